From an optimization exercise on the open Yosys and OpenROAD flow, aimed at small area, a short achievable clock period and few clock cycles; shortcuts taken in it are not production practice.
At most, simulation tests tie the RTL to the original design; equivalence was not proved.
Order is by start time. A run may have started before the one above it ended, and the first run may already hold edits.
Some runs may be left out. An edit can pass the tests and still lose a function that they never use.
No functional check of the RTL was part of run 2.
No activity file was given, so power comes from the tool's default toggle rates.

--- flow/design.v ---
module add_sub_comp #(
   parameter DATA_W = 4
)(
   input  wire [DATA_W-1:0]   oprand_A,
   input  wire [DATA_W-1:0]   oprand_B,
   input  wire                sub_sel,       
   input  wire                unsigned_sel,
   output wire [DATA_W-1:0]   result,
   output wire                less,          
   output wire                equal       
);
   wire  [DATA_W:0]  extended_A, 
                     extended_B, 
                     new_extended_B;
   assign extended_A     = unsigned_sel ? {1'b0, oprand_A} : {oprand_A[DATA_W-1], oprand_A};
   assign extended_B     = unsigned_sel ? {1'b0, oprand_B} : {oprand_B[DATA_W-1], oprand_B};
   assign new_extended_B = sub_sel      ? (~extended_B + 1'b1) : (extended_B);
   assign {less, result} = extended_A + new_extended_B;
   assign equal          = ~(less|(|result));
endmodule
module alu (
   input  wire [31:0] oprand_a,
   input  wire [31:0] oprand_b,
   input  wire [3:0]  alu_sel,
   output reg  [31:0] alu_data
);
   wire [31:0] result;
   wire        sub_sel, 
               unsigned_sel,
               less;
   assign sub_sel       = (alu_sel == 4'd2) | (alu_sel == 4'd3) | (alu_sel == 4'd4);
   assign unsigned_sel  = (alu_sel == 4'd4);
   add_sub_comp #(
      .DATA_W (32)
   ) u_add_sub_comp (
      .oprand_A      (oprand_a      ),
      .oprand_B      (oprand_b      ),
      .sub_sel       (sub_sel       ),
      .unsigned_sel  (unsigned_sel  ),
      .result        (result        ),
      .less          (less          ),
      .equal         (              )
   );
   always @(*) begin
      case(alu_sel)
         4'd1  : alu_data = result;
         4'd2  : alu_data = result;
         4'd3  : alu_data = {31'b0, less};
         4'd4 : alu_data = {31'b0, less};
         4'd5  : alu_data = oprand_a ^ oprand_b;
         4'd6   : alu_data = oprand_a | oprand_b;
         4'd7  : alu_data = oprand_a & oprand_b;
         4'd8  : alu_data = oprand_a << oprand_b[4:0];
         4'd9  : alu_data = oprand_a >> oprand_b[4:0];
         4'd10  : alu_data = oprand_a[31] ? ((oprand_a >> oprand_b[4:0]) | ~(32'hFFFF_FFFF >> oprand_b[4:0])) : (oprand_a >> oprand_b[4:0]);
         4'd11  : alu_data = oprand_b;
         default : alu_data = 32'b0;
      endcase
   end  
endmodule
module branch_cmp (
   input  wire [31:0]   a,
                        b,
   input  wire          br_unsigned,
   output wire          br_less,
                        br_equal
);
   add_sub_comp #(
      .DATA_W (32)
   ) u_add_sub_comp (
      .oprand_A      (a          ),
      .oprand_B      (b          ),
      .sub_sel       (1'b1       ),
      .unsigned_sel  (br_unsigned),
      .result        (           ),
      .less          (br_less    ),
      .equal         (br_equal   )
   );
endmodule
module control_unit (
   input  wire [31:0]   instr,
   input  wire          br_less,
                        br_equal,
   output reg           br_unsigned,
                        instr_vld,
                        mem_wr_en,
                        rd_wr_en,
                        pc_sel,
                        a_sel,
                        b_sel,
   output reg  [1:0]    wb_sel,
   output reg  [2:0]    data_mode,
   output reg  [3:0]    alu_sel
);
   wire [6:0] opcode;
   wire [2:0] funct3;
   wire [6:0] funct7;
   assign opcode = instr[6:0];
   assign funct3 = instr[14:12];
   assign funct7 = instr[31:25];
   always @(*) begin
      case (opcode)
         7'b0010011: begin
            instr_vld = 1;
            pc_sel = 0;
            rd_wr_en = 1;
            br_unsigned = 0;
            a_sel = 0;
            b_sel = 1;
            mem_wr_en = 0;
            data_mode = 3'd3;
            wb_sel = 2'd1;
            case (funct3)
               0: alu_sel = 4'd1;
               1: alu_sel = 4'd8;
               2: alu_sel = 4'd3;
               3: alu_sel = 4'd4;
               4: alu_sel = 4'd5;
               5: alu_sel = ((funct7 == 7'h20) ? 4'd10 : 4'd9);
               6: alu_sel = 4'd6;
               7: alu_sel = 4'd7;
               default: alu_sel = 0; 
            endcase
         end
         7'b0000011: begin
            instr_vld = 1;
            pc_sel = 0;
            rd_wr_en = 1;
            br_unsigned = 0;
            a_sel = 0;
            b_sel = 1;
            alu_sel = 4'd1;
            mem_wr_en = 0;
            wb_sel = 2'd2;
            case (funct3)
               0: data_mode = 3'd1;
               1: data_mode = 3'd2;
               2: data_mode = 3'd3;
               4: data_mode = 3'd4;
               5: data_mode = 3'd5;
               default: data_mode = 0;
            endcase
         end
         7'b1100111: begin
            instr_vld = 1;
            pc_sel = 1;
            rd_wr_en = 1;
            br_unsigned = 0;
            a_sel = 0;
            b_sel = 1;
            alu_sel = 4'd1;
            mem_wr_en = 0;
            wb_sel = 2'd3;
            data_mode = 0;
         end
         7'b0110011: begin
            instr_vld = 1;
            pc_sel = 0;
            rd_wr_en = 1;
            br_unsigned = 0;
            a_sel = 0;
            b_sel = 0;
            mem_wr_en = 0;
            wb_sel = 2'd1;
            data_mode = 0;
            case (funct3)
               0: alu_sel = ((funct7 == 7'h20) ? 4'd2 : 4'd1);
               1: alu_sel = 4'd8;
               2: alu_sel = 4'd3;
               3: alu_sel = 4'd4;
               4: alu_sel = 4'd5;
               5: alu_sel = ((funct7 == 7'h20) ? 4'd10 : 4'd9); 
               6: alu_sel = 4'd6;
               7: alu_sel = 4'd7;
               default: alu_sel = 0;
            endcase
         end
         7'b0100011: begin
            instr_vld = 1;
            pc_sel = 0;
            rd_wr_en = 0;
            br_unsigned = 0;
            a_sel = 0;
            b_sel = 1;
            alu_sel = 4'd1;
            mem_wr_en = 1;
            wb_sel = 0;
            case (funct3)
               0: data_mode = 3'd1;
               1: data_mode = 3'd2;
               2: data_mode = 3'd3;
               default: data_mode = 0;
            endcase
         end
         7'b1100011: begin
            instr_vld = 1;
            rd_wr_en = 0;
            a_sel = 1;
            b_sel = 1;
            alu_sel = 4'd1;
            mem_wr_en = 0;
            wb_sel = 0;
            data_mode = 0;
            case (funct3)
               0: begin
                  br_unsigned = 0;
                  pc_sel = br_equal;
               end
               1: begin
                  br_unsigned = 0;
                  pc_sel = ~br_equal;
               end
               4: begin
                  br_unsigned = 0;
                  pc_sel = br_less;
               end
               5: begin
                  br_unsigned = 0;
                  pc_sel = ~br_less;
               end
               6: begin
                  br_unsigned = 1;
                  pc_sel = br_less;
               end
               7: begin
                  br_unsigned = 1;
                  pc_sel = ~br_less;
               end
               default: begin
                  pc_sel = 0;
                  br_unsigned = 0;
               end
            endcase
         end
         7'b1101111: begin
            instr_vld = 1;
            pc_sel = 1;
            rd_wr_en = 1;
            br_unsigned = 0;
            a_sel = 1;
            b_sel = 1;
            alu_sel = 4'd1;
            mem_wr_en = 0;
            wb_sel = 2'd3;
            data_mode = 0;
         end
         7'b0110111: begin
            instr_vld = 1; 
            pc_sel = 0;
            rd_wr_en = 1;
            br_unsigned = 0;
            a_sel = 0;
            b_sel = 1;
            alu_sel = 4'd11;
            mem_wr_en = 0;
            wb_sel = 2'd1;
            data_mode = 0;
         end
         7'b0010111: begin
            instr_vld = 1;
            pc_sel = 0;
            rd_wr_en = 1;
            br_unsigned = 0;
            a_sel = 1;
            b_sel = 1;
            alu_sel = 4'd1;
            mem_wr_en = 0;
            wb_sel = 2'd1;
            data_mode = 0;
         end
         default: begin
            instr_vld = 0;
            pc_sel = 0;
            rd_wr_en = 0;
            br_unsigned = 0;
            a_sel = 0;
            b_sel = 0;
            alu_sel = 0;
            mem_wr_en = 0;
            wb_sel = 0;
            data_mode = 0;
         end
      endcase
   end
endmodule
module imm_gen (
   input  wire [31:0]   instr,
   output reg  [31:0]   imm
);
   always @(*) begin
      case(instr[6:0])
         7'b0010011, 7'b0000011, 7'b1100111: 
            imm = {{20{instr[31]}}, instr[31:20]};
         7'b0100011: 
            imm = {{20{instr[31]}}, instr[31:25], instr[11:7]};
         7'b1100011: 
            imm = {{19{instr[31]}}, instr[31], instr[7], instr[30:25], instr[11:8], 1'b0};
         7'b0110111, 7'b0010111:
            imm = {{instr[31:12]}, 12'b0};
         7'b1101111:
            imm = {{11{instr[31]}}, instr[31], instr[19:12], instr[20], instr[30:21], 1'b0};
         default: 
            imm = 32'b0;
      endcase
   end
endmodule
module reg_file (
   input  wire          clk, 
                        rst_n,
                        rd_wr_en,
   input  wire [4:0]    rs1_addr, 
                        rs2_addr, 
                        rd_addr,
   input  wire [31:0]   rd_data,
   output wire [31:0]   rs1_data, 
                        rs2_data
);
   reg [31:0] REG [0:31];
   always @(negedge clk or negedge rst_n) begin
      if (!rst_n) begin
         REG[0]   <= 32'b0;
         REG[1]   <= 32'b0;
         REG[2]   <= 32'b0;
         REG[3]   <= 32'b0;
         REG[4]   <= 32'b0;
         REG[5]   <= 32'b0;
         REG[6]   <= 32'b0;
         REG[7]   <= 32'b0;
         REG[8]   <= 32'b0;
         REG[9]   <= 32'b0;
         REG[10]  <= 32'b0;
         REG[11]  <= 32'b0;
         REG[12]  <= 32'b0;
         REG[13]  <= 32'b0;
         REG[14]  <= 32'b0;
         REG[15]  <= 32'b0;
         REG[16]  <= 32'b0;
         REG[17]  <= 32'b0;
         REG[18]  <= 32'b0;
         REG[19]  <= 32'b0;
         REG[20]  <= 32'b0;
         REG[21]  <= 32'b0;
         REG[22]  <= 32'b0;
         REG[23]  <= 32'b0;
         REG[24]  <= 32'b0;
         REG[25]  <= 32'b0;
         REG[26]  <= 32'b0;
         REG[27]  <= 32'b0;
         REG[28]  <= 32'b0;
         REG[29]  <= 32'b0;
         REG[30]  <= 32'b0;
         REG[31]  <= 32'b0; 
      end
      else begin 
         if (rd_wr_en && rd_addr != 0) begin
            REG[rd_addr] <= rd_data;
         end
      end
   end
   assign rs1_data = REG[rs1_addr];            
   assign rs2_data = REG[rs2_addr];
endmodule
module lsu (
   input  wire          w_en,
   input  wire [31:0]   w_data,
   output reg  [31:0]   r_data,
   input  wire [31:0]   addr,
   input  wire [2:0]    data_mode,      
   output wire          dmem_we,
   output reg  [3:0]    dmem_wstrb,
   output wire [31:0]   dmem_addr,
   output wire [31:0]   dmem_wdata,
   input  wire [31:0]   dmem_rdata
); 
   assign dmem_we    = w_en;
   assign dmem_addr  = addr;
   assign dmem_wdata = w_data;
   always @(*) begin
      case (data_mode)
         3'd1: dmem_wstrb = 4'b0001;
         3'd2: dmem_wstrb = 4'b0011;
         3'd3: dmem_wstrb = 4'b1111;
         default: dmem_wstrb = 4'b0000;
      endcase
   end
   always @(*) begin
      case (data_mode)
         3'd1: r_data = {{24{dmem_rdata[7]}}, dmem_rdata[7:0]};
         3'd2: r_data = {{16{dmem_rdata[15]}}, dmem_rdata[15:0]};
         3'd3: r_data = dmem_rdata;
         3'd4: r_data = {24'b0, dmem_rdata[7:0]};
         3'd5: r_data = {16'b0, dmem_rdata[15:0]};
         default: r_data = 32'b0;
      endcase
   end
endmodule
module F_reg (
   input  wire          clk,
                        rst_n,
                        stallF,
   input  wire [31:0]   nxt_pc,
   output reg  [31:0]   pcF
);
   always @(posedge clk or negedge rst_n) begin
      if (~rst_n) begin
         pcF <= 0;
      end
      else begin
         if (~stallF) begin
            pcF <= nxt_pc;
         end
         else begin
            pcF <= pcF;
         end
      end
   end
endmodule
module D_reg (
   input  wire          clk,
                        rst_n,
   input  wire          stallD, flushD,
   input  wire [31:0]   pcF, instrF, pc4F,
   output reg  [31:0]   pcD, instrD, pc4D
);
   always @(posedge clk or negedge rst_n) begin
      if (~rst_n) begin
         pcD <= 0;
         instrD <= 0;
         pc4D <= 0;
      end
      else begin
         if (flushD) begin
            pcD <= 0;
            instrD <= 0;
            pc4D <= 0;
         end
         else begin
            if (~stallD) begin
               pcD <= pcF;
               instrD <= instrF;
               pc4D <= pc4F;
            end
            else begin
               pcD <= pcD;
               instrD <= instrD;
               pc4D <= pc4D;               
            end
         end
      end
   end
endmodule
module E_reg (
   input  wire          clk,
                        rst_n,
   input  wire          flushE,
   input  wire          rd_wr_enD,
   input  wire [1:0]    wb_selD,
   input  wire          mem_wr_enD,
   input  wire [2:0]    data_modeD,
   input  wire [3:0]    alu_selD,
   input  wire          b_selD, a_selD,
                        br_unsignedD,
   input  wire [31:0]   instrD,
                        pcD,
                        rs1_dataD, rs2_dataD,
                        immD,
                        pc4D,
   input  wire [4:0]    rs1_addrD, rs2_addrD, rd_addrD,
   output reg           rd_wr_enE,
   output reg  [1:0]    wb_selE,
   output reg           mem_wr_enE,
   output reg  [2:0]    data_modeE,
   output reg  [3:0]    alu_selE,
   output reg           b_selE, a_selE,
                        br_unsignedE,
   output reg  [31:0]   instrE,
                        pcE,
                        rs1_dataE, rs2_dataE,
                        immE,
                        pc4E,
   output reg  [4:0]    rs1_addrE, rs2_addrE, rd_addrE
);
   always @(posedge clk or negedge rst_n) begin
      if (~rst_n) begin
         rd_wr_enE <= 0;
         wb_selE <= 0;
         mem_wr_enE <= 0;
         data_modeE <= 0;
         alu_selE <= 0;
         b_selE <= 0;
         a_selE <= 0;
         br_unsignedE <= 0;
         instrE <= 0;
         pcE <= 0;
         rs1_dataE <= 0; 
         rs2_dataE <= 0;
         immE <= 0;
         pc4E <= 0;
         rs1_addrE <= 0; 
         rs2_addrE <= 0;
         rd_addrE <= 0;
      end
      else begin
         if (flushE) begin
            rd_wr_enE <= 0;
            wb_selE <= 0;
            mem_wr_enE <= 0;
            data_modeE <= 0;
            alu_selE <= 0;
            b_selE <= 0;
            a_selE <= 0;
            br_unsignedE <= 0;
            instrE <= 0;
            pcE <= 0;
            rs1_dataE <= 0; 
            rs2_dataE <= 0;
            immE <= 0;
            pc4E <= 0;
            rs1_addrE <= 0; 
            rs2_addrE <= 0;
            rd_addrE <= 0;            
         end
         else begin
            rd_wr_enE <= rd_wr_enD;
            wb_selE <= wb_selD;
            mem_wr_enE <= mem_wr_enD;
            data_modeE <= data_modeD;
            alu_selE <= alu_selD;
            b_selE <= b_selD;
            a_selE <= a_selD;
            br_unsignedE <= br_unsignedD;
            instrE <= instrD;
            pcE <= pcD;
            rs1_dataE <= rs1_dataD; 
            rs2_dataE <= rs2_dataD;
            immE <= immD;
            pc4E <= pc4D;
            rs1_addrE <= rs1_addrD; 
            rs2_addrE <= rs2_addrD;
            rd_addrE <= rd_addrD;
         end
      end
   end
endmodule
module M_reg (
   input  wire          clk,
                        rst_n,
   input  wire          rd_wr_enE,
   input  wire [1:0]    wb_selE,
   input  wire          mem_wr_enE,
   input  wire [2:0]    data_modeE,
   input  wire [31:0]   alu_dataE,
                        FW_bE,
                        pc4E,
   input  wire [4:0]    rd_addrE,  
   output reg           rd_wr_enM,
   output reg  [1:0]    wb_selM,
   output reg           mem_wr_enM,
   output reg  [2:0]    data_modeM,
   output reg  [31:0]   alu_dataM,
                        FW_bM,
                        pc4M,
   output reg  [4:0]    rd_addrM
);
   always @(posedge clk or negedge rst_n) begin
      if (~rst_n) begin
         rd_wr_enM <= 0;
         wb_selM <= 0;
         mem_wr_enM <= 0;
         data_modeM <= 0;
         alu_dataM <= 0;
         FW_bM <= 0;
         pc4M <= 0;
         rd_addrM <= 0;
      end
      else begin
         rd_wr_enM <= rd_wr_enE;
         wb_selM <= wb_selE;
         mem_wr_enM <= mem_wr_enE;
         data_modeM <= data_modeE;
         alu_dataM <= alu_dataE;
         FW_bM <= FW_bE;
         pc4M <= pc4E;
         rd_addrM <= rd_addrE;       
      end
   end
endmodule
module W_reg (
   input  wire          clk,
                        rst_n,
   input  wire          rd_wr_enM,
   input  wire [1:0]    wb_selM,
   input  wire [31:0]   alu_dataM,
                        lsu_dataM,
                        pc4M,
   input  wire [4:0]    rd_addrM,
   output reg           rd_wr_enW,
   output reg  [1:0]    wb_selW,
   output reg  [31:0]   alu_dataW,
                        lsu_dataW,
                        pc4W,
   output reg  [4:0]    rd_addrW                      
);
   always @(posedge clk or negedge rst_n) begin
      if (~rst_n) begin
         rd_wr_enW <= 0;
         wb_selW <= 0;
         alu_dataW <= 0;
         lsu_dataW <= 0;
         pc4W <= 0;
         rd_addrW <= 0;
      end
      else begin
         rd_wr_enW <= rd_wr_enM;
         wb_selW <= wb_selM;
         alu_dataW <= alu_dataM;
         lsu_dataW <= lsu_dataM;
         pc4W <= pc4M;
         rd_addrW <= rd_addrM;
      end
   end
endmodule
module hazard_unit (
   input  wire [4:0] rs1_addrD, rs1_addrE,
                     rs2_addrD, rs2_addrE,
                     rd_addrE, rd_addrM, rd_addrW,
   input  wire       rd_wr_enM, rd_wr_enW,
                     br_selE, 
   input  wire [1:0] wb_selE,
   output reg        stallF, stallD,
                     flushD, flushE,
   output reg  [1:0] fwa_sel, fwb_sel
);
   wire lw_detect;
   always @(*) begin
      if (rs1_addrE != 5'b0) begin
         if ((rs1_addrE == rd_addrM) && rd_wr_enM) begin
            fwa_sel = 1;
         end
         else begin
            if ((rs1_addrE == rd_addrW) && rd_wr_enW) begin
               fwa_sel = 2;
            end
            else begin
               fwa_sel = 0;
            end
         end
      end
      else begin
         fwa_sel = 0;
      end   
   end
   always @(*) begin
      if (rs2_addrE != 5'b0) begin
         if ((rs2_addrE == rd_addrM) && rd_wr_enM) begin
            fwb_sel = 1;
         end
         else begin
            if ((rs2_addrE == rd_addrW) && rd_wr_enW) begin
               fwb_sel = 2;
            end
            else begin
               fwb_sel = 0;
            end
         end
      end
      else begin
         fwb_sel = 0;
      end   
   end
   assign lw_detect = (wb_selE == 2'd2) && ((rd_addrE == rs1_addrD)||(rd_addrE == rs2_addrD));
   always @(*) begin
      stallF = lw_detect;
      stallD = lw_detect; 
   end
   always @(*) begin
      flushD = 1'b0;
      flushE = lw_detect;
   end
endmodule   
module branch_sel (
   input  wire          br_lessE,
                        br_equalE,
   input  wire [31:0]   instrE,
   output reg           br_selE
);
   wire [6:0] opcode;
   wire [2:0] funct3;
   wire [6:0] funct7;
   assign opcode = instrE[6:0];
   assign funct3 = instrE[14:12];
   assign funct7 = instrE[31:25];
   always @(*) begin
      case (opcode)
         7'b1100111: begin
            br_selE = 1;
         end
         7'b1101111: begin
            br_selE = 1;
         end
         7'b1100011: begin
            case (funct3) 
               0: br_selE = br_equalE;
               1: br_selE = ~br_equalE;
               4: br_selE = br_lessE;
               5: br_selE = ~br_lessE;
               6: br_selE = br_lessE;
               7: br_selE = ~br_lessE;
               default: br_selE = 0;
            endcase
         end
         default: br_selE = 0;
      endcase
   end
endmodule
module two_bit_predictor (
   input  wire clk,
               rst_n,
               is_branch,
               prev_taken,
   output reg  predict_taken
);
   localparam STRONG_TAKEN = 2'b00;
   localparam WEAK_TAKEN   = 2'b01;
   localparam STRONG_NOT_TAKEN = 2'b10;
   localparam WEAK_NOT_TAKEN = 2'b11;
   reg [1:0] state, next_state;
   always @(*) begin
      case (state)
         STRONG_TAKEN:     next_state = prev_taken ? STRONG_TAKEN : WEAK_TAKEN;
         WEAK_TAKEN:       next_state = prev_taken ? STRONG_TAKEN : WEAK_NOT_TAKEN;
         WEAK_NOT_TAKEN:   next_state = prev_taken ? WEAK_TAKEN : STRONG_NOT_TAKEN;
         STRONG_NOT_TAKEN: next_state = prev_taken ? WEAK_NOT_TAKEN : STRONG_NOT_TAKEN;
         default: next_state = STRONG_NOT_TAKEN;
      endcase
   end
   always @(posedge clk or negedge rst_n) begin
      if (~rst_n) begin
         state <= STRONG_NOT_TAKEN;
      end
      else begin
         if (is_branch) begin
            state <= next_state;
         end
      end
   end
   always @(*) begin
      if (is_branch) begin
         case (state)
         STRONG_TAKEN:     predict_taken = 1;
         WEAK_TAKEN:       predict_taken = 1;
         WEAK_NOT_TAKEN:   predict_taken = 0;
         STRONG_NOT_TAKEN: predict_taken = 0;
         default:          predict_taken = 0;
         endcase      
      end
      else begin
         predict_taken = 0;
      end
   end
endmodule
module btb (
   input  wire          clk,
                        rst_n,
   input  wire [2:0]    r_addr, w_addr,         
   input  wire          w_en,
   input  wire [31:0]   pc_target_i,
   input  wire [26:0]   tag_i,                  
   output wire [31:0]   pc_target_o,
   output wire [26:0]   tag_o,
   output wire          vld_o
);
   reg        vld   [0:7];
   reg [56:0] cache [0:7];
   integer i;
   always @(posedge clk or negedge rst_n) begin
      if (~rst_n) begin
         for (i = 0; i < 8; i = i + 1) begin
            vld[i] <= 0;                
         end
      end
      else begin
         if (w_en) begin
            vld[w_addr] <= 1'b1;
         end      
      end
   end   
   always @(posedge clk) begin
      if (w_en) begin
         cache[w_addr] <= {tag_i, pc_target_i[31:2]};
      end
   end
   assign vld_o = vld[r_addr];
   assign {tag_o, pc_target_o[31:2]} = cache[r_addr];
   assign pc_target_o[1:0] = 2'b00;
endmodule
module branch_predictor (
   input  wire          clk,
                        rst_n,
   input  wire [31:0]   pcF, pc4F, pcD, pcE, pc4E,
                        alu_dataE,
   input  wire [31:0]   instrF, instrE,
   input  wire          br_selE,
   output wire [31:0]   nxt_pc,
   output               br_flush
);
   wire [6:0]  opcodeE, opcodeF;
   wire [2:0]  funct3E, funct3F;
   wire [6:0]  funct7E, funct7F;
   wire        is_branchF, is_branchE,
               predict_taken,
               vld_o;
   wire [31:0] pc_target_o,
               expected_pc,
               nxt_pc_tmp;
   wire [26:0] tag_o;
   assign opcodeE = instrE[6:0];
   assign funct3E = instrE[14:12];
   assign funct7E = instrE[31:25];
   assign opcodeF = instrF[6:0];
   assign funct3F = instrF[14:12];
   assign funct7F = instrF[31:25];
   assign is_branchE = (opcodeE == 7'b1100111) || (opcodeE == 7'b1101111) || (opcodeE == 7'b1100011);
   assign is_branchF = (opcodeF == 7'b1100111) || (opcodeF == 7'b1101111) || (opcodeF == 7'b1100011);
   assign expected_pc = br_selE ? alu_dataE : pc4E;
   assign br_flush = is_branchE && (pcD != expected_pc);
   assign nxt_pc_tmp = ((pcF[31:5] == tag_o) && vld_o && predict_taken && is_branchF) ? pc_target_o : pc4F;
   assign nxt_pc   = br_flush ? expected_pc : nxt_pc_tmp;
      two_bit_predictor u_two_bit_predictor (
         .clk           (clk),
         .rst_n         (rst_n),
         .is_branch     (is_branchE),
         .prev_taken    (br_selE),
         .predict_taken (predict_taken)
      );
   btb u_btb (
      .clk        (clk),
      .rst_n      (rst_n),
      .r_addr     (pcF[4:2]),
      .w_addr     (pcE[4:2]),
      .w_en       (is_branchE),
      .pc_target_i(alu_dataE),
      .tag_i      (pcE[31:5]),
      .pc_target_o(pc_target_o),
      .tag_o      (tag_o),
      .vld_o      (vld_o)
   );
endmodule
module pipelined_ver2 (
   input  wire          clk,
                        rst_n,
   output wire [31:0]   imem_addr,
   input  wire [31:0]   imem_rdata,
   output wire          dmem_we,
   output wire [3:0]    dmem_wstrb,
   output wire [31:0]   dmem_addr,
   output wire [31:0]   dmem_wdata,
   input  wire [31:0]   dmem_rdata
);
   wire        instr_vld_tmp,
               br_selE, 
               stallF, stallD,
               flushD, flushE,
               br_unsignedD, br_unsignedE,
               mem_wr_enD, mem_wr_enE, mem_wr_enM,
               rd_wr_enD, rd_wr_enE, rd_wr_enM, rd_wr_enW,
               a_selD, a_selE,
               b_selD, b_selE,
               br_lessE, br_equalE;
   wire [1:0]  wb_selD, wb_selE, wb_selM, wb_selW,
               fwa_sel, fwb_sel;
   wire [2:0]  data_modeD, data_modeE, data_modeM;
   wire [3:0]  alu_selD, alu_selE;
   wire [4:0]  rs1_addrD, rs1_addrE,
               rs2_addrD, rs2_addrE,
               rd_addrD, rd_addrE, rd_addrM, rd_addrW;
   wire [31:0] nxt_pc,
               pcF, pcD, pcE,
               pc4F, pc4D, pc4E, pc4M, pc4W,
               alu_dataE, alu_dataM, alu_dataW,
               instrF, instrD, instrE,
               rs1_dataD, rs1_dataE,
               rs2_dataD, rs2_dataE,
               immD, immE,
               FW_bM,
               oprand_aE,
               oprand_bE,
               lsu_dataM, lsu_dataW;
	reg [31:0] 	FW_aE, FW_bE,
	            wb_data;
   assign rs1_addrD = instrD[19:15];
   assign rs2_addrD = instrD[24:20];
   assign rd_addrD = instrD[11:7];
   wire br_flush;
   branch_predictor u_branch_predictor (
      .clk(clk),
      .rst_n(rst_n),
      .pcF(pcF),
      .pc4F(pc4F),
      .pcD(pcD),
      .pcE(pcE),
      .pc4E(pc4E),
      .alu_dataE(alu_dataE),
      .instrF(instrF),
      .instrE(instrE),
      .br_selE(br_selE),
      .nxt_pc(nxt_pc),
      .br_flush(br_flush)
   );
   assign pc4F = pcF + 4;
   F_reg u_F_reg (
      .clk     (clk     ),
      .rst_n   (rst_n   ),
      .stallF  (stallF  ),
      .nxt_pc  (nxt_pc  ),
      .pcF     (pcF     )
   );
   assign imem_addr = pcF;
   assign instrF    = imem_rdata;
   D_reg u_D_reg (
      .clk     (clk     ),
      .rst_n   (rst_n   ),
      .stallD  (stallD  ),
      .flushD  (flushD || br_flush),
      .pcF     (pcF     ),
      .instrF  (instrF  ),
      .pc4F    (pc4F    ),
      .pcD     (pcD     ),
      .instrD  (instrD  ),
      .pc4D    (pc4D    )
   );
   control_unit u_control_unit (
      .instr      (instrD        ),
      .br_less    (1'b0          ),
      .br_equal   (1'b0          ),
      .br_unsigned(br_unsignedD  ),
      .instr_vld  (instr_vld_tmp ),
      .mem_wr_en  (mem_wr_enD    ),
      .rd_wr_en   (rd_wr_enD     ),
      .pc_sel     (              ),
      .a_sel      (a_selD        ),
      .b_sel      (b_selD        ),
      .wb_sel     (wb_selD       ),
      .data_mode  (data_modeD    ),
      .alu_sel    (alu_selD      )
   );
   reg_file u_reg_file (
      .clk     (clk        ),
      .rst_n   (rst_n      ),
      .rd_wr_en(rd_wr_enW  ),
      .rs1_addr(rs1_addrD  ),
      .rs2_addr(rs2_addrD  ),
      .rd_addr (rd_addrW   ),
      .rs1_data(rs1_dataD  ),
      .rs2_data(rs2_dataD  ),
      .rd_data (wb_data    )
   );
   imm_gen u_imm_gen (
      .instr(instrD  ),
      .imm  (immD    )
   );
   E_reg u_E_reg (
      .clk           (clk           ),
      .rst_n         (rst_n         ),
      .flushE        (flushE || br_flush),
      .rd_wr_enD     (rd_wr_enD     ),
      .wb_selD       (wb_selD       ),
      .mem_wr_enD    (mem_wr_enD    ),
      .data_modeD    (data_modeD    ),
      .alu_selD      (alu_selD      ),
      .b_selD        (b_selD        ),
      .a_selD        (a_selD        ),
      .br_unsignedD  (br_unsignedD  ),
      .instrD        (instrD        ),
      .pcD           (pcD           ),
      .rs1_dataD     (rs1_dataD     ),
      .rs2_dataD     (rs2_dataD     ),
      .immD          (immD          ),
      .pc4D          (pc4D          ),
      .rs1_addrD     (rs1_addrD     ),
      .rs2_addrD     (rs2_addrD     ),
      .rd_addrD      (rd_addrD      ),
      .rd_wr_enE     (rd_wr_enE     ),
      .wb_selE       (wb_selE       ),
      .mem_wr_enE    (mem_wr_enE    ),
      .data_modeE    (data_modeE    ),
      .alu_selE      (alu_selE      ),
      .b_selE        (b_selE        ),
      .a_selE        (a_selE        ),
      .br_unsignedE  (br_unsignedE  ),
      .instrE        (instrE        ),
      .pcE           (pcE           ),
      .rs1_dataE     (rs1_dataE     ),
      .rs2_dataE     (rs2_dataE     ),
      .immE          (immE          ),
      .pc4E          (pc4E          ),
      .rs1_addrE     (rs1_addrE     ),
      .rs2_addrE     (rs2_addrE     ),
      .rd_addrE      (rd_addrE      )
   );
   wire [31:0] fw_dataM = (wb_selM == 2'd3) ? pc4M : alu_dataM;
   always @(*) begin
      case (fwa_sel)
         0: FW_aE = rs1_dataE;
         1: FW_aE = fw_dataM;
         2: FW_aE = wb_data;
         default: FW_aE = 0;
      endcase
   end
   always @(*) begin
      case (fwb_sel)
         0: FW_bE = rs2_dataE;
         1: FW_bE = fw_dataM;
         2: FW_bE = wb_data;
         default: FW_bE = 0;
      endcase
   end
   assign oprand_aE = a_selE ? pcE : FW_aE;
   assign oprand_bE = b_selE ? immE : FW_bE;
   alu u_alu (
      .oprand_a(oprand_aE  ),
      .oprand_b(oprand_bE  ),
      .alu_sel (alu_selE   ),
      .alu_data(alu_dataE  )
   );
   branch_cmp u_branch_cmp (
      .a          (FW_aE         ),
      .b          (FW_bE         ),
      .br_unsigned(br_unsignedE  ),
      .br_less    (br_lessE      ),
      .br_equal   (br_equalE     )
   );
   branch_sel u_branch_sel (
      .br_lessE   (br_lessE   ),
      .br_equalE  (br_equalE  ),
      .instrE     (instrE     ),
      .br_selE    (br_selE    )
   );
   M_reg u_M_reg (
      .clk        (clk        ),
      .rst_n      (rst_n      ),
      .rd_wr_enE  (rd_wr_enE  ),
      .wb_selE    (wb_selE    ),
      .mem_wr_enE (mem_wr_enE ),
      .data_modeE (data_modeE ),
      .alu_dataE  (alu_dataE  ),
      .FW_bE      (FW_bE      ),
      .pc4E       (pc4E       ),
      .rd_addrE   (rd_addrE   ),
      .rd_wr_enM  (rd_wr_enM  ),
      .wb_selM    (wb_selM    ),
      .mem_wr_enM (mem_wr_enM ),
      .data_modeM (data_modeM ),
      .alu_dataM  (alu_dataM  ),
      .FW_bM      (FW_bM      ),
      .pc4M       (pc4M       ),
      .rd_addrM   (rd_addrM   )
   );
   lsu u_lsu (
      .w_en       (mem_wr_enM       ),
      .w_data     (FW_bM            ),
      .r_data     (lsu_dataM        ),
      .addr       (alu_dataM        ),
      .data_mode  (data_modeM       ),
      .dmem_we    (dmem_we          ),
      .dmem_wstrb (dmem_wstrb       ),
      .dmem_addr  (dmem_addr        ),
      .dmem_wdata (dmem_wdata       ),
      .dmem_rdata (dmem_rdata       )
   );
   W_reg u_W_reg (
      .clk        (clk        ),
      .rst_n      (rst_n      ),
      .rd_wr_enM  (rd_wr_enM  ),
      .wb_selM    (wb_selM    ),
      .alu_dataM  (alu_dataM  ),
      .lsu_dataM  (lsu_dataM  ),
      .pc4M       (pc4M       ),
      .rd_addrM   (rd_addrM   ),
      .rd_wr_enW  (rd_wr_enW  ),
      .wb_selW    (wb_selW    ),
      .alu_dataW  (alu_dataW  ),
      .lsu_dataW   (lsu_dataW  ),
      .pc4W       (pc4W       ),
      .rd_addrW   (rd_addrW   )
   );
   always @(*) begin
      case (wb_selW)
         2'd1: wb_data = alu_dataW;
         2'd2: wb_data = lsu_dataW;
         2'd3: wb_data = pc4W;
         default: wb_data = 0;
      endcase
   end
   hazard_unit u_hazard_unit (
      .rs1_addrD  (rs1_addrD  ),
      .rs2_addrD  (rs2_addrD  ),
      .rs1_addrE  (rs1_addrE  ),
      .rs2_addrE  (rs2_addrE  ),
      .rd_addrE   (rd_addrE   ),
      .rd_addrM   (rd_addrM   ),
      .rd_addrW   (rd_addrW   ),
      .rd_wr_enM  (rd_wr_enM  ),
      .rd_wr_enW  (rd_wr_enW  ),
      .br_selE    (br_selE    ),
      .wb_selE    (wb_selE    ),
      .stallF     (stallF     ),
      .stallD     (stallD     ),
      .flushD     (flushD     ),
      .flushE     (flushE     ),
      .fwa_sel    (fwa_sel    ),
      .fwb_sel    (fwb_sel    )
   );
endmodule
--- flow/run.sh ---
#!/bin/bash
# synth_recipe.tcl (not shown) runs the flow's synth.tcl, then flattens the netlist and writes it again
# the make line also repeats each setting of config.mk as NAME=value (left out here)
make -C /OpenROAD-flow-scripts/flow DESIGN_CONFIG=/design/flow/config.mk WORK_HOME=/design/flow/orfs CLKGATE_MAP_FILE= SYNTH_SCRIPT=/design/flow/synth_recipe.tcl finish
--- flow/config.mk ---
export PLATFORM = sky130hd
export DESIGN_NAME = pipelined_ver2
export DESIGN_NICKNAME = pipelined_ver2
export VERILOG_FILES = /design/flow/design.v
export SDC_FILE = /design/flow/constraint.sdc
export NUM_CORES = 4
export LEC_CHECK = 0
export CAP_MARGIN = 20
export CORE_MARGIN = 2
export CORE_UTILIZATION = 40
export SLEW_MARGIN = 20
--- flow/constraint.sdc ---
create_clock -name core_clock -period 20.0 [get_ports {clk}]
set_input_delay 4.0000 -clock core_clock [delete_from_list [all_inputs] [get_ports {clk}]]
set_output_delay 4.0000 -clock core_clock [all_outputs]
set_load 0.01 [all_outputs]
==> run summary, run 1 <==
- Status: timing/DRC/antenna clean
- Worst Setup End Kind: asynchronous set/reset pin
- GRT Total Usage: 38.1%
- Residual DRC: 0
- Synthesized area: 0.0995 sq mm
- Total congestion overflow: 0
- Initial DRC count: 16,725
- Drt total wl: 495,000 um
- Leakage: 46.9 nW
- Final worst slack: 5.32 ns
- Internal reg-to-reg setup slack: 6.33 ns
- Seq/Total Area, Yosys: 53.2%
- Post-synthesis async set-or-reset flop share: 77.5%
- # fillers: 23,038
- Crit path cell chain: buf_16 > buf_4
- Worst path max stage delay: 0.84 ns
- Initial antenna violation count: 50
- Startpoint Class: input pin
- Maximum vdd drop: 0.120 mV
- Slew @ Worst Pin: 1.33 ns
- Clock root cell: clkbuf_16
- Total CTS buffers: 211
- Syn avg cell area: 10.4 sq um
- Slew headroom: 11.3%
- Vias per Instance: 6.96
- Slowest-stage cell, CP: buf_4
- Final Hold Vio Count: 0
- Post-Syn Instances: 9,595
- Max cap viols: 0
- Chip Height: 503 um
- Worst setup path category: input pin to asynchronous set/reset pin
- EDFF count, synth: 456
- CTS clk-pin slew, worst paths: 0.06 ns
- Largest net degree at the start of global routing: 177
- Resized Gates After CTS: 0
- Core Area: 0.248 sq mm
- Nets: 9,673
- Hold Path End: u_W_reg.pc4W[14]
- Die X: 503 um
- HP Class: flip-flop to flip-flop
- Top FF cell, synth: dfrtn_1
- CP Depth: 2
- Worst Hold Path Cells: 0
- First-pass GRT wire length: 677,000 um
- Met1 usage: 48.2%
- Share of layout cells above drive strength 1: 11.7%
- Row cnt: 183
- Yosys Warn Count: 17
- Max FO, Critical Path: 127
- # hold bufs at CTS: 0
- Met3 Use GR: 13.7%
- Vias in the first global route: 84,313
- Worst EP required: 10.86 ns
- Worst r2r path cells: 5
- CTS tree: done
- Reg-to-reg endpoint: u_reg_file.REG[30][24]
- Setup bufs post-CTS: 0
- Via count: 90,557
- Cell variety after synth: 112
- Worst slack, placed: 4.53 ns
- Worst r2r src: u_W_reg.rd_addrW[1]
- Post-Route Skew: 0.163 ns
- Synth Register Bits: 2,025
- Slew Viols, Final: 0
- Die ar.: 0.253 sq mm
- Min-Delay Startpoint: u_M_reg.pc4M[14]
- Drt pass-1 iters: 8
- CTS Buffer Depth: 3
- WL per Instance: 38.0 um
- WHS: 0.341 ns
- Busiest grt layer: met2
- Syn-to-layout area delta: 13.8%
- Setup Total Neg Slack: 0 ns
- PD cells: 99.5 mW/mm^2
- Non-Filler Instances: 13,018
- Io pins: 167
- GR met2 Demand/Resource: 54.5%
- Clk Latency, worst-skew pair: 0.92 ns
- Setup violators final: 0
- CP top delay family: buffers and inverters
- GPL Wtd Cong: 1.02
- Routed Antenna Nets: 0
- Clock H-tree levels: 4
- CTS Sinks: 2,025
- Buf/Inv on CP: 2
- Input/output buffers: 166
- Detailed Place HPWL: 318,000 um
- RSZ-0062 raised after global routing: no
- Initial Util: 40.1%
- Crit path DAT: 5.54 ns
- Placed insts: 12,582
logic make-up after synthesis:
group | after synthesis | synth area share, %
simple gates | 2673 | 12.1
fa+ha+maj | 140 | 1.78
buf+inv | 1020 | 4.05
compound gates | 3140 | 21.5
flops | 2025 | 53.2
xor+xnor | 167 | 1.48
mux | 430 | 5.86
cell usage after synthesis, drive strengths merged (90+ instances only):
cell type	number	share of area (%)
and3	103	0.65
edfxtp	456	14
nand3	168	0.85
xnor2	113	1.0
a22o	326	2.9
nand2	870	3.3
nand4	162	1.0
o21ai	594	3.0
clkbuf	698	2.6
a211oi	93	0.70
o32ai	90	0.80
dfrtn	1024	26
ha	138	1.7
buf	157	0.79
a22oi	393	3.0
mux2i	253	2.6
nor2	981	3.7
a21oi	827	4.2
a221oi	358	3.2
inv	164	0.62
mux4	115	2.6
dfrtp	544	14
placed cells by master (no fill, tap or decap), types with 161 or more instances in the layout:
cell	count
clkdlybuf4s50_1	165
buf_4	336
o21ai_0	580
edfxtp_1	456
nand3_1	167
dfrtn_1	1024
nand4_1	161
a22o_1	326
a221oi_1	358
a21oi_1	823
nand2_1	860
a22oi_1	360
dfrtp_1	540
clkbuf_16	216
mux2i_1	251
nor2_1	898
routing by layer:
layer / vias to the layer above / wire [um]
met5: - / 389
met4: 28 / 42800
met3: 2421 / 66500
met2: 7755 / 205000
met1: 44762 / 180000
li1: 35591 / -
layout make-up:
type | instances | area [sq um] | area share, %
Sequential cell | 2025 | 53000 | 46.8
Timing Repair Buffer | 514 | 4440 | 3.92
Clock inverter | 88 | 1250 | 1.11
Multi-Input combinational cell | 6550 | 43500 | 38.4
Tap cell | 3330 | 4170 | 3.68
Antenna cell | 43 | 108 | 0.0951
Clock buffer | 303 | 6120 | 5.41
Inverter | 165 | 622 | 0.549
where the power goes:
group	internal, mW	switching [mW]
sequential	4.57	0.472
combinational	0.793	1.27
clock	2.37	1.79
total	7.73	3.53
stage by stage:
| step | utilization [%] | total power, mW | area [sq um] |
|---|---|---|---|
| 2_1_floorplan | - | 6.12 | 99500 |
| 3_3_place_gp | 42.6 | 7.09 | 106000 |
| 3_5_place_dp | 42.6 | 7.11 | 106000 |
| 4_1_cts | 45.6 | 11.2 | 113000 |
| 5_1_grt | 45.6 | 11.6 | 113000 |
| 6_report | 45.6 | 11.3 | 113000 |
state kept, by name, summed over array words and instances, names as in the netlist, 5 cells and up, named ones only:
signal                          count
u_M_reg.FW_bM                      32
u_W_reg.lsu_dataW                  32
u_F_reg.pcF                        32
u_E_reg.rs2_addrE                   5
u_E_reg.pcE                        32
u_E_reg.rs2_dataE                  32
u_branch_predictor.u_btb.cache    456
u_M_reg.rd_addrM                    5
u_E_reg.rs1_addrE                   5
u_E_reg.rs1_dataE                  32
u_W_reg.rd_addrW                    5
u_E_reg.instrE                     15
u_W_reg.pc4W                       32
u_E_reg.immE                       32
u_D_reg.instrD                     32
u_M_reg.pc4M                       32
u_D_reg.pc4D                       32
u_reg_file.REG                   1024
u_D_reg.pcD                        30
u_W_reg.alu_dataW                  32
u_branch_predictor.u_btb.vld        8
u_M_reg.alu_dataM                  32
u_E_reg.pc4E                       30
how the worst max path moves through the flow:
stage,to,start,slack (ns)
2_1_floorplan,u_reg_file.REG[0][0],rst_n,6.30
3_3_place_gp,u_reg_file.REG[26][18],rst_n,4.58
3_5_place_dp,u_reg_file.REG[29][18],rst_n,4.53
4_1_cts,u_reg_file.REG[29][18],rst_n,5.34
5_1_grt,u_reg_file.REG[29][18],rst_n,5.15
6_report,u_reg_file.REG[7][17],rst_n,5.32
Testbench counts, summed over its fixed seeds: cycles 193,428.
==> inputs of run 2 (changes only) <==
==> flow/design.v (replaced) <==
module pipelined_ver2 (
   input  wire          clk,
                        rst_n,
   output wire [31:0]   imem_addr,
   input  wire [31:0]   imem_rdata,
   output wire          dmem_we,
   output wire [3:0]    dmem_wstrb,
   output wire [31:0]   dmem_addr,
   output wire [31:0]   dmem_wdata,
   input  wire [31:0]   dmem_rdata
);
   integer i;
   reg  [31:2] pc;                       
   reg         x_vld;
   reg         x_stall;                  
   reg  [31:2] x_pc;
   reg  [31:0] x_imm;
   reg  [31:1] x_oh1, x_oh2;             
   reg         x_fm1, x_fw1, x_fm2, x_fw2;  
   reg         x_usep;                   
   reg         x_bimm, x_b4;             
   reg         x_sub;
   reg         x_sgn;                    
   reg         x_op_add, x_op_lt, x_op_xor, x_op_or, x_op_and, x_op_sh;
   reg         x_sh_l, x_sh_a;           
   reg         x_jal, x_jalr, x_br;
   reg         x_br_lt, x_br_inv;        
   reg         x_ld, x_st;
   reg  [2:0]  x_f3;
   reg         x_rw;                     
   reg  [4:0]  x_rd;
   reg         m_rw, m_we;
   reg  [4:0]  m_rd;
   reg  [31:0] m_res, m_wdata;
   reg  [3:0]  m_wstrb;
   reg         m_ldw, m_ldh, m_ldhs, m_ldbs, m_alu;
   reg         w_rw;
   reg  [4:0]  w_rd;
   reg  [31:0] w_data;
   reg  [32*32-1:32] rf;                
   reg  [31:1] rf_vld;
   wire [31:0] ins = imem_rdata;
   wire [4:0]  opc = ins[6:2];
   wire [4:0]  rs1 = ins[19:15];
   wire [4:0]  rs2 = ins[24:20];
   wire [4:0]  rd  = ins[11:7];
   wire [2:0]  f3  = ins[14:12];
   wire d_lui   = (opc == 5'b01101);
   wire d_auipc = (opc == 5'b00101);
   wire d_jal   = (opc == 5'b11011);
   wire d_jalr  = (opc == 5'b11001);
   wire d_br    = (opc == 5'b11000);
   wire d_ld    = (opc == 5'b00000);
   wire d_st    = (opc == 5'b01000);
   wire d_opi   = (opc == 5'b00100);
   wire d_op    = (opc == 5'b01100);
   wire d_use1  = d_jalr | d_br | d_ld | d_st | d_opi | d_op;
   wire d_use2  = d_br | d_st | d_op;
   wire d_rw    = (d_lui | d_auipc | d_jal | d_jalr | d_ld | d_opi | d_op) && (rd != 5'd0);
   reg [31:0] d_imm;
   always @(*) begin
      if (d_st)
         d_imm = {{20{ins[31]}}, ins[31:25], ins[11:7]};
      else if (d_br)
         d_imm = {{19{ins[31]}}, ins[31], ins[7], ins[30:25], ins[11:8], 1'b0};
      else if (d_lui | d_auipc)
         d_imm = {ins[31:12], 12'b0};
      else if (d_jal)
         d_imm = {{11{ins[31]}}, ins[31], ins[19:12], ins[20], ins[30:21], 1'b0};
      else
         d_imm = {{20{ins[31]}}, ins[31:20]};
   end
   wire d_alu = d_op | d_opi;
   wire d_sub = d_op & ins[30] & (f3 == 3'd0);
   wire x_adv_rw = x_vld & x_rw;
   wire d_fm1 = d_use1 & x_adv_rw & (x_rd == rs1);
   wire d_fm2 = d_use2 & x_adv_rw & (x_rd == rs2);
   wire d_fw1 = d_use1 & m_rw & (m_rd == rs1) & ~d_fm1;
   wire d_fw2 = d_use2 & m_rw & (m_rd == rs2) & ~d_fm2;
   wire d_stall = x_ld & (d_fm1 | d_fm2);
   reg [31:1] d_oh1, d_oh2;
   always @(*) begin
      for (i = 1; i < 32; i = i + 1) begin
         d_oh1[i] = d_use1 & (rs1 == i);
         d_oh2[i] = d_use2 & (rs2 == i);
      end
   end
   wire stall = x_stall & x_vld;
   reg [31:1] sel1, sel2;
   reg [31:0] rs1v, rs2v;
   always @(*) begin
      sel1 = x_oh1 & rf_vld & {31{~(x_fm1 | x_fw1)}};
      sel2 = x_oh2 & rf_vld & {31{~(x_fm2 | x_fw2)}};
      rs1v = ({32{x_fm1}} & m_res) | ({32{x_fw1}} & w_data);
      rs2v = ({32{x_fm2}} & m_res) | ({32{x_fw2}} & w_data);
      for (i = 1; i < 32; i = i + 1) begin
         rs1v = rs1v | ({32{sel1[i]}} & rf[32*i +: 32]);
         rs2v = rs2v | ({32{sel2[i]}} & rf[32*i +: 32]);
      end
   end
   wire [31:0] opa = x_usep ? {x_pc, 2'b00} : rs1v;
   wire [31:0] opb = x_b4 ? 32'd4 : (x_bimm ? x_imm : rs2v);
   wire [31:0] sum = opa + (opb ^ {32{x_sub}}) + {31'b0, x_sub};
   wire        eq  = (opa == opb);
   wire        lt  = ({opa[31] ^ x_sgn, opa[30:0]} < {opb[31] ^ x_sgn, opb[30:0]});
   reg  [31:0] sh_in, sh_rev;
   always @(*) begin
      for (i = 0; i < 32; i = i + 1) sh_in[i] = x_sh_l ? opa[31 - i] : opa[i];
   end
   wire [32:0] sh_ext = {x_sh_a & opa[31], sh_in};
   wire [32:0] sh_out = $signed(sh_ext) >>> opb[4:0];
   always @(*) begin
      for (i = 0; i < 32; i = i + 1) sh_rev[i] = x_sh_l ? sh_out[31 - i] : sh_out[i];
   end
   wire [31:0] res = ({32{x_op_add}} & sum)
                   | {31'b0, x_op_lt & lt}
                   | ({32{x_op_xor}} & (opa ^ opb))
                   | ({32{x_op_or }} & (opa | opb))
                   | ({32{x_op_and}} & (opa & opb))
                   | ({32{x_op_sh }} & sh_rev);
   wire        cond     = (x_br_lt ? lt : eq) ^ x_br_inv;
   wire        taken    = x_jal | x_jalr | (x_br & cond);
   wire [31:0] tgt      = (x_jalr ? rs1v : {x_pc, 2'b00}) + x_imm;
   wire        tgt_next = ~x_jalr & (x_imm == 32'd4);
   wire        redirect = x_vld & ~x_stall & taken & ~tgt_next;
   wire        x_go     = x_vld & ~stall;    
   always @(posedge clk or negedge rst_n) begin
      if (!rst_n) begin
         pc    <= 30'd0;
         x_vld <= 1'b0;
         m_rw  <= 1'b0;
         m_we  <= 1'b0;
         w_rw  <= 1'b0;
      end else begin
         if (!stall)
            pc <= redirect ? tgt[31:2] : pc + 30'd1;
         x_vld <= stall | ~redirect;
         m_rw  <= x_go & x_rw;
         m_we  <= x_go & x_st;
         w_rw  <= m_rw;
      end
   end
   always @(posedge clk) begin
      if (stall) begin
         x_stall <= 1'b0;
         x_fm1   <= 1'b0;
         x_fw1   <= x_fm1;
         x_fm2   <= 1'b0;
         x_fw2   <= x_fm2;
      end else begin
         x_stall  <= d_stall;
         x_pc     <= pc;
         x_imm    <= d_imm;
         x_oh1    <= d_oh1;
         x_oh2    <= d_oh2;
         x_fm1    <= d_fm1;
         x_fw1    <= d_fw1;
         x_fm2    <= d_fm2;
         x_fw2    <= d_fw2;
         x_usep   <= d_auipc | d_jal | d_jalr;
         x_bimm   <= ~(d_op | d_br);
         x_b4     <= d_jal | d_jalr;
         x_sub    <= d_sub;
         x_sgn    <= d_br ? ~f3[1] : ~f3[0];
         x_op_add <= ~d_alu | (f3 == 3'd0);
         x_op_lt  <= d_alu & (f3[2:1] == 2'b01);
         x_op_xor <= d_alu & (f3 == 3'd4);
         x_op_or  <= d_alu & (f3 == 3'd6);
         x_op_and <= d_alu & (f3 == 3'd7);
         x_op_sh  <= d_alu & (f3[1:0] == 2'b01);
         x_sh_l   <= ~f3[2];
         x_sh_a   <= ins[30] & f3[2];
         x_jal    <= d_jal;
         x_jalr   <= d_jalr;
         x_br     <= d_br;
         x_br_lt  <= f3[2];
         x_br_inv <= f3[0];
         x_ld     <= d_ld;
         x_st     <= d_st;
         x_f3     <= f3;
         x_rw     <= d_rw;
         x_rd     <= rd;
      end
      m_rd    <= x_rd;
      m_res   <= res;
      m_wdata <= rs2v;
      m_wstrb <= {x_f3[1], x_f3[1], x_f3[1] | x_f3[0], 1'b1};
      m_ldw   <= x_ld & (x_f3[1:0] == 2'b10);
      m_ldh   <= x_ld & (x_f3[1:0] == 2'b01);
      m_ldhs  <= x_ld & (x_f3[1:0] == 2'b01) & ~x_f3[2];
      m_ldbs  <= x_ld & (x_f3[1:0] == 2'b00) & ~x_f3[2];
      m_alu   <= ~x_ld;
      w_rd   <= m_rd;
      w_data[7:0]   <= ({8{m_alu}} & m_res[7:0]) | ({8{~m_alu}} & dmem_rdata[7:0]);
      w_data[15:8]  <= ({8{m_alu}} & m_res[15:8]) | ({8{m_ldw | m_ldh}} & dmem_rdata[15:8])
                     | ({8{m_ldbs & dmem_rdata[7]}});
      w_data[31:16] <= ({16{m_alu}} & m_res[31:16]) | ({16{m_ldw}} & dmem_rdata[31:16])
                     | ({16{m_ldbs & dmem_rdata[7]}}) | ({16{m_ldhs & dmem_rdata[15]}});
      for (i = 1; i < 32; i = i + 1)
         if (w_rw && w_rd == i) rf[32*i +: 32] <= w_data;
   end
   always @(posedge clk or negedge rst_n) begin
      if (!rst_n)
         rf_vld <= 31'd0;
      else
         for (i = 1; i < 32; i = i + 1)
            if (w_rw && w_rd == i) rf_vld[i] <= 1'b1;
   end
   assign imem_addr  = {pc, 2'b00};
   assign dmem_we    = m_we;
   assign dmem_wstrb = m_wstrb;
   assign dmem_addr  = m_res;
   assign dmem_wdata = m_wdata;
endmodule
==> run 2 against run 1 <==
Register-to-register slack better by 4.2 ns. Routed wire length down 35%. Sequential power down 31%. Clock power decreased by 35%. Sequential share of layout area is 5.2 points higher. Die area fell by 35%. Highest routed layer unchanged. Cell count is 43% lower. Largest power group unchanged.
==> run summary, run 2 <==
- Synthesized-area fraction occupied by adder cells: 3.07%
- Die X: 405 um
- Area share of the largest cell type after synthesis: 53.4%
- Slew headroom: 17.1%
- Switching power: 2.02 mW
- Post-Syn Instances: 5,014
- Worst setup path startpoint: x_fm1
- # hold bufs at CTS: 0
- CP top delay family: compound AO/OA/AOI/OAI gates
- Min Clock Period, post-route: 9.50 ns
- Max FO, Critical Path: 24
- Slew Viols, Final: 0
- Setup bufs post-CTS: 0
- Post-Route Skew: 0.0526 ns
- Row cnt: 147
- Worst EP required: 20.62 ns
- Post-synthesis mux area share: 2.78%
- Final Hold Vio Count: 0
- CTS Sinks: 1,326
- Setup Total Neg Slack: 0 ns
- Final Instance Area: 0.0738 sq mm
- Largest net degree at the start of global routing: 105
- Worst r2r path cells: 19
- Core Area: 0.160 sq mm
- Startpoint Class: flip-flop
- Leakage: 25.2 nW
- Total congestion overflow: 0
- Post-DP Area: 0.0690 sq mm
- Vias per Instance: 7.37
- Buf/Inv on CP: 4
- Share of layout cells above drive strength 1: 13.4%
- Initial antenna violation count: 28
- PD cells: 97.4 mW/mm^2
- Maximum vdd drop: 0.0589 mV
- Status: timing/DRC/antenna clean
- Worst r2r src: x_fm1
- Vias in the first global route: 50,755
- Crit path DAT: 10.12 ns
- Synth Area in Simple Gates: 10.6%
- Max FFs per register: 992
- Most common cell after layout, fill and taps aside: edfxtp_1
- Total power: 7.19 mW
- Non-Filler Instances: 7,481
- Synth Register Bits: 1,326
- Input/output buffers: 161
- Commonest cells in the netlist: edfxtp_1, a22oi_1, nor2_1
- Seq/Total Area, Yosys: 59.6%
- Max cap viols: 0
- Total CTS buffers: 140
- Switching part of the total power: 28.1%
- WL per Instance: 42.7 um
- Top post-synthesis cells by area: edfxtp_1, a22oi_1, dfxtp_1
- WHS: 0.404 ns
- Max Clock Freq: 0.105 GHz
- Slowest-stage cell, CP: nor3_1
- Top cell type by total area after synthesis: edfxtp_1
- Clock root cell: clkbuf_16
- Final worst slack: 10.50 ns
- Nets: 5,416
- GRT Total Usage: 37.9%
- Initial DRC count: 13,556
- GPL Wtd Cong: 1.01
- Syn-to-layout area delta: 14.7%
- Via count: 55,107
- XOR/XNOR Fraction of Synth Area: 1.48%
- Synthesized area: 0.0643 sq mm
- Clk Latency, worst-skew pair: 0.84 ns
- Fin crit share: 47.5%
- Crit path cell chain: buf_4 > buf_4 > nor4bb_4 > buf_4 > buf_4 > a222oi_1 > nand4_1 > nor3_1 > a31oi_2 > ha_1 > and4_1 > and3_1 > a2111oi_1 > o32a_1 > o311ai_0 > a31oi_1 > o311ai_0 > xnor2_1 > o221ai_1
- RSZ-0062 raised after global routing: no
- Comb pwr share: 13.6%
- CTS Buffer Depth: 3
- Sequential share of power: 48.7%
- Drt pass-1 iters: 12
- Worst Setup End Kind: flip-flop
- HP Class: flip-flop to flip-flop
- Final core occ: 46.0%
- CP Depth: 19
- Post-synthesis async set-or-reset flop share: 4.90%
- Routed Antenna Nets: 0
- Commonest cells after routing, fill and taps aside: edfxtp_1, a22oi_1, nor2_1, nand2_1, nand4_1
- Setup violators final: 0
- Placed insts: 7,209
- Main combinational cell family by area after synthesis: compound AO/OA/AOI/OAI gates
- Chip Height: 405 um
- CTS tree: done
- Clock H-tree levels: 4
- Internal power: 5.17 mW
- Initial Util: 40.2%
- Worst slack, placed: 11.28 ns
- Resized Gates After CTS: 0
- Worst setup path category: flip-flop to flip-flop
- Yosys Warn Count: 1
- Die ar.: 0.164 sq mm
- Detailed Place HPWL: 192,000 um
- Syn avg cell area: 12.8 sq um
- Min-Delay Startpoint: m_rd[0]
- Crit path top cell by count: buf_4
- Top FF cell, synth: edfxtp_1
- CTS clk-pin slew, worst paths: 0.06 ns
- Residual DRC: 0
- Largest reg by FF count: rf
- EDFF count, synth: 1,143
- Slew @ Worst Pin: 1.24 ns
- First-pass GRT wire length: 425,000 um
- Io pins: 167
- Worst Hold Path Cells: 0
- Cell variety after synth: 112
- Clock Power Share: 37.7%
- Post-synthesis compound-gate area fraction: 18.7%
- Drt total wl: 319,000 um
- Count leader, synth: edfxtp_1
- Worst path max stage delay: 1.01 ns
run 2: cell types whose count changed in the layout (fill, tap and decap cells not counted), sizes merged, moves of 479 or more:
cell and change:
a21oi -679, o21ai -493, nor2 -656, edfxtp +687, dfrtp -479, a22oi +487
dfrtn -1024, nand2 -621
run 2: power groups by stage:
stage / registers [mW] / logic, mW / clock network [mW]
floorplan: 3.46 / 0.527 / 0
global placement: 3.54 / 0.937 / 0
detailed placement: 3.54 / 0.943 / 0
CTS: 3.49 / 0.947 / 2.70
global route: 3.51 / 1.04 / 2.80
finish: 3.50 / 0.979 / 2.71
run 2: cell families after synthesis:
kind of cell | after synthesis
adder cells (fa/ha/maj) | 157
AO/OA/AOI/OAI | 1590
multiplexers | 141
flip-flops | 1326
AND/OR/NAND/NOR | 1193
other | 2
XOR/XNOR | 109
buffers and inverters | 496
run 2: path summary, 6_finish.rpt:
path | end | slack (ns)
worst max-delay path | m_res[30] | 10.50
worst min-delay path | w_rd[0] | 0.40
worst max register to register | m_res[30] | 10.50
worst min register to register | w_rd[0] | 0.40
max in group asynchronous | rf_vld[27] | 15.80
min in group asynchronous | pc[25] | 3.06
run 2: area by class of cell:
cell class | count | area, sq um
clock inverter | 64 | 823
antenna | 9 | 22.5
inverter | 147 | 564
fill | 14269 | 86400
multi-input combinational | 3193 | 24100
clock buffer | 197 | 3880
tap | 2160 | 2700
timing repair buffer | 385 | 3300
sequential | 1326 | 38300
run 2: worst register-to-register path, stage by stage (launching register included):
cell and delay, ns:
dfxtp_4 0.75, buf_4 0.70, buf_4 0.75, nor4bb_4 0.16, buf_4 0.36, buf_4 0.46
a222oi_1 0.39, nand4_1 0.19, nor3_1 1.01, a31oi_2 0.52, ha_1 0.52, and4_1 0.24
and3_1 0.19, a2111oi_1 0.90, o32a_1 0.31, o311ai_0 0.28, a31oi_1 0.34, o311ai_0 0.22
xnor2_1 0.19, o221ai_1 0.85
run 2: metal layers:
layer / vias up / part of all wire, % / GRT usage (%)
met1: 26709 / 34 / 46.4
met3: 1675 / 17 / 17.5
met4: 39 / 9.9 / 28.6
li1: 20707 / - / -
met2: 5977 / 39 / 51.6
met5: - / 0.13 / 0.357
==> inputs of run 3 (changes only) <==
==> flow/design.v (replaced) <==
module pipelined_ver2 (
   input  wire          clk,
                        rst_n,
   output wire [31:0]   imem_addr,
   input  wire [31:0]   imem_rdata,
   output wire          dmem_we,
   output wire [3:0]    dmem_wstrb,
   output wire [31:0]   dmem_addr,
   output wire [31:0]   dmem_wdata,
   input  wire [31:0]   dmem_rdata
);
   integer i;
   localparam IB = 2;
   localparam NE = 1 << IB;
   localparam TB = 11 - IB;
   reg  [31:2] pc;                       
   reg         x_vld;
   reg         x_pred;                   
   reg  [31:2] x_pc;
   reg  [31:0] x_imm;
   reg  [31:1] x_sel1, x_sel2;           
   reg         x_fm1, x_fw1, x_fm2, x_fw2;  
   reg         x_usep;                   
   reg         x_bimm;                   
   reg         x_ta;                     
   reg         x_sub;
   reg         x_sgn;                    
   reg         x_op_add, x_op_lt, x_op_xor, x_op_or, x_op_and, x_op_sh;
   reg         x_sh_l, x_sh_a;           
   reg         x_jal, x_jalr, x_br;
   reg         x_br_lt, x_br_inv;        
   reg         x_tnext;                  
   reg         x_ld, x_st;
   reg  [2:0]  x_f3;
   reg         x_rw;                     
   reg  [4:0]  x_rd;
   reg         m_rw, m_we;
   reg  [4:0]  m_rd;
   reg  [31:0] m_res, m_wdata;
   reg  [3:0]  m_wstrb;
   reg         m_ldw, m_ldh, m_ldhs, m_ldbs, m_alu;
   reg         w_rw;
   reg  [4:0]  w_rd;
   reg  [31:0] w_data;
   reg  [32*32-1:32] rf;
   reg  [NE-1:0]    bt_vld;
   reg  [NE*TB-1:0] bt_tag;
   reg  [NE*11-1:0] bt_tgt;
   wire [31:0] ins = imem_rdata;
   wire [4:0]  opc = ins[6:2];
   wire [4:0]  rs1 = ins[19:15];
   wire [4:0]  rs2 = ins[24:20];
   wire [4:0]  rd  = ins[11:7];
   wire [2:0]  f3  = ins[14:12];
   wire d_lui   = (opc == 5'b01101);
   wire d_auipc = (opc == 5'b00101);
   wire d_jal   = (opc == 5'b11011);
   wire d_jalr  = (opc == 5'b11001);
   wire d_br    = (opc == 5'b11000);
   wire d_ld    = (opc == 5'b00000);
   wire d_st    = (opc == 5'b01000);
   wire d_opi   = (opc == 5'b00100);
   wire d_op    = (opc == 5'b01100);
   wire d_use1  = d_jalr | d_br | d_ld | d_st | d_opi | d_op;
   wire d_use2  = d_br | d_st | d_op;
   wire d_rw    = (d_lui | d_auipc | d_jal | d_jalr | d_ld | d_opi | d_op) && (rd != 5'd0);
   reg [31:0] d_imm;
   always @(*) begin
      if (d_st)
         d_imm = {{20{ins[31]}}, ins[31:25], ins[11:7]};
      else if (d_br)
         d_imm = {{19{ins[31]}}, ins[31], ins[7], ins[30:25], ins[11:8], 1'b0};
      else if (d_lui | d_auipc)
         d_imm = {ins[31:12], 12'b0};
      else if (d_jal)
         d_imm = {{11{ins[31]}}, ins[31], ins[19:12], ins[20], ins[30:21], 1'b0};
      else
         d_imm = {{20{ins[31]}}, ins[31:20]};
   end
   wire d_tnext = d_jal ? (ins[31:12] == 20'h00400)
                        : ({ins[31:25], ins[11:7]} == 12'h004);
   wire d_alu = d_op | d_opi;
   wire d_sub = d_op & ins[30] & (f3 == 3'd0);
   wire x_adv_rw = x_vld & x_rw;
   wire d_fm1 = d_use1 & x_adv_rw & (x_rd == rs1);
   wire d_fm2 = d_use2 & x_adv_rw & (x_rd == rs2);
   wire d_fw1 = d_use1 & m_rw & (m_rd == rs1) & ~d_fm1;
   wire d_fw2 = d_use2 & m_rw & (m_rd == rs2) & ~d_fm2;
   wire x_ldv   = x_vld & x_ld & x_rw;
   wire d_stall = x_ldv & ((x_rd == rs1) | (x_rd == rs2));
   reg [31:1] d_sel1, d_sel2;
   always @(*) begin
      for (i = 1; i < 32; i = i + 1) begin
         d_sel1[i] = d_use1 & ~(d_fm1 | d_fw1) & (rs1 == i);
         d_sel2[i] = d_use2 & ~(d_fm2 | d_fw2) & (rs2 == i);
      end
   end
   wire [IB-1:0] f_idx  = pc[IB+1:2];
   wire          bt_hit = bt_vld[f_idx] & (bt_tag[f_idx*TB +: TB] == pc[12:IB+2]);
   wire [31:2]   bt_pc  = {pc[31:13], bt_tgt[f_idx*11 +: 11]};
   reg [31:0] opa, opb;
   always @(*) begin
      opa = ({32{x_fm1}} & m_res) | ({32{x_fw1}} & w_data) | ({32{x_usep}} & {x_pc, 2'b00});
      opb = ({32{x_fm2}} & m_res) | ({32{x_fw2}} & w_data) | ({32{x_bimm}} & x_imm);
      for (i = 1; i < 32; i = i + 1) begin
         opa = opa | ({32{x_sel1[i]}} & rf[32*i +: 32]);
         opb = opb | ({32{x_sel2[i]}} & rf[32*i +: 32]);
      end
   end
   wire [31:0] sum = opa + (opb ^ {32{x_sub}}) + {31'b0, x_sub};
   wire        eq  = (opa == opb);
   wire        lt  = ({opa[31] ^ x_sgn, opa[30:0]} < {opb[31] ^ x_sgn, opb[30:0]});
   reg  [31:0] sh_in, sh_rev;
   always @(*) begin
      for (i = 0; i < 32; i = i + 1) sh_in[i] = x_sh_l ? opa[31 - i] : opa[i];
   end
   wire        sh_f   = x_sh_a & opa[31];
   wire [31:0] sh_1   = opb[0] ? {sh_f, sh_in[31:1]} : sh_in;
   wire [31:0] sh_2   = opb[1] ? {{2{sh_f}}, sh_1[31:2]} : sh_1;
   wire [31:0] sh_4   = opb[2] ? {{4{sh_f}}, sh_2[31:4]} : sh_2;
   wire [31:0] sh_8   = opb[3] ? {{8{sh_f}}, sh_4[31:8]} : sh_4;
   wire [31:0] sh_out = opb[4] ? {{16{sh_f}}, sh_8[31:16]} : sh_8;
   always @(*) begin
      for (i = 0; i < 32; i = i + 1) sh_rev[i] = x_sh_l ? sh_out[31 - i] : sh_out[i];
   end
   wire [31:0] tgt   = (x_ta ? opa : {x_pc, 2'b00}) + x_imm;
   wire [31:2] x_pc1 = x_pc + 30'd1;
   wire [31:0] res = ({32{x_op_add}} & sum)
                   | {31'b0, x_op_lt & lt}
                   | ({32{x_op_xor}} & (opa ^ opb))
                   | ({32{x_op_or }} & (opa | opb))
                   | ({32{x_op_and}} & (opa & opb))
                   | ({32{x_op_sh }} & sh_rev)
                   | ({32{x_jal | x_jalr}} & {x_pc1, 2'b00})
                   | ({32{x_st}} & tgt);
   wire        cond     = (x_br_lt ? lt : eq) ^ x_br_inv;
   wire        taken    = x_jal | x_jalr | (x_br & cond);
   wire        fix_t    = x_vld & (x_jalr | ~(x_pred | x_tnext));
   wire        fix_n    = x_vld & x_pred;
   wire [31:2] seq_pc   = d_stall ? pc : (bt_hit ? bt_pc : pc + 30'd1);
   wire [31:2] npc_t    = fix_t ? tgt[31:2] : seq_pc;
   wire [31:2] npc_n    = fix_n ? x_pc1 : seq_pc;
   wire [31:2] npc      = taken ? npc_t : npc_n;
   wire        redirect = taken ? fix_t : fix_n;
   wire [IB-1:0] x_idx  = x_pc[IB+1:2];
   wire        bt_ins   = x_vld & (x_jal | x_br) & taken;
   wire        bt_del   = x_vld & x_br & ~taken & x_pred;
   wire [31:0] rf_wd = w_data & {32{rst_n}};
   reg  [31:1] rf_we;
   always @(*) begin
      for (i = 1; i < 32; i = i + 1) rf_we[i] = ~rst_n | (w_rw & (w_rd == i));
   end
   always @(posedge clk or negedge rst_n) begin
      if (!rst_n) begin
         pc     <= 30'd0;
         x_vld  <= 1'b0;
         m_rw   <= 1'b0;
         m_we   <= 1'b0;
         w_rw   <= 1'b0;
         bt_vld <= {NE{1'b0}};
      end else begin
         pc    <= npc;
         x_vld <= ~redirect & ~d_stall;
         m_rw  <= x_vld & x_rw;
         m_we  <= x_vld & x_st;
         w_rw  <= m_rw;
         if (bt_ins) bt_vld[x_idx] <= 1'b1;
         else if (bt_del) bt_vld[x_idx] <= 1'b0;
      end
   end
   always @(posedge clk) begin
         x_pred   <= bt_hit;
         x_pc     <= pc;
         x_imm    <= d_imm;
         x_sel1   <= d_sel1;
         x_sel2   <= d_sel2;
         x_fm1    <= d_fm1;
         x_fw1    <= d_fw1;
         x_fm2    <= d_fm2;
         x_fw2    <= d_fw2;
         x_usep   <= d_auipc;
         x_bimm   <= ~(d_op | d_br | d_st);
         x_ta     <= d_jalr | d_st;
         x_sub    <= d_sub;
         x_sgn    <= d_br ? ~f3[1] : ~f3[0];
         x_op_add <= d_ld | d_lui | d_auipc | (d_alu & (f3 == 3'd0));
         x_op_lt  <= d_alu & (f3[2:1] == 2'b01);
         x_op_xor <= d_alu & (f3 == 3'd4);
         x_op_or  <= d_alu & (f3 == 3'd6);
         x_op_and <= d_alu & (f3 == 3'd7);
         x_op_sh  <= d_alu & (f3[1:0] == 2'b01);
         x_sh_l   <= ~f3[2];
         x_sh_a   <= ins[30] & f3[2];
         x_jal    <= d_jal;
         x_jalr   <= d_jalr;
         x_br     <= d_br;
         x_br_lt  <= f3[2];
         x_br_inv <= f3[0];
         x_tnext  <= d_tnext;
         x_ld     <= d_ld;
         x_st     <= d_st;
         x_f3     <= f3;
         x_rw     <= d_rw;
         x_rd     <= rd;
      if (bt_ins) begin
         bt_tag[x_idx*TB +: TB] <= x_pc[12:IB+2];
         bt_tgt[x_idx*11 +: 11] <= tgt[12:2];
      end
      m_rd    <= x_rd;
      m_res   <= res;
      m_wdata <= opb;
      m_wstrb <= {x_f3[1], x_f3[1], x_f3[1] | x_f3[0], 1'b1};
      m_ldw   <= x_ld & (x_f3[1:0] == 2'b10);
      m_ldh   <= x_ld & (x_f3[1:0] == 2'b01);
      m_ldhs  <= x_ld & (x_f3[1:0] == 2'b01) & ~x_f3[2];
      m_ldbs  <= x_ld & (x_f3[1:0] == 2'b00) & ~x_f3[2];
      m_alu   <= ~x_ld;
      w_rd   <= m_rd;
      w_data[7:0]   <= ({8{m_alu}} & m_res[7:0]) | ({8{~m_alu}} & dmem_rdata[7:0]);
      w_data[15:8]  <= ({8{m_alu}} & m_res[15:8]) | ({8{m_ldw | m_ldh}} & dmem_rdata[15:8])
                     | ({8{m_ldbs & dmem_rdata[7]}});
      w_data[31:16] <= ({16{m_alu}} & m_res[31:16]) | ({16{m_ldw}} & dmem_rdata[31:16])
                     | ({16{m_ldbs & dmem_rdata[7]}}) | ({16{m_ldhs & dmem_rdata[15]}});
      for (i = 1; i < 32; i = i + 1)
         if (rf_we[i]) rf[32*i +: 32] <= rf_wd;
   end
   assign imem_addr  = {pc, 2'b00};
   assign dmem_we    = m_we;
   assign dmem_wstrb = m_wstrb;
   assign dmem_addr  = m_res;
   assign dmem_wdata = m_wdata;
endmodule
==> flow/flow/run.sh (new file) <==
#!/bin/bash
# The standard layout, with timing repair aimed well inside the clock
# period: the repair steps of the standard flow work to a setup margin.
set -euo pipefail
bash standard.sh SETUP_SLACK_MARGIN=15 finish > standard.log 2>&1
==> flow/standard.sh (new file) <==
#!/bin/bash
# synth_recipe.tcl (not shown) runs the flow's synth.tcl, then flattens the netlist and writes it again
# the make line also repeats each setting of config.mk as NAME=value (left out here)
make -C /OpenROAD-flow-scripts/flow DESIGN_CONFIG=/design/flow/config.mk WORK_HOME=/design/flow/orfs CLKGATE_MAP_FILE= SYNTH_SCRIPT=/design/flow/synth_recipe.tcl "${@:-finish}"
removed: flow/run.sh
==> run 3 against run 2 <==
Design area up 12%. Synthesized cell count up 6.8%. Die area up 1.4%. Clock power up 6%. Cell count up 11%. Combinational power up 120%. Via count up 13%. Routed wire length up 16%. Largest cell class unchanged.
==> run summary, run 3 <==
- Die X: 408 um
- Nets: 6,188
- CTS clk-pin slew, worst paths: 0.06 ns
- CTS Sinks: 1,380
- Max FFs per register: 992
- # hold bufs at CTS: 0
- Comb pwr share: 24.4%
- Top post-synthesis cells by area: edfxtp_1, a22oi_1, dfxtp_1
- Synth Register Bits: 1,380
- Met3 routed WL: 70,600 um
- Most common cell after layout, fill and taps aside: edfxtp_1
- Vias in the first global route: 55,445
- Startpoint Class: flip-flop
- Max Clock Freq: 0.183 GHz
- Slew Viols, Final: 0
- Biggest regs: rf: 992 flops, bt_tgt: 44 flops, bt_tag: 36 flops
- Worst EP required: 16.00 ns
- Die ar.: 0.166 sq mm
- Largest net degree at the start of global routing: 63
- Count leader, synth: edfxtp_1
- HP Class: flip-flop to flip-flop
- Top FF cell, synth: edfxtp_1
- Final Hold Vio Count: 0
- Internal reg-to-reg setup slack: 14.69 ns
- Initial antenna violation count: 39
- Setup Total Neg Slack: 0 ns
- Post-DP Area: 0.0701 sq mm
- Maximum vdd drop: 0.0945 mV
- Switching part of the total power: 33.5%
- Share of layout cells above drive strength 1: 25.6%
- Worst Setup End Kind: output port
- Post-synthesis async set-or-reset flop share: 2.75%
- Area share of the largest cell type after synthesis: 49.3%
- Detailed Place HPWL: 208,000 um
- Max FO, Critical Path: 4
- CTS tree: done
- Commonest cells in the netlist: edfxtp_1, a22oi_1, nand2_1
- Drt pass-1 iters: 22
- Initial DRC count: 15,233
- Slowest-stage cell, CP: dfxtp_4
- Syn-to-layout area delta: 27.1%
- Synthesized area: 0.0653 sq mm
- Crit path cell chain: buf_6
- Top cell type by total area after synthesis: edfxtp_1
- DR WL met2: 142,000 um
- Drt total wl: 371,000 um
- Internal power: 5.84 mW
- Setup violators final: 0
- Crit path DAT: 1.47 ns
- Routed Antenna Nets: 0
- Slew headroom: 19.3%
- Final Instance Area: 0.0830 sq mm
- WL per Instance: 44.8 um
- Fin crit share: 27.3%
- Yosys Warn Count: 1
- Max cap viols: 0
- Chip Height: 408 um
- CP top delay family: flip-flops
- Worst setup path category: flip-flop to output port
- Input/output buffers: 161
- Commonest cells after routing, fill and taps aside: edfxtp_1, a22oi_1, buf_4, nand2_1, nand4_1
- GRT Total Usage: 41.7%
- Post-Route Skew: 0.0306 ns
- Slew @ Worst Pin: 1.21 ns
- Seq/Total Area, Yosys: 59.1%
- Post-Syn Instances: 5,356
- RSZ-0062 raised after global routing: yes
- Total congestion overflow: 0
- Core Area: 0.162 sq mm
- Wl on met1: 118,000 um
- EDFF count, synth: 1,072
- Io pins: 167
- CTS Buffer Depth: 3
- GPL Wtd Cong: 1.01
- Row cnt: 148
- Largest reg by FF count: rf
- Vias per Instance: 7.53
- Cell variety after synth: 89
- Worst path max stage delay: 0.50 ns
- Residual DRC: 0
- Clk Latency, worst-skew pair: 0.82 ns
- Sequential share of power: 43.0%
- Clock H-tree levels: 4
- Highest routed metal layer: met5
- Initial Util: 40.2%
- Status: timing/DRC/antenna clean
- PD cells: 106 mW/mm^2
- Syn avg cell area: 12.2 sq um
- Clock root cell: clkbuf_16
- Buf/Inv on CP: 1
- Via count: 62,455
- Min Clock Period, post-route: 5.47 ns
- Leakage: 30.4 nW
- Switching power: 2.95 mW
- Clock Power Share: 32.6%
- First-pass GRT wire length: 475,000 um
- Total CTS buffers: 144
## run 3: layout make-up
class,count,area (sq um)
multi-input combinational,3454,26900
clock inverter,79,920
tap,2175,2720
antenna,37,92.6
timing repair inverter,2,32.5
fill,13830,79400
clock buffer,186,4030
timing repair buffer,793,8570
inverter,183,732
sequential,1380,38900
## run 3: path summary, 6_finish.rpt
| kind | end | start | cells after the start |
|---|---|---|---|
| min in group asynchronous | pc[6] | rst_n | 1 |
| worst min-delay path | w_rd[3] | m_rd[3] | 0 |
| worst max-delay path | dmem_addr[21] | m_res[21] | 1 |
| worst max register to register | m_res[31] | x_sel1[28] | 22 |
| max in group asynchronous | pc[5] | rst_n | 2 |
| worst min register to register | w_rd[3] | m_rd[3] | 0 |
## run 3: repair_timing
action | 4_1_cts | 5_1_grt
pin swaps | 118 | 146
gates resized for setup | 1141 | 335
cloned | 21 | 22
endpoints found under the setup margin | 2054 | 836
buffers inserted | 239 | 179
## run 3: power by group through the flow
stage | clock [mW] | combinational, mW | sequential, mW
6_report | 2.86 | 2.14 | 3.78
5_1_grt | 2.96 | 2.20 | 3.77
4_1_cts | 2.84 | 1.89 | 3.73
3_5_place_dp | 0 | 1.64 | 3.82
3_3_place_gp | 0 | 1.63 | 3.83
2_1_floorplan | 0 | 0.943 | 3.62
## run 3: worst register-to-register path, cell delays in order (launching register included)
cell	delay [ns]
dfxtp_2	0.32
buf_8	0.19
buf_16	0.26
a22oi_1	0.20
nand4_1	0.17
nor4_2	0.33
nand4_1	0.14
buf_6	0.17
inv_2	0.12
a21oi_1	0.09
ha_2	0.26
a211oi_2	0.28
o211ai_1	0.21
a31oi_4	0.29
nor3_2	0.09
o31a_1	0.28
buf_4	0.17
a311o_1	0.43
and2_4	0.19
a21oi_4	0.19
nor3_1	0.09
o21ai_1	0.15
nand4_1	0.41
## run 3: kinds of logic (layout without fill, tap and decap cells)
family          after synthesis  count (layout)  synth area share, %
compound gates             1772            1772                 19.6
flops                      1380            1380                 59.1
simple gates               1143            1158                 8.77
buf+inv                     538            1243                 3.30
mux                         193             193                 3.89
fa+ha+maj                   164             164                 3.17
xor+xnor                    164             164                 2.20
other cells                   2              40               0.0115
## run 3: stage by stage
stage          std cells  hold WS [ns]  setup WS, ns  utilization (%)  power (mW)
2_1_floorplan       5357         0.366         14.18                -        4.57
3_3_place_gp        7525         0.391         11.98             43.2        5.46
3_5_place_dp        7525         0.386         12.04             43.2        5.47
4_1_cts             8050         0.421         14.57             48.9        8.45
5_1_grt             8258         0.431         14.48             51.0        8.93
6_report            8289         0.403         14.53             51.1        8.78
## run 3: metal layers
| metal | global-route usage [%] | vias to the layer above |
|---|---|---|
| li1 | - | 22719 |
| met1 | 48.0 | 29758 |
| met3 | 23.8 | 2438 |
| met2 | 56.7 | 7498 |
| met5 | 4.66 | - |
| met4 | 31.0 | 42 |
Testbench counts for the RTL of run 3, summed over its fixed seeds: cycles 155,275.
==> inputs of run 4 (changes only) <==
--- a/flow/design.v
+++ b/flow/design.v
@@ -19,7 +19,7 @@
    reg  [31:2] x_pc;
    reg  [31:0] x_imm;
    reg  [31:1] x_sel1, x_sel2;           
-   reg         x_fm1, x_fw1, x_fm2, x_fw2;  
+   reg         x_fm1, x_fm2;             
    reg         x_usep;                   
    reg         x_bimm;                   
    reg         x_ta;                     
@@ -39,9 +39,6 @@
    reg  [31:0] m_res, m_wdata;
    reg  [3:0]  m_wstrb;
    reg         m_ldw, m_ldh, m_ldhs, m_ldbs, m_alu;
-   reg         w_rw;
-   reg  [4:0]  w_rd;
-   reg  [31:0] w_data;
    reg  [32*32-1:32] rf;
    reg  [NE-1:0]    bt_vld;
    reg  [NE*TB-1:0] bt_tag;
@@ -84,15 +81,13 @@
    wire x_adv_rw = x_vld & x_rw;
    wire d_fm1 = d_use1 & x_adv_rw & (x_rd == rs1);
    wire d_fm2 = d_use2 & x_adv_rw & (x_rd == rs2);
-   wire d_fw1 = d_use1 & m_rw & (m_rd == rs1) & ~d_fm1;
-   wire d_fw2 = d_use2 & m_rw & (m_rd == rs2) & ~d_fm2;
    wire x_ldv   = x_vld & x_ld & x_rw;
    wire d_stall = x_ldv & ((x_rd == rs1) | (x_rd == rs2));
    reg [31:1] d_sel1, d_sel2;
    always @(*) begin
       for (i = 1; i < 32; i = i + 1) begin
-         d_sel1[i] = d_use1 & ~(d_fm1 | d_fw1) & (rs1 == i);
-         d_sel2[i] = d_use2 & ~(d_fm2 | d_fw2) & (rs2 == i);
+         d_sel1[i] = d_use1 & ~d_fm1 & (rs1 == i);
+         d_sel2[i] = d_use2 & ~d_fm2 & (rs2 == i);
       end
    end
    wire [IB-1:0] f_idx  = pc[IB+1:2];
@@ -100,8 +95,8 @@
    wire [31:2]   bt_pc  = {pc[31:13], bt_tgt[f_idx*11 +: 11]};
    reg [31:0] opa, opb;
    always @(*) begin
-      opa = ({32{x_fm1}} & m_res) | ({32{x_fw1}} & w_data) | ({32{x_usep}} & {x_pc, 2'b00});
-      opb = ({32{x_fm2}} & m_res) | ({32{x_fw2}} & w_data) | ({32{x_bimm}} & x_imm);
+      opa = ({32{x_fm1}} & m_res) | ({32{x_usep}} & {x_pc, 2'b00});
+      opb = ({32{x_fm2}} & m_res) | ({32{x_bimm}} & x_imm);
       for (i = 1; i < 32; i = i + 1) begin
          opa = opa | ({32{x_sel1[i]}} & rf[32*i +: 32]);
          opb = opb | ({32{x_sel2[i]}} & rf[32*i +: 32]);
@@ -137,18 +132,23 @@
    wire        taken    = x_jal | x_jalr | (x_br & cond);
    wire        fix_t    = x_vld & (x_jalr | ~(x_pred | x_tnext));
    wire        fix_n    = x_vld & x_pred;
-   wire [31:2] seq_pc   = d_stall ? pc : (bt_hit ? bt_pc : pc + 30'd1);
+   wire [31:2] seq_pc   = bt_hit ? bt_pc : pc + 30'd1;
    wire [31:2] npc_t    = fix_t ? tgt[31:2] : seq_pc;
    wire [31:2] npc_n    = fix_n ? x_pc1 : seq_pc;
-   wire [31:2] npc      = taken ? npc_t : npc_n;
+   wire [31:2] npc      = d_stall ? (fix_n ? x_pc1 : pc) : (taken ? npc_t : npc_n);
    wire        redirect = taken ? fix_t : fix_n;
    wire [IB-1:0] x_idx  = x_pc[IB+1:2];
    wire        bt_ins   = x_vld & (x_jal | x_br) & taken;
    wire        bt_del   = x_vld & x_br & ~taken & x_pred;
-   wire [31:0] rf_wd = w_data & {32{rst_n}};
+   wire [31:0] rf_wd;
+   assign rf_wd[7:0]   = ({8{m_alu}} & m_res[7:0]) | ({8{~m_alu}} & dmem_rdata[7:0]);
+   assign rf_wd[15:8]  = ({8{m_alu}} & m_res[15:8]) | ({8{m_ldw | m_ldh}} & dmem_rdata[15:8])
+                       | ({8{m_ldbs & dmem_rdata[7]}});
+   assign rf_wd[31:16] = ({16{m_alu}} & m_res[31:16]) | ({16{m_ldw}} & dmem_rdata[31:16])
+                       | ({16{m_ldbs & dmem_rdata[7]}}) | ({16{m_ldhs & dmem_rdata[15]}});
    reg  [31:1] rf_we;
    always @(*) begin
-      for (i = 1; i < 32; i = i + 1) rf_we[i] = ~rst_n | (w_rw & (w_rd == i));
+      for (i = 1; i < 32; i = i + 1) rf_we[i] = ~rst_n | (m_rw & (m_rd == i));
    end
    always @(posedge clk or negedge rst_n) begin
       if (!rst_n) begin
@@ -156,14 +156,12 @@
          x_vld  <= 1'b0;
          m_rw   <= 1'b0;
          m_we   <= 1'b0;
-         w_rw   <= 1'b0;
          bt_vld <= {NE{1'b0}};
       end else begin
          pc    <= npc;
          x_vld <= ~redirect & ~d_stall;
          m_rw  <= x_vld & x_rw;
          m_we  <= x_vld & x_st;
-         w_rw  <= m_rw;
          if (bt_ins) bt_vld[x_idx] <= 1'b1;
          else if (bt_del) bt_vld[x_idx] <= 1'b0;
       end
@@ -175,9 +173,7 @@
          x_sel1   <= d_sel1;
          x_sel2   <= d_sel2;
          x_fm1    <= d_fm1;
-         x_fw1    <= d_fw1;
          x_fm2    <= d_fm2;
-         x_fw2    <= d_fw2;
          x_usep   <= d_auipc;
          x_bimm   <= ~(d_op | d_br | d_st);
          x_ta     <= d_jalr | d_st;
@@ -215,14 +211,8 @@
       m_ldhs  <= x_ld & (x_f3[1:0] == 2'b01) & ~x_f3[2];
       m_ldbs  <= x_ld & (x_f3[1:0] == 2'b00) & ~x_f3[2];
       m_alu   <= ~x_ld;
-      w_rd   <= m_rd;
-      w_data[7:0]   <= ({8{m_alu}} & m_res[7:0]) | ({8{~m_alu}} & dmem_rdata[7:0]);
-      w_data[15:8]  <= ({8{m_alu}} & m_res[15:8]) | ({8{m_ldw | m_ldh}} & dmem_rdata[15:8])
-                     | ({8{m_ldbs & dmem_rdata[7]}});
-      w_data[31:16] <= ({16{m_alu}} & m_res[31:16]) | ({16{m_ldw}} & dmem_rdata[31:16])
-                     | ({16{m_ldbs & dmem_rdata[7]}}) | ({16{m_ldhs & dmem_rdata[15]}});
       for (i = 1; i < 32; i = i + 1)
-         if (rf_we[i]) rf[32*i +: 32] <= rf_wd;
+         if (rf_we[i]) rf[32*i +: 32] <= rf_wd & {32{rst_n}};
    end
    assign imem_addr  = {pc, 2'b00};
    assign dmem_we    = m_we;
--- a/flow/config.mk
+++ b/flow/config.mk
@@ -7,5 +7,5 @@
 export LEC_CHECK = 0
 export CAP_MARGIN = 20
 export CORE_MARGIN = 2
-export CORE_UTILIZATION = 40
+export CORE_UTILIZATION = 50
 export SLEW_MARGIN = 20
==> run 4 against run 3 <==
Still clean on timing, DRC and antenna. Clock-buffer cell count is 4 higher. Utilization grew 12 points. Sequential power is 3% lower. Sequential cell count decreased by 40. Total power down 3.4%. Non-clock buffer count decreased by 106. Worst hold slack better by 0.023 ns. Critical path depth did not move. Clock skew increased by 0.0099 ns. Critical endpoint is now dmem_addr[26].
==> run summary, run 4 <==
- Status: timing/DRC/antenna clean
- Initial antenna violation count: 28
- CTS clk-pin slew, worst paths: 0.06 ns
- Worst setup path category: flip-flop to output port
- Chip Height: 364 um
- Top cell type by total area after synthesis: edfxtp_1
- Count leader, synth: edfxtp_1
- Input/output buffers: 161
- Worst Hold Path Cells: 0
- Clock H-tree levels: 4
- GPL Wtd Cong: 1.02
- EDFF count, synth: 1,072
- Final core occ: 63.0%
- Synthesized area: 0.0647 sq mm
- CP Depth: 1
- Drt pass-1 iters: 14
- Leakage: 30.0 nW
- Largest net degree at the start of global routing: 67
- Row cnt: 132
- Core Area: 0.129 sq mm
- Worst Setup End Kind: output port
- Total CTS buffers: 143
- PD cells: 104 mW/mm^2
- Area share of the largest cell type after synthesis: 49.7%
- Max cap viols: 0
- Commonest cells after routing, fill and taps aside: edfxtp_1, a22oi_1, buf_4, nand2_1, nor2_1
- Startpoint Class: flip-flop
- Yosys Warn Count: 1
- Post-Route Skew: 0.0405 ns
- Residual DRC: 0
- Initial Util: 50.2%
- Setup violators final: 0
- Maximum vdd drop: 0.0798 mV
- CTS Buffer Depth: 3
- Clock root cell: clkbuf_16
- Setup Total Neg Slack: 0 ns
- Worst slack, placed: 12.76 ns
- Slew Viols, Final: 0
- Via count: 62,682
- Worst path max stage delay: 0.50 ns
- Routed Antenna Nets: 0
- CP top delay family: flip-flops
- Max FO, Critical Path: 2
- Buf/Inv on CP: 1
- Final Instance Area: 0.0813 sq mm
- Share of layout cells above drive strength 1: 24.8%
- Vias per Instance: 8.07
- Slew @ Worst Pin: 1.26 ns
- Syn avg cell area: 12.1 sq um
- Crit path DAT: 1.48 ns
- Biggest regs: rf: 992 flops, bt_tgt: 44 flops, bt_tag: 36 flops
- Post-DP Area: 0.0692 sq mm
- Synth Register Bits: 1,340
- Post-synthesis async set-or-reset flop share: 2.76%
- Min Clock Period, post-route: 5.48 ns
- Fin crit share: 27.4%
- Initial DRC count: 14,792
- Max FFs per register: 992
- Commonest cells in the netlist: edfxtp_1, a22oi_1, nand2_1
- Total congestion overflow: 0
- Crit path cell chain: buf_6
- HP Class: flip-flop to flip-flop
- Final Hold Vio Count: 0
- Total power: 8.49 mW
- Drt total wl: 364,000 um
- Cell variety after synth: 95
- CTS tree: done
- Nets: 6,097
- Clk Latency, worst-skew pair: 0.83 ns
- Top FF cell, synth: edfxtp_1
- Die ar.: 0.132 sq mm
- GRT Total Usage: 53.0%
- Slowest-stage cell, CP: dfxtp_4
- CTS Sinks: 1,340
- First-pass GRT wire length: 473,000 um
- Top post-synthesis cells by area: edfxtp_1, a22oi_1, dfxtp_1
- Largest reg by FF count: rf
- Worst EP required: 16.00 ns
- Most common cell after layout, fill and taps aside: edfxtp_1
- Vias in the first global route: 55,625
- Post-Syn Instances: 5,367
- RSZ-0062 raised after global routing: yes
- Max Clock Freq: 0.183 GHz
- Syn-to-layout area delta: 25.5%
- Slew headroom: 15.8%
- Die X: 364 um
- WL per Instance: 46.9 um
- Final worst slack: 14.52 ns
- Seq/Total Area, Yosys: 58.3%
- Io pins: 167
- Detailed Place HPWL: 203,000 um
- Worst r2r path cells: 19
## run 4: cell types whose count changed in the layout (fill, tap and decap cells not counted), sizes merged, moves of 41 or more
cell	delta
a22oi	-171
buf	-111
nand4	-73
a222oi	+67
nand2	+55
a221oi	+45
nand3	+41
## run 4: path summary, 6_finish.rpt
path	startpoint	end	slack (ns)
worst min-delay path	x_rd[4]	m_rd[4]	0.43
worst min register to register	x_rd[4]	m_rd[4]	0.43
worst max-delay path	m_res[26]	dmem_addr[26]	14.52
worst max register to register	x_sel2[5]	m_res[26]	14.85
min in group asynchronous	rst_n	asynchronous set/reset pin	3.18
max in group asynchronous	rst_n	pc[29]	16.31
## run 4: layer usage
layer  track usage [%]  vias up  part of all wire (%)
met5              3.89        -                  0.50
met4              42.0       42                    11
met2              71.0     7570                    38
met3              30.0     2488                    18
li1                  -    22718                     -
met1              61.3    29864                    32
## run 4: cell families (layout without fill, tap and decap cells)
group / Yosys count / in the layout / share of synthesized area, %
XOR/XNOR: 152 / 152 / 2.06
other: 2 / 45 / 0.0116
buffers and inverters: 544 / 1127 / 3.62
adder cells (fa/ha/maj): 164 / 164 / 3.19
AO/OA/AOI/OAI: 1831 / 1848 / 20.8
multiplexers: 138 / 138 / 2.93
AND/OR/NAND/NOR: 1196 / 1212 / 9.07
flip-flops: 1340 / 1340 / 58.3
## run 4: where the power goes
group	switching (mW)	leakage [nW]	internal, mW	total, mW
logic	1.31	14.3	0.763	2.07
registers	0.339	13.4	3.32	3.66
clock network	1.18	2.33	1.57	2.75
## run 4: through the flow
stage	cells	hold slack [ns]
3_5_place_dp	7080	0.386
4_1_cts	7597	0.404
2_1_floorplan	5368	0.373
3_3_place_gp	7080	0.397
5_1_grt	7733	0.431
6_report	7768	0.426
## run 4: cell type report
type	instances	area (sq um)
inverter	178	701
tap	1742	2180
antenna	42	105
sequential	1340	38100
clock buffer	190	4040
multi-input combinational	3517	27600
timing repair buffer	687	7780
fill	9923	47700
clock inverter	72	746
## run 4: timing repair
action,4_1_cts,5_1_grt
hold buffers,0,0
gates resized for setup,1125,269
hold endpoints to repair,0,0
cloned,55,10
setup endpoints to repair,1440,706
pin swaps,101,106
buffers inserted,200,119
## run 4: worst register-to-register path: cells and delay by family (launching register included)
| family | cells | cell delay, ns |
|---|---|---|
| compound gates | 9 | 2.39 |
| xor+xnor | 1 | 0.12 |
| fa+ha+maj | 1 | 0.33 |
| buf+inv | 4 | 0.89 |
| flops | 1 | 0.77 |
| simple gates | 4 | 0.54 |
Testbench counts for the RTL of run 4, summed over its fixed seeds: cycles 155,275.
==> inputs of run 5 (changes only) <==
--- a/flow/design.v
+++ b/flow/design.v
@@ -10,7 +10,7 @@
    input  wire [31:0]   dmem_rdata
 );
    integer i;
-   localparam IB = 2;
+   localparam IB = 1;
    localparam NE = 1 << IB;
    localparam TB = 11 - IB;
    reg  [31:2] pc;                       
@@ -41,6 +41,7 @@
    reg         m_ldw, m_ldh, m_ldhs, m_ldbs, m_alu;
    reg  [32*32-1:32] rf;
    reg  [NE-1:0]    bt_vld;
+   reg  [NE-1:0]    bt_bwd;              
    reg  [NE*TB-1:0] bt_tag;
    reg  [NE*11-1:0] bt_tgt;
    wire [31:0] ins = imem_rdata;
@@ -93,6 +94,9 @@
    wire [IB-1:0] f_idx  = pc[IB+1:2];
    wire          bt_hit = bt_vld[f_idx] & (bt_tag[f_idx*TB +: TB] == pc[12:IB+2]);
    wire [31:2]   bt_pc  = {pc[31:13], bt_tgt[f_idx*11 +: 11]};
+   wire [4:0]    f_low  = {1'b0, pc[5:2]} + {1'b0, ins[25:22]};
+   wire          f_jal  = d_jal & (ins[31:26] == 6'd0) & (ins[21:12] == 10'd0) & ~f_low[4];
+   wire [31:2]   f_tgt  = {pc[31:6], f_low[3:0]};
    reg [31:0] opa, opb;
    always @(*) begin
       opa = ({32{x_fm1}} & m_res) | ({32{x_usep}} & {x_pc, 2'b00});
@@ -133,12 +137,12 @@
    wire        fix_t    = x_vld & (x_jalr | ~(x_pred | x_tnext));
    wire        fix_n    = x_vld & x_pred;
    wire [31:2] seq_pc   = bt_hit ? bt_pc : pc + 30'd1;
-   wire [31:2] npc_t    = fix_t ? tgt[31:2] : seq_pc;
-   wire [31:2] npc_n    = fix_n ? x_pc1 : seq_pc;
-   wire [31:2] npc      = d_stall ? (fix_n ? x_pc1 : pc) : (taken ? npc_t : npc_n);
+   wire [31:2] fix_pc   = taken ? tgt[31:2] : x_pc1;
+   wire [31:2] npc      = d_stall ? (fix_n ? x_pc1 : pc) : redirect ? fix_pc : f_jal ? f_tgt : seq_pc;
    wire        redirect = taken ? fix_t : fix_n;
    wire [IB-1:0] x_idx  = x_pc[IB+1:2];
-   wire        bt_ins   = x_vld & (x_jal | x_br) & taken;
+   wire        bt_ins   = x_vld & (x_jal | x_br) & taken
+                        & (x_imm[31] | ~(bt_vld[x_idx] & bt_bwd[x_idx]));
    wire        bt_del   = x_vld & x_br & ~taken & x_pred;
    wire [31:0] rf_wd;
    assign rf_wd[7:0]   = ({8{m_alu}} & m_res[7:0]) | ({8{~m_alu}} & dmem_rdata[7:0]);
@@ -167,7 +171,7 @@
       end
    end
    always @(posedge clk) begin
-         x_pred   <= bt_hit;
+         x_pred   <= bt_hit | f_jal;
          x_pc     <= pc;
          x_imm    <= d_imm;
          x_sel1   <= d_sel1;
@@ -201,6 +205,7 @@
       if (bt_ins) begin
          bt_tag[x_idx*TB +: TB] <= x_pc[12:IB+2];
          bt_tgt[x_idx*11 +: 11] <= tgt[12:2];
+         bt_bwd[x_idx]          <= x_imm[31];
       end
       m_rd    <= x_rd;
       m_res   <= res;
--- a/flow/config.mk
+++ b/flow/config.mk
@@ -7,5 +7,7 @@
 export LEC_CHECK = 0
 export CAP_MARGIN = 20
 export CORE_MARGIN = 2
-export CORE_UTILIZATION = 50
+export CORE_UTILIZATION = 55
+export CTS_CLUSTER_DIAMETER = 100
+export CTS_CLUSTER_SIZE = 20
 export SLEW_MARGIN = 20
==> run 5 against run 4 <==
Die area is 13% lower. Via count decreased by 2.8%. Critical path type is now input pin to flip-flop. Routed wire length is 4.2% lower. Highest routed layer unchanged. Utilization increased by 6.0 points.
==> run summary, run 5 <==
- Maximum vdd drop: 0.0898 mV
- CTS tree: done
- Die ar.: 0.115 sq mm
- Total power: 7.24 mW
- CTS Sinks: 1,302
- Routed Antenna Nets: 0
- Final Instance Area: 0.0774 sq mm
- Most common cell after layout, fill and taps aside: edfxtp_1
- Area share of the largest cell type after synthesis: 50.2%
- Die X: 340 um
- # fillers: 8,006
- Core Area: 0.112 sq mm
- Clock H-tree levels: 3
- Via count: 60,953
- Worst path max stage delay: 0.29 ns
- GRT Total Usage: 57.2%
- Slowest-stage cell, CP: nor4_1
- Initial DRC count: 14,880
- Nets: 5,855
- Worst setup path startpoint: imem_rdata[16]
- Largest net degree at the start of global routing: 62
- Crit path top cell by count: buf_12
- Worst setup path category: input pin to flip-flop
- Post-DP Area: 0.0664 sq mm
- Slew headroom: 23.2%
- HP Class: flip-flop to flip-flop
- Io pins: 167
- Commonest cells in the netlist: edfxtp_1, a22oi_1, nand2_1
- Min Clock Period, post-route: 5.46 ns
- Clock Power Share: 23.5%
- Max cap viols: 0
- Worst r2r src: x_sel2[16]
- Largest reg by FF count: rf
- Min-Delay Startpoint: x_rd[0]
- Total congestion overflow: 0
- Worst EP required: 20.65 ns
- Post-synthesis async set-or-reset flop share: 2.69%
- Vias per Instance: 8.45
- Crit path DAT: 6.11 ns
- Chip Height: 340 um
- Crit path cell chain: buf_12 > xor2_1 > nor4_1 > nand3_1 > nand2_4 > nand2_8 > nor2_4 > a31oi_4 > buf_12 > and3_4 > buf_4 > buf_6 > o311ai_4
- Yosys Warn Count: 1
- Share of layout cells above drive strength 1: 26.0%
- Fin crit share: 27.3%
- Vias in the first global route: 54,283
- Post-Route Skew: 0.0477 ns
- Worst Setup End Kind: flip-flop
- Leakage: 28.3 nW
- EDFF count, synth: 1,036
- Clock root cell: clkbuf_16
- Input/output buffers: 161
- Final Hold Vio Count: 0
- Top post-synthesis cells by area: edfxtp_1, a22oi_1, dfxtp_1
- Commonest cells after routing, fill and taps aside: edfxtp_1, a22oi_1, buf_4, nor2_1, nand2_1
- Slew @ Worst Pin: 1.15 ns
- Residual DRC: 0
- Syn-to-layout area delta: 24.9%
- Post-Syn Instances: 5,079
- Drt total wl: 349,000 um
- Seq/Total Area, Yosys: 59.1%
- Max FFs per register: 992
- Worst slack, placed: 12.05 ns
- Detailed Place HPWL: 189,000 um
- First-pass GRT wire length: 450,000 um
- Status: timing/DRC/antenna clean
- Placed insts: 6,566
- Switching power: 2.55 mW
- PD cells: 93.5 mW/mm^2
- Total CTS buffers: 76
- Non-Filler Instances: 7,215
- Syn avg cell area: 12.2 sq um
- RSZ-0062 raised after global routing: yes
- WL per Instance: 48.4 um
- CTS Buffer Depth: 3
- Top cell type by total area after synthesis: edfxtp_1
- Top FF cell, synth: edfxtp_1
- Sequential share of power: 49.2%
- Setup violators final: 0
- Max Clock Freq: 0.183 GHz
- CTS clk-pin slew, worst paths: 0.10 ns
- Final core occ: 69.0%
- Setup Total Neg Slack: 0 ns
- Startpoint Class: input pin
- Synthesized area: 0.0620 sq mm
- Initial antenna violation count: 35
- Synth Register Bits: 1,302
- Final worst slack: 14.54 ns
- Drt pass-1 iters: 13
- Comb pwr share: 27.4%
- Row cnt: 123
- Switching part of the total power: 35.2%
- Clk Latency, worst-skew pair: 0.75 ns
- GPL Wtd Cong: 1.02
- Internal power: 4.69 mW
- Slew Viols, Final: 0
- Cell variety after synth: 86
- Initial Util: 55.3%
- Max FO, Critical Path: 7
- Count leader, synth: edfxtp_1
- WHS: 0.419 ns
run 5: cell types whose count changed in the layout (fill, tap and decap cells not counted), sizes merged, moves of 15 or more:
cell    previous run  this run
mux2i             88       122
inv              176       129
clkinv            55         9
o31ai              8        23
buf              611       693
nand2            334       268
nand3            128       143
o221ai            35        15
clkbuf           201       143
o22ai             51        12
o21ai            222       184
nor3              76        93
edfxtp          1072      1036
run 5: final timing paths:
kind | depth (start not counted) | slack (ns) | endpoint
setup / recovery | 13 | 14.54 | pc[27]
hold / removal | 0 | 0.42 | m_rd[0]
setup reg to reg | 20 | 14.55 | pc[26]
hold reg to reg | 0 | 0.42 | m_rd[0]
max in group asynchronous | 1 | 16.56 | pc[17]
min in group asynchronous | 1 | 3.11 | pc[11]
run 5: worst max-delay path, delay by kind of cell:
kind | cells | cell delay, ns
xor gates and xnor gates | 1 | 0.15
buffers and inverters | 4 | 0.57
and+or+nand+nor | 6 | 1.13
AOI/OAI and AO/OA | 2 | 0.25
run 5: cells by family (layout without fill, tap and decap cells):
| kind of cell | Yosys count | in the layout | share of synthesized area, % |
|---|---|---|---|
| compound gates | 1705 | 1722 | 20.4 |
| mux | 161 | 161 | 3.19 |
| xor+xnor | 149 | 149 | 2.10 |
| simple gates | 1131 | 1149 | 8.98 |
| flops | 1302 | 1302 | 59.1 |
| buf+inv | 462 | 1026 | 2.90 |
| other cells | 2 | 39 | 0.0121 |
| fa+ha+maj | 167 | 167 | 3.41 |
run 5: per-layer routing:
metal | up-vias | wire length (um) | track usage [%]
li1 | 21649 | - | -
met5 | - | 1860 | 6.78
met2 | 7734 | 133000 | 77.3
met1 | 28749 | 103000 | 63.8
met4 | 43 | 42600 | 46.6
met3 | 2778 | 68700 | 34.3
run 5: power by group through the flow:
stage          clock (mW)  sequential, mW  combinational, mW
4_1_cts              1.67            3.51               1.71
2_1_floorplan           0            3.45              0.802
3_3_place_gp            0            3.61               1.43
6_report             1.70            3.56               1.98
3_5_place_dp            0            3.61               1.44
5_1_grt              1.76            3.55               2.02
run 5: area by class of cell:
type	instances	area (sq um)	share of cell area, %
Antenna cell	36	90.1	0.116
Inverter	129	538	0.695
Timing Repair inverter	1	11.3	0.0145
Clock inverter	9	155	0.200
Clock buffer	126	2100	2.71
Multi-Input combinational cell	3351	27300	35.2
Tap cell	1500	1880	2.42
Timing Repair Buffer	761	8450	10.9
Sequential cell	1302	37000	47.7
run 5: timing repair:
action,in CTS,in global routing
endpoints found under the setup margin,2292,1053
resized for setup,1215,361
pin swaps,115,145
setup buffers,227,187
hold buffers,0,0
gates cloned,37,25
Testbench counts for the RTL of run 5, summed over its fixed seeds: cycles 152,409.
==> inputs of run 6 (changes only) <==
--- a/flow/design.v
+++ b/flow/design.v
@@ -78,7 +78,7 @@
    wire d_tnext = d_jal ? (ins[31:12] == 20'h00400)
                         : ({ins[31:25], ins[11:7]} == 12'h004);
    wire d_alu = d_op | d_opi;
-   wire d_sub = d_op & ins[30] & (f3 == 3'd0);
+   wire d_sub = d_br | (d_alu & (f3[2:1] == 2'b01)) | (d_op & ins[30] & (f3 == 3'd0));
    wire x_adv_rw = x_vld & x_rw;
    wire d_fm1 = d_use1 & x_adv_rw & (x_rd == rs1);
    wire d_fm2 = d_use2 & x_adv_rw & (x_rd == rs2);
@@ -106,9 +106,9 @@
          opb = opb | ({32{x_sel2[i]}} & rf[32*i +: 32]);
       end
    end
-   wire [31:0] sum = opa + (opb ^ {32{x_sub}}) + {31'b0, x_sub};
+   wire [32:0] sum = {1'b0, opa} + {1'b0, opb ^ {32{x_sub}}} + {32'b0, x_sub};
    wire        eq  = (opa == opb);
-   wire        lt  = ({opa[31] ^ x_sgn, opa[30:0]} < {opb[31] ^ x_sgn, opb[30:0]});
+   wire        lt  = (opa[31] ^ opb[31]) ? (x_sgn ? opa[31] : opb[31]) : sum[31];
    reg  [31:0] sh_in, sh_rev;
    always @(*) begin
       for (i = 0; i < 32; i = i + 1) sh_in[i] = x_sh_l ? opa[31 - i] : opa[i];
@@ -124,7 +124,7 @@
    end
    wire [31:0] tgt   = (x_ta ? opa : {x_pc, 2'b00}) + x_imm;
    wire [31:2] x_pc1 = x_pc + 30'd1;
-   wire [31:0] res = ({32{x_op_add}} & sum)
+   wire [31:0] res = ({32{x_op_add}} & sum[31:0])
                    | {31'b0, x_op_lt & lt}
                    | ({32{x_op_xor}} & (opa ^ opb))
                    | ({32{x_op_or }} & (opa | opb))
==> run 6 against run 5 <==
Still clean on timing, DRC and antenna. Clock-buffer cell count shrank 4. Largest cell class unchanged. Global-route usage grew 3.7 points. Die area shrank 1.7%.
==> run summary, run 6 <==
- Initial DRC count: 15,267
- CTS clk-pin slew, worst paths: 0.08 ns
- Max FFs per register: 992
- Count leader, synth: edfxtp_1
- Residual DRC: 0
- Comb pwr share: 26.8%
- Switching part of the total power: 35.4%
- CTS tree: done
- Vias per Instance: 8.58
- Maximum vdd drop: 0.0870 mV
- Placed insts: 6,378
- Most common cell after layout, fill and taps aside: edfxtp_1
- Via count: 60,491
- Slew Viols, Final: 0
- Chip Height: 337 um
- GRT Total Usage: 60.9%
- Slew headroom: 2.32%
- Switching power: 2.56 mW
- Top post-synthesis cells by area: edfxtp_1, a22oi_1, dfxtp_1
- Max Clock Freq: 0.174 GHz
- Yosys Warn Count: 1
- Min Clock Period, post-route: 5.74 ns
- Core Area: 0.110 sq mm
- Drt total wl: 356,000 um
- # fillers: 7,853
- Post-synthesis async set-or-reset flop share: 2.69%
- Final core occ: 69.2%
- Internal power: 4.66 mW
- Share of layout cells above drive strength 1: 26.9%
- Setup Total Neg Slack: 0 ns
- Sequential share of power: 49.6%
- EDFF count, synth: 1,036
- Largest reg by FF count: rf
- Startpoint Class: input pin
- Input/output buffers: 161
- Setup violators final: 0
- Largest net degree at the start of global routing: 59
- Fin crit share: 28.7%
- Register area: 0.0370 sq mm
- Top FF cell, synth: edfxtp_1
- CTS Sinks: 1,302
- Initial antenna violation count: 47
- HP Class: flip-flop to flip-flop
- CTS Buffer Depth: 3
- Routed Antenna Nets: 0
- Syn avg cell area: 12.4 sq um
- Synth Register Bits: 1,302
- GPL Wtd Cong: 1.04
- Leakage: 27.8 nW
- Clock Power Share: 23.6%
- Non-Filler Instances: 7,051
- First-pass GRT wire length: 461,000 um
- Die ar.: 0.114 sq mm
- Seq/Total Area, Yosys: 60.1%
- Worst setup path category: input pin to flip-flop
- Commonest cells after routing, fill and taps aside: edfxtp_1, a22oi_1, buf_4, nand2_1, nand4_1
- Total congestion overflow: 0
- Crit path DAT: 6.34 ns
- Area share of the largest cell type after synthesis: 51.0%
- Top cell type by total area after synthesis: edfxtp_1
- Worst Setup End Kind: flip-flop
- Io pins: 167
- Post-Route Skew: 0.0500 ns
- WL per Instance: 50.5 um
- Clock H-tree levels: 3
- Status: timing/DRC/antenna clean
- Initial Util: 55.2%
- Final Hold Vio Count: 0
- PD cells: 94.4 mW/mm^2
- Area occupied by multi-input gates: 0.0262 sq mm
- Detailed Place HPWL: 186,000 um
- Die X: 337 um
- Row cnt: 122
- Clock root cell: clkbuf_16
- Max cap viols: 0
- Synthesized area: 0.0610 sq mm
- Total power: 7.22 mW
- Syn-to-layout area delta: 25.3%
- Max FO, Critical Path: 6
- Worst slack, placed: 12.27 ns
- Worst EP required: 20.60 ns
- Nets: 5,658
- RSZ-0062 raised after global routing: yes
- Post-Syn Instances: 4,917
- Total CTS buffers: 76
- Cell variety after synth: 92
- Vias in the first global route: 53,986
- Clk Latency, worst-skew pair: 0.77 ns
- Slew @ Worst Pin: 1.46 ns
- Commonest cells in the netlist: edfxtp_1, a22oi_1, clkbuf_1
- Drt pass-1 iters: 17
- Final worst slack: 14.26 ns
-- run 6: layout make-up --
cell class,count,share of cell area [%]
Antenna cell,54,0.177
Clock buffer,122,2.77
Clock inverter,8,0.183
Inverter,116,0.594
Multi-Input combinational cell,3195,34.3
Sequential cell,1302,48.4
Tap cell,1488,2.44
Timing Repair Buffer,764,11.2
Timing Repair inverter,2,0.0164
-- run 6: power by group through the flow --
stage	logic, mW	clock network [mW]	registers, mW
2_1_floorplan	0.792	0	3.45
6_report	1.94	1.70	3.58
3_3_place_gp	1.40	0	3.62
5_1_grt	1.96	1.76	3.57
4_1_cts	1.69	1.66	3.52
3_5_place_dp	1.40	0	3.62
-- run 6: layer usage --
metal | vias up | share of wire (%) | track usage (%) | wire, um
met1 | 28530 | 29 | 65.3 | 104000
met3 | 2982 | 20 | 40.4 | 70400
met2 | 7812 | 37 | 79.2 | 133000
li1 | 21101 | - | - | -
met5 | - | 0.77 | 19.1 | 2730
met4 | 66 | 13 | 53.8 | 45900
-- run 6: final timing paths --
path / from / to / slack (ns) / depth (start not counted)
worst max-delay path: imem_rdata[22] / pc[25] / 14.26 / 17
worst min-delay path: x_rd[3] / m_rd[3] / 0.41 / 0
worst max register to register: x_fm2 / pc[7] / 14.37 / 21
worst min register to register: x_rd[3] / m_rd[3] / 0.41 / 0
max in group asynchronous: rst_n / pc[13] / 16.55 / 1
min in group asynchronous: rst_n / pc[30] / 3.11 / 1
-- run 6: cell families after synthesis --
group,synth area share (%)
AO/OA/AOI/OAI,20.3
flip-flops,60.1
AND/OR/NAND/NOR,8.56
buffers and inverters,2.87
XOR/XNOR,2.34
multiplexers,3.10
adder cells (fa/ha/maj),2.81
other,0.0123
-- run 6: stage by stage --
stage	hold slack, ns	cell area (sq um)
2_1_floorplan	0.375	62400
3_3_place_gp	0.392	65300
3_5_place_dp	0.393	65300
4_1_cts	0.429	73900
5_1_grt	0.433	76300
6_report	0.409	76400
-- run 6: critical path, stage by stage --
cell and delay [ns]:
buf_12 0.08, ha_4 0.12, inv_2 0.04, fa_2 0.35, nor2b_2 0.14, o21ai_2 0.09
nand2_2 0.10, nor3_4 0.06, nor2_4 0.13, buf_12 0.15, clkinv_8 0.09, a31oi_4 0.21
o21ai_4 0.10, buf_12 0.17, buf_6 0.13, a21oi_4 0.25, a211oi_2 0.11
-- run 6: what timing repair did --
action                                  4_1_cts  5_1_grt
gates cloned                                 57       10
pin swaps                                   163      110
endpoints found under the setup margin     1669      479
gates resized for setup                    1277      242
buffers inserted                            326       94
hold buffers                                  0        0
Testbench counts for the RTL of run 6, summed over its fixed seeds: cycles 152,409.

==> static timing again, ports no longer ideal <==
The flow's constraints put no driver on any port. The routed layouts listed below were extracted and timed again, unchanged, in two steps. Step 1: set_driving_cell puts a clkbuf_16 on clk and a buf_2 on each other input, an assumption about the parent block. Step 2 moves the port delays by t, midway between the first and last clock arrival at a register: inputs arrive t later, outputs are due t later. That takes back most of the time a late clock gives input paths. Slacks: ideal ports / drivers / drivers and shift; pairs: ideal ports / drivers.
run | t, ns | setup WS [ns] | clock arrival spread, ns | worst slew at a driven data input, ns | pins driven straight from the clock port
run 2 | 0.899 | 10.499 / 10.499 / 10.499 | 0.052 / 0.052 | 0.09 | 1
run 3 | 0.889 | 14.533 / 14.444 / 13.697 | 0.037 / 0.037 | 0.16 | 1
run 4 | 0.902 | 14.524 / 14.440 / 13.846 | 0.052 / 0.052 | 0.15 | 1
run 5 | 0.810 | 14.540 / 14.548 / 13.750 | 0.048 / 0.047 | 0.14 | 1
run 6 | 0.823 | 14.255 / 14.274 / 13.452 | 0.052 / 0.053 | 0.20 | 1
After both steps setup and hold are still met in every run listed. The setup slack of run 3, which loses most, moves by -0.089 ns with the drivers and by -0.836 ns with both steps.
